From an optimization exercise on the open Yosys and OpenROAD flow, aimed at a short achievable clock period and few clock cycles; shortcuts taken in it are not production practice. Function was checked by simulation only, so behaviour that the tests miss may differ from the original. Order is by start time. A run may have started before the one above it ended, and the first run may already hold edits. The series may have gaps, and a smaller design here may also do less where the tests do not look. Power is estimated from default activity; no workload was simulated.

==> run.sh <==
#!/bin/bash
# synth_recipe.tcl (not shown) runs the flow's synth.tcl, then flattens the netlist and writes it again
# the make line also repeats each setting of config.mk as NAME=value (left out here)
make -C /OpenROAD-flow-scripts/flow DESIGN_CONFIG=/design/flow/config.mk WORK_HOME=/design/flow/orfs CLKGATE_MAP_FILE= SYNTH_SCRIPT=/design/flow/synth_recipe.tcl finish
==> config.mk <==
export PLATFORM = sky130hd
export DESIGN_NAME = CombinedCUnDP
export DESIGN_NICKNAME = CombinedCUnDP
export VERILOG_FILES = /design/flow/design.v
export SDC_FILE = /design/flow/constraint.sdc
export NUM_CORES = 4
export LEC_CHECK = 0
export CAP_MARGIN = 20
export CORE_MARGIN = 2
export CORE_UTILIZATION = 40
export PLACE_DENSITY = 0.6
export SLEW_MARGIN = 20
==> constraint.sdc <==
create_clock -name core_clock -period 6.5 [get_ports {clock}]
set_input_delay 1.3000 -clock core_clock [delete_from_list [all_inputs] [get_ports {clock}]]
set_output_delay 1.3000 -clock core_clock [all_outputs]
set_load 0.01 [all_outputs]
==> design.v <==
module DFF_reg	#(parameter size = 1)(Q, load, clear, clock, D);
	output reg [size -1 :0]Q;
	input clock, load, clear;
	input [size -1 :0]D;
always @ (posedge clock, negedge clear)
	 if(~clear)
		Q <= 0;
	 else if(load)	
		Q <= D;
	 else
		Q <= Q;
endmodule
module	mux2to1 #(parameter size = 2)(input S0, input[size - 1 :0] i1, i0, output [size - 1 :0] out);
	assign out = (S0 == 0)? i0 :i1 ;	
endmodule		
module mux4to1 #(parameter size = 4)(input S0, S1, input [size - 1 : 0] i0, i1, i2, i3, output [size - 1 : 0] out);
assign out = (({S1, S0} == 2'b00) ? i0 :
			  ({S1, S0} == 2'b01) ? i1 :
			  ({S1, S0} == 2'b10) ? i2 :
			  i3);
endmodule
module addSubstractor(sub,A, B, out);
	input sub;
	input [7:0] A, B;
	output reg [8:0] out;
	always @(sub or A or B)
	begin
		if(sub)
			out = A - B;
		else
			out = A + B;
	end
endmodule	
module RAM #(parameter RAM_LOCATIONS = 32, 	parameter RAM_BITS = 8)(input [RAM_BITS - 1:0] DATA_IN, input [4:0] ADDR, input WRITE, clk,
	input LOAD_WE, input [4:0] LOAD_ADDR, input [RAM_BITS - 1:0] LOAD_DATA,
	output reg[RAM_BITS - 1:0] DATA_OUT);
	reg [RAM_BITS - 1: 0] RAM [RAM_LOCATIONS - 1:0];
	always@(posedge clk)
	    if(LOAD_WE)
			RAM[LOAD_ADDR] <= LOAD_DATA;
	    else if(WRITE)
			RAM[ADDR] <= DATA_IN;
		else
			DATA_OUT <= RAM[ADDR];
endmodule
module CU(
	output reg IRload, JMPmux, PCload, Meminst, MemWr, Aload, Sub, Halt,
	output reg [1:0] Asel,
	input clock, reset, Enter, Aeq0, Apos,
	input [2:0] IR
);
reg [3:0] state, nextState;
parameter start = 4'b0000, fetch = 4'b0001, decode = 4'b0010, 
		  load = 4'b1000, store = 4'b1001, add = 4'b1010, sub = 4'b1011,
		  Input = 4'b1100, jz = 4'b1101, jpos = 4'b1110, halt = 4'b1111;
always @(posedge clock, negedge reset)
begin
	if(~reset)
	state <= start;	 
	else
	state <= nextState;	 
end
always @(*)	 
	case (state)
	start	: begin
			  {IRload, JMPmux, PCload, Meminst, MemWr, Aload, Sub} = 7'b0000000;			  
			  Asel[1:0] = 2'b00;
			  Halt = 1'b0;
			  nextState = fetch;
			  end
	fetch	: begin
			  {IRload, JMPmux, PCload, Meminst, MemWr, Aload, Sub} = 7'b1010000;
			  Asel[1:0] = 2'b00;
			  Halt = 1'b0;	
			  nextState = decode;
			  end
	decode	:begin
			{IRload, JMPmux, PCload, Meminst, MemWr, Aload, Sub} = 7'b0001000; 
			Asel[1:0] = 2'b00;
			Halt = 1'b0;
				case (IR)
					3'b000 :	nextState = load;	
					3'b001 :	nextState = store;	
					3'b010 :	nextState = add;				
					3'b011 :	nextState = sub;		
					3'b100 :	nextState = Input;								
					3'b101 :	nextState = jz;					
					3'b110 :	nextState = jpos;
					3'b111 :	nextState = halt;			
					default :	nextState = decode;							
				endcase
			end
	load	: begin
			  Halt = 1'b0;
			  Asel[1:0] = 2'b10;
			  {IRload, JMPmux, PCload, Meminst, MemWr, Aload, Sub} = 7'b0000010;
			  nextState = fetch;	 
			  end		
	store	: begin
			  Halt = 1'b0;
			  Asel[1:0] = 2'b00;
			  {IRload, JMPmux, PCload, Meminst, MemWr, Aload, Sub} = 7'b0001100;
			  nextState = start;
			  end	
	add		: begin
			  Halt = 1'b0;
			  Asel[1:0] = 2'b00;
			  {IRload, JMPmux, PCload, Meminst, MemWr, Aload, Sub} = 7'b0000010;
			  nextState = fetch;	 
			  end	
	sub		: begin
			  Halt = 1'b0;
			  Asel[1:0] = 2'b00;
			  {IRload, JMPmux, PCload, Meminst, MemWr, Aload, Sub} = 7'b0000011;
			  nextState = fetch;	 
			  end	
	Input	: begin
			  Halt = 1'b0;
			  Asel[1:0] = 2'b01;
			  {IRload, JMPmux, PCload, Meminst, MemWr, Aload, Sub} = 7'b0000010;
			  if(~Enter)
				nextState = Input;
			  else
				nextState = fetch;	 
			  end
	jz		: begin
			  Halt = 1'b0;
			  Asel[1:0] = 2'b00;
			  {IRload, JMPmux, Meminst, MemWr, Aload, Sub} = 6'b010000;
			  PCload = Aeq0;
			  nextState = start;
			  end	
	jpos	: begin
			  Halt = 1'b0;
			  Asel[1:0] = 2'b00;
			  {IRload, JMPmux, Meminst, MemWr, Aload, Sub} = 6'b010000;
			  PCload = Apos;
			  nextState = start;
			  end	
	halt	: begin
			  Halt = 1'b1;
			  Asel[1:0] = 2'b00;
			  {IRload, JMPmux, PCload, Meminst, MemWr, Aload, Sub} = 7'b0000000;
			  nextState = halt;
			  end		  
	default	: begin
			  {IRload, JMPmux, PCload, Meminst, MemWr, Aload, Sub} = 7'b0000000;
			  Asel[1:0] = 2'b00;
			  Halt = 1'b0;
			  nextState = fetch;
			  end
	endcase
endmodule
module DP(
	input IRload, JMPmux, PCload, Meminst, MemWr, Aload, Reset, Clock , Sub, 
	input [1:0] Asel, 
	input [7:0] INPUT,
	input LoadWe,
	input [4:0] LoadAddr,
	input [7:0] LoadData,
	output [7:0] OUTPUT,
	output [2:0] IR, 
	output Aeq0, Apos
);
	wire [7:0] qIR, qA;
	wire [4:0] qPC;
	wire [7:0] qRAM;
	wire [7:0] dIR, dA, dRAM;
	wire [4:0] dPC; 
	wire [1:0] wireNOR;
	wire [4:0] wireJMP;
	wire [7:0] wireAddSubRslt;
	wire [7:0] wireMux4to1;
	wire [1:0] wireAsel;
	wire [4:0] address;
	wire [8:0] resultAddSub;
	wire [4:0] increment5bits;
	wire [7:0] Z;
	assign Z = 8'b00000000;	 
	assign  increment5bits = qPC[4:0] + 5'b00001;
	assign  wireAddSubRslt = resultAddSub;
	assign  IR[2:0] = qIR[7:5];
	assign  wireAsel = Asel;
	assign  OUTPUT = qA;
	or (wireNOR[0], qA[0], qA[1], qA[2], qA[3]);
	or (wireNOR[1], qA[4], qA[5], qA[6], qA[7]);
	nor (Aeq0, wireNOR[0], wireNOR[1]);
	not	(Apos, qA[7]);
	mux2to1	#(5)		muxJMP     (JMPmux, qIR[4:0], increment5bits, dPC);
	mux2to1	#(5)		muxMeminst (Meminst, qIR[4:0], qPC, address);
	mux4to1	#(8)		mux1    (Asel[0], Asel[1], wireAddSubRslt, INPUT, qRAM, Z, wireMux4to1);
	DFF_reg #(8)		IRreg   (qIR, IRload, Reset, Clock, qRAM);
	DFF_reg #(5)		PCreg   (qPC, PCload, Reset, Clock, dPC);
	DFF_reg #(8)		Areg    (qA , Aload , Reset, Clock, wireMux4to1);
	RAM		#(32, 8)	RAM32x8 (qA, address, MemWr, Clock, LoadWe, LoadAddr, LoadData, qRAM);
	addSubstractor 		addSub1 (Sub, qA, qRAM, resultAddSub);
endmodule 
module CombinedCUnDP(input [7:0]dataIn, input clock, input reset, input enter,
		  input progWe, input [4:0]progAddr, input [7:0]progData,
		  output [7:0]dataOut, output Halt, output wire [2:0]IR);
wire IRload, JMPmux, PCload, Meminst, MemWr, Aload, Sub, Aeq0, Apos;
wire [1:0] Asel;
CU controlUnit(IRload, JMPmux, PCload, Meminst, MemWr, Aload, Sub, Halt, Asel,
		  clock, reset, enter, Aeq0, Apos,
		  IR
		  );
DP dataPath(IRload, JMPmux, PCload, Meminst, MemWr, Aload, reset, clock , Sub, 
		  Asel, dataIn, progWe, progAddr, progData, dataOut ,IR, Aeq0, Apos);
endmodule
==> report_table.html, run 1 <==
<table>
<tr><th>Metric</th><th>Value</th></tr>
<tr><th colspan="2">Outcome</th></tr>
<tr><td>Run status</td><td>complete, no violations</td></tr>
<tr><th colspan="2">Die</th></tr>
<tr><td>Std cell rows</td><td>64</td></tr>
<tr><td>Die span in x</td><td>179 µm</td></tr>
<tr><td>Area enclosed by the die boundary</td><td>0.0322 mm²</td></tr>
<tr><td>Initial core utilization</td><td>40.4%</td></tr>
<tr><td>Core footprint</td><td>0.0304 mm²</td></tr>
<tr><td>I/O pin total</td><td>37</td></tr>
<tr><td>Die outline height</td><td>179 µm</td></tr>
<tr><th colspan="2">CTS</th></tr>
<tr><td>Worst-skew pair later-pin latency</td><td>0.55 ns</td></tr>
<tr><td>Number of CTS-inserted buffers</td><td>31</td></tr>
<tr><td>Clock H-tree levels</td><td>1</td></tr>
<tr><td>Quantity of gates resized following cts</td><td>0</td></tr>
<tr><td>TritonCTS clock tree</td><td>built</td></tr>
<tr><td>Clock sink count</td><td>289</td></tr>
<tr><td>Number of buffers between clock root and the deepest sink</td><td>3</td></tr>
<tr><td>Clock Tree Root</td><td>sky130_fd_sc_hd__clkbuf_16</td></tr>
<tr><td>Clock-pin slew reported for the worst setup and hold paths after clock tree synthesis</td><td>0.06 ns</td></tr>
<tr><td>Number of hold buffers added after cts</td><td>0</td></tr>
<tr><td>Setup bufs post-CTS</td><td>0</td></tr>
<tr><th colspan="2">Yosys</th></tr>
<tr><td>Top post-synthesis cells by area</td><td>sky130_fd_sc_hd__edfxtp_1, sky130_fd_sc_hd__mux4_2, sky130_fd_sc_hd__dfrtp_1</td></tr>
<tr><td>Largest area contributor in the synthesized netlist</td><td>sky130_fd_sc_hd__edfxtp_1</td></tr>
<tr><td>Yosys top cell area share</td><td>64.5%</td></tr>
<tr><td>Library cell with the highest instance count after synthesis</td><td>sky130_fd_sc_hd__edfxtp_1</td></tr>
<tr><td>Synth cell count leaders</td><td>sky130_fd_sc_hd__edfxtp_1, sky130_fd_sc_hd__nand2_1, sky130_fd_sc_hd__nand3_1</td></tr>
<tr><td>Share of async-settable or async-resettable flops after synthesis</td><td>8.65%</td></tr>
<tr><td>Mean Syn Cell Area</td><td>14.2 µm²</td></tr>
<tr><td>Synthesized netlist cell count</td><td>865</td></tr>
<tr><td>Number of nets produced by synthesis</td><td>900</td></tr>
<tr><td>Number of synthesized register bits</td><td>289</td></tr>
<tr><td>Yosys warning count</td><td>5</td></tr>
<tr><td>Number of enable-type register cells in the synthesized netlist</td><td>264</td></tr>
<tr><td>Top flip-flop cell by instance count after synthesis</td><td>sky130_fd_sc_hd__edfxtp_1</td></tr>
<tr><td>Synth Cell Area</td><td>0.0123 mm²</td></tr>
<tr><td>Distinct cell type count after synthesis</td><td>51</td></tr>
<tr><td>Post-synthesis sequential area ratio</td><td>69.5%</td></tr>
<tr><th colspan="2">Finish</th></tr>
<tr><td>Post-layout net count</td><td>928</td></tr>
<tr><td>Non-filler instance count after layout</td><td>1309</td></tr>
<tr><td>Multi-input logic area</td><td>0.00349 mm²</td></tr>
<tr><td>Filler Cells Inserted</td><td>2691</td></tr>
<tr><td>Fraction of layout cells with a size suffix above 1</td><td>12.4%</td></tr>
<tr><td>Storage element area</td><td>0.00855 mm²</td></tr>
<tr><td>Final antenna diode count</td><td>0</td></tr>
<tr><td>Area growth from synthesis to final layout</td><td>13.3%</td></tr>
<tr><th colspan="2">Worst setup path</th></tr>
<tr><td>Critical path data arrival time</td><td>4.17 ns</td></tr>
<tr><td>Stage delay of the slowest cell on the critical path</td><td>0.79 ns</td></tr>
<tr><td>Critical Path End Type</td><td>register</td></tr>
<tr><td>Cells along the critical path</td><td>a21oi_1, o21bai_1, and3_4, buf_4, mux2i_1, nor2_1, nand2_1, nor2_1</td></tr>
<tr><td>Setup crit start kind</td><td>register</td></tr>
<tr><td>Crit path max-delay cell type</td><td>sky130_fd_sc_hd__dfrtp_1</td></tr>
<tr><td>Crit Path Class</td><td>register to register</td></tr>
<tr><td>CP Max Fanout</td><td>66</td></tr>
<tr><td>Most frequent cell on the critical path</td><td>sky130_fd_sc_hd__nor2_1</td></tr>
<tr><td>Required time at the endpoint of the critical path</td><td>6.67 ns</td></tr>
<tr><th colspan="2">Global routing</th></tr>
<tr><td>Antenna violations before repair</td><td>0</td></tr>
<tr><td>Final global-route overflow total</td><td>0</td></tr>
<tr><td>Vias in the first global route</td><td>7226</td></tr>
<tr><td>First-pass GRT wire length</td><td>45.0 mm</td></tr>
<tr><td>Maximum number of pins on one net before global-route repair</td><td>67</td></tr>
<tr><td>Total GRT Usage</td><td>18.8%</td></tr>
<tr><th colspan="2">STA</th></tr>
<tr><td>Sum of negative setup slack</td><td>0 ns</td></tr>
<tr><td>Slew of the pin with the lowest slew margin</td><td>1.12 ns</td></tr>
<tr><td>Final hold slack</td><td>0.543 ns</td></tr>
<tr><td>Final Hold Viols</td><td>0</td></tr>
<tr><td>Worst clock skew</td><td>0.0160 ns</td></tr>
<tr><td>Setup repair after global routing missed its margin</td><td>false</td></tr>
<tr><td>Number of max-slew violations in the final report</td><td>0</td></tr>
<tr><td>Period utilisation layout</td><td>61.6%</td></tr>
<tr><td>Max_slew headroom</td><td>24.8%</td></tr>
<tr><td>Max Clk Rate</td><td>250 MHz</td></tr>
<tr><td>Shortest clock period the worst path allows after layout</td><td>4.00 ns</td></tr>
<tr><td>Count of endpoints failing setup in the final report</td><td>0</td></tr>
<tr><td>Minimum setup slack in the final design</td><td>2.50 ns</td></tr>
<tr><th colspan="2">Detailed routing</th></tr>
<tr><td>Final routed DRC violation total</td><td>0</td></tr>
<tr><td>Remaining antenna violation count after routing</td><td>0</td></tr>
<tr><td>Average vias per placed instance</td><td>5.66</td></tr>
<tr><td>Number of violations reported at the end of detailed-routing iteration 0</td><td>708</td></tr>
<tr><td>DR WL/cell</td><td>22.4 µm</td></tr>
<tr><td>Number of vias in the routed layout</td><td>7411</td></tr>
<tr><td>Router iterations before antenna repair</td><td>5</td></tr>
<tr><td>Total wire length after detailed routing</td><td>29.4 mm</td></tr>
<tr><th colspan="2">Pwr</th></tr>
<tr><td>Power density of the placed cells</td><td>502 mW/mm²</td></tr>
<tr><td>Switching component of the power</td><td>2.66 mW</td></tr>
<tr><td>Combinational power share</td><td>41.3%</td></tr>
<tr><td>Cell internal power dissipation</td><td>4.34 mW</td></tr>
<tr><td>Net Sw Frac</td><td>38.0%</td></tr>
<tr><td>Worst vdd ir</td><td>352 µV</td></tr>
<tr><td>Static leakage</td><td>4.58 nW</td></tr>
<tr><td>Power after layout</td><td>7.00 mW</td></tr>
<tr><td>Clk network pwr share</td><td>23.8%</td></tr>
<tr><td>Proportion of power drawn by flip-flops and latches</td><td>34.9%</td></tr>
<tr><th colspan="2">Place</th></tr>
<tr><td>DP HPWL</td><td>18.8 mm</td></tr>
<tr><td>Number of buffers added on ports</td><td>36</td></tr>
<tr><td>Placed cells</td><td>1256</td></tr>
<tr><td>Pre-CTS WS</td><td>2.13 ns</td></tr>
<tr><td>RD Place Congestion</td><td>0.802</td></tr>
<tr><th colspan="2">Run</th></tr>
<tr><td>Number of max-capacitance violations reported</td><td>0</td></tr>
<tr><th colspan="2">Hold path</th></tr>
<tr><td>Worst min path class</td><td>register to register</td></tr>
</table>
==> cell type report <==
| type | instances | share of cell area, % |
|---|---|---|
| Clock inverter | 17 | 1.16 |
| Clock buffer | 36 | 5.70 |
| Multi-Input combinational cell | 520 | 25.1 |
| Tap cell | 396 | 3.56 |
| Inverter | 10 | 0.269 |
| Timing Repair Buffer | 41 | 2.86 |
| Sequential cell | 289 | 61.4 |
==> worst paths after layout <==
check | start | to | slack, ns | depth (start not counted)
worst max-delay path | controlUnit.state[3] | dataPath.RAM32x8.RAM[17][6] | 2.50 | 8
worst min-delay path | dataPath.IRreg.Q[6] | dataPath.IRreg.Q[6] | 0.54 | 1
worst max register to register | controlUnit.state[3] | dataPath.RAM32x8.RAM[17][6] | 2.50 | 8
worst min register to register | dataPath.IRreg.Q[6] | dataPath.IRreg.Q[6] | 0.54 | 1
max in group asynchronous | reset | controlUnit.state[1] | 5.09 | 2
min in group asynchronous | reset | dataPath.Areg.Q[3] | 1.13 | 2
==> critical path: cells and delay by family, from the launching register on <==
kind | cells | cell delay [ns]
multiplexers | 1 | 0.20
flip-flops | 1 | 0.79
AND/OR/NAND/NOR | 4 | 1.57
buffers and inverters | 1 | 0.67
AO/OA/AOI/OAI | 2 | 0.39
==> placed cells by master (no fill, tap or decap), types with 12 or more instances in the layout <==
master / instances
sky130_fd_sc_hd__mux4_2: 32
sky130_fd_sc_hd__a21oi_1: 16
sky130_fd_sc_hd__o21ai_0: 22
sky130_fd_sc_hd__a31oi_1: 28
sky130_fd_sc_hd__nand2_1: 155
sky130_fd_sc_hd__clkdlybuf4s50_1: 36
sky130_fd_sc_hd__edfxtp_1: 264
sky130_fd_sc_hd__clkbuf_16: 31
sky130_fd_sc_hd__nand3_1: 57
sky130_fd_sc_hd__nor3_1: 12
sky130_fd_sc_hd__nor2_1: 55
sky130_fd_sc_hd__nand4_1: 19
sky130_fd_sc_hd__dfrtp_1: 25
sky130_fd_sc_hd__mux2_2: 21
==> per-layer routing <==
metal	up-vias	wire length, µm	global-route usage [%]
li1	3345	-	-
met1	3685	12700	27.1
met2	331	13400	28.8
met3	50	2440	3.88
met4	0	792	5.85
met5	-	0	0
==> sequential cells by signal (all words and copies together) (netlist names) <==
| register | count |
|---|---|
| dataPath.RAM32x8.RAM | 256 |
| dataPath.PCreg.Q | 5 |
| dataPath.IRreg.Q | 8 |
| dataPath.Areg.Q | 8 |
| controlUnit.state | 4 |
| dataPath.RAM32x8.DATA_OUT | 8 |
==> per-stage QoR <==
| stage | instance area (µm²) | utilization, % |
|---|---|---|
| floorplan | 12300 | - |
| global placement | 13000 | 42.6 |
| detailed placement | 13000 | 42.6 |
| CTS | 13900 | 45.8 |
| global route | 13900 | 45.8 |
| finish | 13900 | 45.8 |
==> power by group through the flow <==
stage | logic, mW | registers [mW] | clock network, mW
final | 2.89 | 2.44 | 1.67
after detailed placement | 2.88 | 2.48 | 0
after CTS | 2.89 | 2.44 | 1.69
after floorplan | 2.17 | 2.37 | 0
after global placement | 2.86 | 2.48 | 0
after global routing | 3.18 | 2.47 | 1.76
==> cell families after synthesis <==
kind of cell,after synthesis,synth area share (%)
AND/OR/NAND/NOR,334,12.2
flip-flops,289,69.5
AO/OA/AOI/OAI,101,5.52
multiplexers,65,8.80
buffers and inverters,56,2.18
XOR/XNOR,10,0.712
adder cells (fa/ha/maj),10,1.08
Testbench counts, summed over its fixed seeds: cycles 86,395.
==> run 2, diff against run 1 <==
==> design.v (replaced) <==
module CombinedCUnDP(input [7:0]dataIn, input clock, input reset, input enter,
		  input progWe, input [4:0]progAddr, input [7:0]progData,
		  output [7:0]dataOut, output Halt, output wire [2:0]IR);
	reg [7:0] M [0:31];
	reg [7:0] A;
	reg [4:0] PC;
	reg [7:0] ir;
	reg       halt_q;
	reg       primed;	 
	reg       rs;		 
	wire [2:0] op = ir[7:5];
	wire [4:0] ad = ir[4:0];
	wire valid = primed | ~rs;
	wire isLoad  = op == 3'd0;
	wire isStore = op == 3'd1;
	wire isAdd   = op == 3'd2;
	wire isSub   = op == 3'd3;
	wire isIn    = op == 3'd4;
	wire isJz    = op == 3'd5;
	wire isJpos  = op == 3'd6;
	wire isHalt  = op == 3'd7;
	wire [7:0] opnd = M[ad];
	wire [7:0] seqw = M[PC];
	wire taken = valid & ((isJz & (A == 8'd0)) | (isJpos & ~A[7]));
	wire stall = valid & (isHalt | (isIn & ~enter));
	wire store = valid & isStore & reset;
	wire fwd   = valid & isStore & (ad == PC);
	wire [7:0] fetched = taken ? opnd : (fwd ? A : seqw);
	wire [4:0] nextPC  = taken ? ad + 5'd1 : PC + 5'd1;
	wire [7:0] irRun   = stall ? ir : fetched;
	wire [7:0] word0   = (progWe && progAddr == 5'd0) ? progData : M[0];
	always @(posedge clock) begin
		rs <= reset;
		if (~reset | ~valid)
			ir <= word0;
		else
			ir <= irRun;
	end
	always @(posedge clock, negedge reset)
		if (~reset) begin
			A <= 8'd0;
			PC <= 5'd1;
			halt_q <= 1'b0;
			primed <= 1'b0;
		end else begin
			primed <= 1'b1;
			halt_q <= irRun[7:5] == 3'd7;
			if (valid & ~stall)
				PC <= nextPC;
			if (valid) begin
				if (isLoad)
					A <= opnd;
				else if (isAdd)
					A <= A + opnd;
				else if (isSub)
					A <= A - opnd;
				else if (isIn & enter)
					A <= dataIn;
			end
		end
	integer i;
	always @(posedge clock)
		for (i = 0; i < 32; i = i + 1)
			if (progWe && progAddr == i)
				M[i] <= progData;
			else if (store && ad == i)
				M[i] <= A;
	assign dataOut = A;
	assign Halt = halt_q;
	assign IR = op;
endmodule
==> run 2 against run 1 <==
Register-to-register slack got worse by 1.1 ns. Fmax is 22% lower. Non-clock buffer count increased by 80. Clock skew increased by 0.0028 ns. Critical endpoint is now A[6]. Largest cell class is now multi-input combinational cells. Largest power group unchanged.
==> report_table.html, run 2 <==
<table>
<tr><th>Metric</th><th>Value</th></tr>
<tr><th colspan="2">Finish</th></tr>
<tr><td>Post-layout net count</td><td>1797</td></tr>
<tr><td>Final antenna diode count</td><td>0</td></tr>
<tr><td>Non-filler instance count after layout</td><td>2370</td></tr>
<tr><td>Commonest non-fill, non-tap cells in the layout</td><td>sky130_fd_sc_hd__nand3_1, sky130_fd_sc_hd__edfxtp_1, sky130_fd_sc_hd__mux2_2, sky130_fd_sc_hd__nand2_1, sky130_fd_sc_hd__buf_4</td></tr>
<tr><td>Area growth from synthesis to final layout</td><td>12.0%</td></tr>
<tr><td>Commonest non-fill, non-tap cell in the layout</td><td>sky130_fd_sc_hd__nand3_1</td></tr>
<tr><td>Most flop-heavy register</td><td>M</td></tr>
<tr><td>Largest registers</td><td>M (256), A (8), ir (8)</td></tr>
<tr><td>Fraction of layout cells with a size suffix above 1</td><td>22.2%</td></tr>
<tr><td>Max FFs per register</td><td>256</td></tr>
<tr><th colspan="2">Yosys</th></tr>
<tr><td>Distinct cell type count after synthesis</td><td>79</td></tr>
<tr><td>Synth Cell Area</td><td>0.0179 mm²</td></tr>
<tr><td>Synthesized netlist cell count</td><td>1777</td></tr>
<tr><td>Number of synthesized register bits</td><td>280</td></tr>
<tr><td>Yosys warning count</td><td>2</td></tr>
<tr><td>Share of async-settable or async-resettable flops after synthesis</td><td>5.36%</td></tr>
<tr><td>Largest area contributor in the synthesized netlist</td><td>sky130_fd_sc_hd__edfxtp_1</td></tr>
<tr><td>Post-synthesis sequential area ratio</td><td>46.4%</td></tr>
<tr><td>Number of nets produced by synthesis</td><td>1819</td></tr>
<tr><td>Yosys top cell area share</td><td>43.8%</td></tr>
<tr><td>Top flip-flop cell by instance count after synthesis</td><td>sky130_fd_sc_hd__edfxtp_1</td></tr>
<tr><td>Mean Syn Cell Area</td><td>10.1 µm²</td></tr>
<tr><td>Top post-synthesis cells by area</td><td>sky130_fd_sc_hd__edfxtp_1, sky130_fd_sc_hd__mux2_2, sky130_fd_sc_hd__nand3_1</td></tr>
<tr><td>Library cell with the highest instance count after synthesis</td><td>sky130_fd_sc_hd__nand3_1</td></tr>
<tr><td>Synth cell count leaders</td><td>sky130_fd_sc_hd__nand3_1, sky130_fd_sc_hd__edfxtp_1, sky130_fd_sc_hd__mux2_2</td></tr>
<tr><td>Number of enable-type register cells in the synthesized netlist</td><td>261</td></tr>
<tr><th colspan="2">STA</th></tr>
<tr><td>Sum of negative setup slack</td><td>0 ns</td></tr>
<tr><td>Final Hold Viols</td><td>0</td></tr>
<tr><td>Setup repair after global routing missed its margin</td><td>false</td></tr>
<tr><td>Count of endpoints failing setup in the final report</td><td>0</td></tr>
<tr><td>Final hold slack</td><td>0.661 ns</td></tr>
<tr><td>Slew of the pin with the lowest slew margin</td><td>1.23 ns</td></tr>
<tr><td>Max_slew headroom</td><td>17.6%</td></tr>
<tr><td>Shortest clock period the worst path allows after layout</td><td>5.10 ns</td></tr>
<tr><td>Worst clock skew</td><td>0.0188 ns</td></tr>
<tr><td>Period utilisation layout</td><td>78.5%</td></tr>
<tr><td>Number of max-slew violations in the final report</td><td>0</td></tr>
<tr><td>Minimum setup slack in the final design</td><td>1.40 ns</td></tr>
<tr><td>Max Clk Rate</td><td>196 MHz</td></tr>
<tr><th colspan="2">Global routing</th></tr>
<tr><td>Total GRT Usage</td><td>39.6%</td></tr>
<tr><td>Antenna violations before repair</td><td>0</td></tr>
<tr><td>Final global-route overflow total</td><td>0</td></tr>
<tr><td>Vias in the first global route</td><td>15.9k</td></tr>
<tr><td>First-pass GRT wire length</td><td>128 mm</td></tr>
<tr><td>Maximum number of pins on one net before global-route repair</td><td>41</td></tr>
<tr><th colspan="2">Place</th></tr>
<tr><td>RD Place Congestion</td><td>1.07</td></tr>
<tr><td>Number of buffers added on ports</td><td>36</td></tr>
<tr><td>DP HPWL</td><td>66.5 mm</td></tr>
<tr><td>Placed cells</td><td>2310</td></tr>
<tr><td>Pre-CTS WS</td><td>1.65 ns</td></tr>
<tr><th colspan="2">CTS</th></tr>
<tr><td>Worst-skew pair later-pin latency</td><td>0.56 ns</td></tr>
<tr><td>Quantity of gates resized following cts</td><td>0</td></tr>
<tr><td>Clock sink count</td><td>280</td></tr>
<tr><td>Setup bufs post-CTS</td><td>0</td></tr>
<tr><td>Number of buffers between clock root and the deepest sink</td><td>3</td></tr>
<tr><td>Number of CTS-inserted buffers</td><td>35</td></tr>
<tr><td>Clock H-tree levels</td><td>2</td></tr>
<tr><td>TritonCTS clock tree</td><td>built</td></tr>
<tr><td>Clock-pin slew reported for the worst setup and hold paths after clock tree synthesis</td><td>0.06 ns</td></tr>
<tr><td>Clock Tree Root</td><td>sky130_fd_sc_hd__clkbuf_16</td></tr>
<tr><td>Number of hold buffers added after cts</td><td>0</td></tr>
<tr><th colspan="2">Pwr</th></tr>
<tr><td>Power after layout</td><td>9.80 mW</td></tr>
<tr><td>Worst vdd ir</td><td>304 µV</td></tr>
<tr><td>Static leakage</td><td>6.81 nW</td></tr>
<tr><td>Power density of the placed cells</td><td>490 mW/mm²</td></tr>
<tr><th colspan="2">Worst setup path</th></tr>
<tr><td>Crit Path Class</td><td>register to register</td></tr>
<tr><td>Required time at the endpoint of the critical path</td><td>6.97 ns</td></tr>
<tr><td>Start of the worst register-to-register path</td><td>ir[3]</td></tr>
<tr><td>Critical Path End Type</td><td>register</td></tr>
<tr><td>Reg-to-reg critical path endpoint</td><td>A[6]</td></tr>
<tr><td>CP Max Fanout</td><td>16</td></tr>
<tr><td>Critical path data arrival time</td><td>5.57 ns</td></tr>
<tr><td>Worst reg-to-reg path cell count</td><td>17</td></tr>
<tr><td>Setup crit start kind</td><td>register</td></tr>
<tr><td>Setup slack of the worst register-to-register path</td><td>1.40 ns</td></tr>
<tr><th colspan="2">Hold path</th></tr>
<tr><td>Worst hold start</td><td>PC[0]</td></tr>
<tr><td>Worst min path class</td><td>register to register</td></tr>
<tr><td>Hold Path Depth</td><td>2</td></tr>
<tr><td>Hold-critical path endpoint</td><td>PC[0]</td></tr>
<tr><th colspan="2">Die</th></tr>
<tr><td>Std cell rows</td><td>77</td></tr>
<tr><td>Core footprint</td><td>0.0441 mm²</td></tr>
<tr><td>Initial core utilization</td><td>40.5%</td></tr>
<tr><td>Die outline height</td><td>215 µm</td></tr>
<tr><td>Area enclosed by the die boundary</td><td>0.0464 mm²</td></tr>
<tr><td>Die span in x</td><td>215 µm</td></tr>
<tr><td>I/O pin total</td><td>37</td></tr>
<tr><th colspan="2">Run</th></tr>
<tr><td>Number of max-capacitance violations reported</td><td>0</td></tr>
<tr><th colspan="2">Detailed routing</th></tr>
<tr><td>Number of violations reported at the end of detailed-routing iteration 0</td><td>2534</td></tr>
<tr><td>Number of vias in the routed layout</td><td>16.8k</td></tr>
<tr><td>Remaining antenna violation count after routing</td><td>0</td></tr>
<tr><td>Total wire length after detailed routing</td><td>93.0 mm</td></tr>
<tr><td>DR WL/cell</td><td>39.3 µm</td></tr>
<tr><td>Final routed DRC violation total</td><td>0</td></tr>
<tr><td>Average vias per placed instance</td><td>7.10</td></tr>
<tr><td>Router iterations before antenna repair</td><td>6</td></tr>
<tr><th colspan="2">Outcome</th></tr>
<tr><td>Run status</td><td>complete, no violations</td></tr>
</table>
## run 2: changes by cell type after synthesis, moves of 28 or more
cell / change
sky130_fd_sc_hd__buf_2: +29
sky130_fd_sc_hd__clkbuf_1: +91
sky130_fd_sc_hd__nand3_1: +224
sky130_fd_sc_hd__a22oi_1: +65
sky130_fd_sc_hd__mux4_2: -32
sky130_fd_sc_hd__and3_1: +28
sky130_fd_sc_hd__o21ai_0: +50
sky130_fd_sc_hd__nor2_1: +31
sky130_fd_sc_hd__nand4_1: +59
sky130_fd_sc_hd__mux2_2: +184
## run 2: worst max path at each step
stage               startpoint  endpoint  slack, ns  cells past startpoint
CTS                      ir[3]      A[6]       1.60                     17
finish                   ir[3]      A[6]       1.40                     17
floorplan                ir[1]      A[7]       2.81                     16
global route             ir[3]      A[6]       1.21                     17
detailed placement       ir[3]      A[6]       1.65                     17
global placement         ir[4]      A[7]       1.51                     15
## run 2: critical path, stage by stage (launching register included)
cell and delay (ns):
sky130_fd_sc_hd__edfxtp_1 0.44, sky130_fd_sc_hd__buf_4 0.23, sky130_fd_sc_hd__nand2b_1 0.42, sky130_fd_sc_hd__nor2_1 0.36, sky130_fd_sc_hd__a22oi_1 0.43, sky130_fd_sc_hd__nand2_1 0.16
sky130_fd_sc_hd__nor4_1 0.44, sky130_fd_sc_hd__a21oi_1 0.26, sky130_fd_sc_hd__ha_1 0.30, sky130_fd_sc_hd__fa_1 0.45, sky130_fd_sc_hd__a21o_1 0.21, sky130_fd_sc_hd__a21oi_1 0.19
sky130_fd_sc_hd__nor2_1 0.08, sky130_fd_sc_hd__a2111oi_0 0.35, sky130_fd_sc_hd__a31oi_1 0.10, sky130_fd_sc_hd__xnor2_1 0.24, sky130_fd_sc_hd__o221ai_1 0.14, sky130_fd_sc_hd__o21ai_0 0.21
## run 2: final cells by class
type                       instances  area [µm²]
clock buffer                      49         991
inverter                          19        71.3
timing repair buffer             121         995
clock inverter                    11        87.6
tap                              592         741
sequential                       280        8290
multi-input combinational       1298        8840
fill                            4308       24100
## run 2: where the power goes
| group | total, mW | switching, mW | internal, mW |
|---|---|---|---|
| registers | 2.56 | 0.231 | 2.33 |
| logic | 5.34 | 3.48 | 1.86 |
| clock network | 1.90 | 0.800 | 1.10 |
## run 2: logic make-up after synthesis
| group | after synthesis | share of synthesized area (%) |
|---|---|---|
| AND/OR/NAND/NOR | 746 | 21.3 |
| AO/OA/AOI/OAI | 303 | 11.9 |
| flip-flops | 280 | 46.4 |
| multiplexers | 219 | 13.7 |
| buffers and inverters | 199 | 4.82 |
| adder cells (fa/ha/maj) | 17 | 1.27 |
| XOR/XNOR | 12 | 0.588 |
| other | 1 | 0.0210 |
## run 2: through the flow
step           utilization (%)  cell area [µm²]
6_report                  45.4            20000
5_1_grt                   45.4            20000
4_1_cts                   45.4            20000
3_5_place_dp              42.9            18900
3_3_place_gp              42.8            18900
2_1_floorplan                -            17900
## run 2: per-layer routing
metal	share of wire (%)	wire [µm]	global-route usage, %
met2	43	40400	59.3
met5	0	0	0
met1	39	36000	52.4
met4	7.6	7030	25.1
met3	10	9620	7.96
Testbench counts for the RTL of run 2, summed over its fixed seeds: cycles 33,193.
==> run 3, diff against run 2 <==
==> design.v (replaced) <==
module CombinedCUnDP(input [7:0]dataIn, input clock, input reset, input enter,
		  input progWe, input [4:0]progAddr, input [7:0]progData,
		  output [7:0]dataOut, output Halt, output wire [2:0]IR);
	reg [7:0] M [0:31];
	reg [7:0] A;
	reg [4:0] P;
	reg [7:0] i0, i1;
	reg       halt_q;
	reg       primed;	 
	reg       rs;		 
	wire valid = primed | ~rs;
	wire [2:0] op0 = i0[7:5];
	wire [4:0] a0  = i0[4:0];
	wire [2:0] op1 = i1[7:5];
	wire [4:0] a1  = i1[4:0];
	wire [4:0] P1  = P + 5'd1;
	wire [4:0] P2  = P + 5'd2;
	wire [4:0] P3  = P + 5'd3;
	localparam LOAD = 3'd0, STORE = 3'd1, ADD = 3'd2, SUB = 3'd3,
	           IN = 3'd4, JZ = 3'd5, JPOS = 3'd6, HALT = 3'd7;
	wire [7:0] m_a0  = M[a0];
	wire [7:0] m_a0n = M[a0 + 5'd1];
	wire [7:0] m_a1  = M[a1];
	wire [7:0] m_a1n = M[a1 + 5'd1];
	wire [7:0] m_p2  = M[P2];
	wire [7:0] m_p3  = M[P3];
	wire Az = A == 8'd0;
	wire Ap = ~A[7];
	wire c0 = (op0 == JZ & Az) | (op0 == JPOS & Ap);
	wire c1 = (op1 == JZ & Az) | (op1 == JPOS & Ap);
	wire br0 = op0 == JZ | op0 == JPOS;
	wire br1 = op1 == JZ | op1 == JPOS;
	wire rd1 = op1 == LOAD | op1 == ADD | op1 == SUB;
	wire take0 = valid & c0;
	wire stall = valid & (op0 == HALT | (op0 == IN & ~enter));
	wire pairOK =
		(op0 == STORE & a0 != P1 & ((rd1 & a1 != a0) | op1 == STORE | br1)) |
		(br0 & ~c0 & (rd1 | op1 == STORE | br1)) |
		(op0 == LOAD & rd1);
	wire dual  = valid & pairOK;
	wire take1 = dual & c1;
	wire st0 = valid & reset & op0 == STORE;
	wire st1 = dual & reset & op1 == STORE;
	wire f0 = op0 == STORE;
	wire f1 = dual & op1 == STORE;
	function [7:0] fw(input [7:0] w, input [4:0] wa);
		fw = ((f0 & a0 == wa) | (f1 & a1 == wa)) ? A : w;
	endfunction
	reg [7:0] n0, n1;
	reg [4:0] nP;
	always @(*) begin
		if (take0) begin
			n0 = m_a0; n1 = m_a0n; nP = a0;
		end else if (take1) begin
			n0 = fw(m_a1, a1); n1 = fw(m_a1n, a1 + 5'd1); nP = a1;
		end else if (dual) begin
			n0 = fw(m_p2, P2); n1 = fw(m_p3, P3); nP = P2;
		end else begin
			n0 = fw(i1, P1); n1 = fw(m_p2, P2); nP = P1;
		end
	end
	wire [7:0] r0run = stall ? i0 : n0;
	wire [7:0] r1run = stall ? i1 : n1;
	wire [7:0] w0 = (progWe && progAddr == 5'd0) ? progData : M[0];
	wire [7:0] w1 = (progWe && progAddr == 5'd1) ? progData : M[1];
	always @(posedge clock) begin
		rs <= reset;
		if (~reset | ~valid) begin
			i0 <= w0;
			i1 <= w1;
		end else begin
			i0 <= r0run;
			i1 <= r1run;
		end
	end
	reg       ldA;
	reg [7:0] nA;
	always @(*) begin
		ldA = 1'b1;
		nA = A;
		if (dual & rd1) begin
			if (op0 == LOAD)
				nA = op1 == LOAD ? m_a1 : op1 == ADD ? m_a0 + m_a1 : m_a0 - m_a1;
			else
				nA = op1 == LOAD ? m_a1 : op1 == ADD ? A + m_a1 : A - m_a1;
		end else if (~dual) begin
			case (op0)
				LOAD: nA = m_a0;
				ADD:  nA = A + m_a0;
				SUB:  nA = A - m_a0;
				IN:   nA = dataIn;
				default: ldA = 1'b0;
			endcase
			if (op0 == IN & ~enter)
				ldA = 1'b0;
		end else
			ldA = 1'b0;
	end
	always @(posedge clock, negedge reset)
		if (~reset) begin
			A <= 8'd0;
			P <= 5'd0;
			halt_q <= 1'b0;
			primed <= 1'b0;
		end else begin
			primed <= 1'b1;
			halt_q <= r0run[7:5] == HALT;
			if (valid & ~stall)
				P <= nP;
			if (valid & ldA)
				A <= nA;
		end
	integer i;
	always @(posedge clock)
		for (i = 0; i < 32; i = i + 1)
			if (progWe && progAddr == i)
				M[i] <= progData;
			else if ((st0 && a0 == i) || (st1 && a1 == i))
				M[i] <= A;
	assign dataOut = A;
	assign Halt = halt_q;
	assign IR = op0;
endmodule
==> run 3 against run 2 <==
The flow now stops in 5_1_grt. Synthesized cell count increased by 84%. Area after synthesis increased by 59%.
==> report_table.html, run 3 <==
<table>
<tr><th>Metric</th><th>Value</th></tr>
<tr><th colspan="2">Die</th></tr>
<tr><td>Die span in x</td><td>271 µm</td></tr>
<tr><td>Std cell rows</td><td>97</td></tr>
<tr><td>I/O pin total</td><td>37</td></tr>
<tr><td>Die outline height</td><td>271 µm</td></tr>
<tr><td>Initial core utilization</td><td>40.5%</td></tr>
<tr><th colspan="2">Global routing</th></tr>
<tr><td>Total GRT Usage</td><td>76.9%</td></tr>
<tr><td>Maximum number of pins on one net before global-route repair</td><td>66</td></tr>
<tr><td>Vias in the first global route</td><td>38.9k</td></tr>
<tr><td>Final global-route overflow total</td><td>3</td></tr>
<tr><td>First-pass GRT wire length</td><td>382 mm</td></tr>
<tr><th colspan="2">CTS</th></tr>
<tr><td>Clock sink count</td><td>288</td></tr>
<tr><td>Number of buffers between clock root and the deepest sink</td><td>3</td></tr>
<tr><td>Number of hold buffers added after cts</td><td>0</td></tr>
<tr><td>Setup bufs post-CTS</td><td>0</td></tr>
<tr><td>Clock H-tree levels</td><td>2</td></tr>
<tr><td>Quantity of gates resized following cts</td><td>0</td></tr>
<tr><td>Clock Tree Root</td><td>sky130_fd_sc_hd__clkbuf_16</td></tr>
<tr><td>Number of CTS-inserted buffers</td><td>36</td></tr>
<tr><th colspan="2">Place</th></tr>
<tr><td>Placed cells</td><td>4360</td></tr>
<tr><td>Number of buffers added on ports</td><td>36</td></tr>
<tr><td>RD Place Congestion</td><td>1.42</td></tr>
<tr><td>DP HPWL</td><td>190 mm</td></tr>
<tr><td>Pre-CTS WS</td><td>0.708 ns</td></tr>
<tr><td>Total placed instance area</td><td>0.0320 mm²</td></tr>
<tr><th colspan="2">Yosys</th></tr>
<tr><td>Top flip-flop cell by instance count after synthesis</td><td>sky130_fd_sc_hd__edfxtp_1</td></tr>
<tr><td>Share of async-settable or async-resettable flops after synthesis</td><td>5.21%</td></tr>
<tr><td>Number of synthesized register bits</td><td>288</td></tr>
<tr><td>Distinct cell type count after synthesis</td><td>119</td></tr>
<tr><td>Post-synthesis sequential area ratio</td><td>30.0%</td></tr>
<tr><td>Largest area contributor in the synthesized netlist</td><td>sky130_fd_sc_hd__edfxtp_1</td></tr>
<tr><td>Mean Syn Cell Area</td><td>8.72 µm²</td></tr>
<tr><td>Synth cell count leaders</td><td>sky130_fd_sc_hd__nand2_1, sky130_fd_sc_hd__edfxtp_1, sky130_fd_sc_hd__mux2_2</td></tr>
<tr><td>Synth Cell Area</td><td>0.0285 mm²</td></tr>
<tr><td>Number of nets produced by synthesis</td><td>3334</td></tr>
<tr><td>Synthesized netlist cell count</td><td>3268</td></tr>
<tr><td>Yosys top cell area share</td><td>28.4%</td></tr>
<tr><td>Number of enable-type register cells in the synthesized netlist</td><td>269</td></tr>
<tr><td>Yosys warning count</td><td>2</td></tr>
<tr><td>Top post-synthesis cells by area</td><td>sky130_fd_sc_hd__edfxtp_1, sky130_fd_sc_hd__mux2_2, sky130_fd_sc_hd__a22oi_1</td></tr>
<tr><td>Library cell with the highest instance count after synthesis</td><td>sky130_fd_sc_hd__nand2_1</td></tr>
<tr><th colspan="2">Outcome</th></tr>
<tr><td>Stage reached</td><td>5_1_grt</td></tr>
<tr><td>First error</td><td>[ERROR GRT-0116] Global routing finished with congestion. Check the congestion regions in the DRC Viewer.</td></tr>
<tr><td>Run status</td><td>stopped before the end</td></tr>
</table>
run 3: cell types whose count changed after synthesis, sizes merged, moves of 40 or more:
cell,delta
mux2i,+70
xnor2,+40
nand3,-130
a22oi,+128
nor2,+89
a21oi,+113
o21ai,+113
clkbuf,+67
a221oi,+128
a22o,+104
buf,+52
a32oi,+51
nor3,+57
nand2,+212
run 3: worst min path at each step:
stage | from | slack [ns] | depth (start not counted) | end
global placement | P[1] | 0.69 | 3 | P[1]
detailed placement | P[1] | 0.72 | 3 | P[1]
CTS | P[1] | 0.73 | 3 | P[1]
floorplan | P[3] | 0.63 | 3 | P[3]
run 3: layer usage:
metal | global-route usage, % | GRT overflow
met1 | 78.8 | 0
met2 | 87.8 | 1
met3 | 69.1 | 0
met4 | 68.1 | 2
met5 | 45.8 | 0
run 3: cells by family after synthesis:
group / after synthesis / share of synthesized area [%]
AOI/OAI and AO/OA: 1153 / 30.1
xor gates and xnor gates: 78 / 2.52
adders and majority gates: 43 / 1.93
buffers and inverters: 334 / 5.29
DFF: 288 / 30.0
muxes: 289 / 11.3
other: 1 / 0.0132
and+or+nand+nor: 1082 / 18.8
run 3: power by group through the flow:
stage               sequential [mW]  clock, mW  combinational (mW)
floorplan                      2.58          0                9.78
global placement               2.72          0                15.7
detailed placement             2.73          0                15.8
CTS                            2.69       2.17                15.9
Testbench counts for the RTL of run 3, summed over its fixed seeds: cycles 24,042.
==> run 4, diff against run 3 <==
--- a/config.mk
+++ b/config.mk
@@ -5,8 +5,10 @@
 export SDC_FILE = /design/flow/constraint.sdc
 export NUM_CORES = 4
 export LEC_CHECK = 0
+export ABC_CLOCK_PERIOD_IN_PS = 1500
 export CAP_MARGIN = 20
 export CORE_MARGIN = 2
 export CORE_UTILIZATION = 40
 export PLACE_DENSITY = 0.6
+export SETUP_SLACK_MARGIN = 4.0
 export SLEW_MARGIN = 20
==> run 4 against run 3 <==
The flow again stops in 5_1_grt. Synthesized cell count unchanged. Area after synthesis unchanged.
==> report_table.html, run 4 <==
<table>
<tr><th>Metric</th><th>Value</th></tr>
<tr><th colspan="2">Yosys</th></tr>
<tr><td>Number of nets produced by synthesis</td><td>3334</td></tr>
<tr><td>Number of enable-type register cells in the synthesized netlist</td><td>269</td></tr>
<tr><td>Yosys warning count</td><td>2</td></tr>
<tr><td>Top flip-flop cell by instance count after synthesis</td><td>sky130_fd_sc_hd__edfxtp_1</td></tr>
<tr><td>Mean Syn Cell Area</td><td>8.72 µm²</td></tr>
<tr><td>Synth Cell Area</td><td>0.0285 mm²</td></tr>
<tr><td>Distinct cell type count after synthesis</td><td>119</td></tr>
<tr><td>Synth cell count leaders</td><td>sky130_fd_sc_hd__nand2_1, sky130_fd_sc_hd__edfxtp_1, sky130_fd_sc_hd__mux2_2</td></tr>
<tr><td>Synthesized netlist cell count</td><td>3268</td></tr>
<tr><td>Number of synthesized register bits</td><td>288</td></tr>
<tr><td>Largest area contributor in the synthesized netlist</td><td>sky130_fd_sc_hd__edfxtp_1</td></tr>
<tr><td>Library cell with the highest instance count after synthesis</td><td>sky130_fd_sc_hd__nand2_1</td></tr>
<tr><td>Share of async-settable or async-resettable flops after synthesis</td><td>5.21%</td></tr>
<tr><td>Post-synthesis sequential area ratio</td><td>30.0%</td></tr>
<tr><td>Yosys top cell area share</td><td>28.4%</td></tr>
<tr><td>Top post-synthesis cells by area</td><td>sky130_fd_sc_hd__edfxtp_1, sky130_fd_sc_hd__mux2_2, sky130_fd_sc_hd__a22oi_1</td></tr>
<tr><th colspan="2">Place</th></tr>
<tr><td>Placed cells</td><td>4260</td></tr>
<tr><td>RD Place Congestion</td><td>1.33</td></tr>
<tr><td>Number of buffers added on ports</td><td>36</td></tr>
<tr><td>DP HPWL</td><td>165 mm</td></tr>
<tr><td>Total placed instance area</td><td>0.0323 mm²</td></tr>
<tr><th colspan="2">CTS</th></tr>
<tr><td>Clock H-tree levels</td><td>2</td></tr>
<tr><td>Clock Tree Root</td><td>sky130_fd_sc_hd__clkbuf_16</td></tr>
<tr><td>Number of buffers between clock root and the deepest sink</td><td>3</td></tr>
<tr><td>Clock sink count</td><td>288</td></tr>
<tr><td>Number of hold buffers added after cts</td><td>0</td></tr>
<tr><td>Number of CTS-inserted buffers</td><td>37</td></tr>
<tr><th colspan="2">Outcome</th></tr>
<tr><td>Stage reached</td><td>5_1_grt</td></tr>
<tr><td>First error</td><td>[ERROR GRT-0232] Routing congestion too high. Check the congestion heatmap in the GUI.</td></tr>
<tr><td>Run status</td><td>stopped before the end</td></tr>
<tr><th colspan="2">Global routing</th></tr>
<tr><td>Final global-route overflow total</td><td>1</td></tr>
<tr><td>Maximum number of pins on one net before global-route repair</td><td>86</td></tr>
<tr><td>Total GRT Usage</td><td>77.5%</td></tr>
<tr><th colspan="2">Die</th></tr>
<tr><td>Die span in x</td><td>271 µm</td></tr>
<tr><td>I/O pin total</td><td>37</td></tr>
<tr><td>Initial core utilization</td><td>40.5%</td></tr>
<tr><td>Std cell rows</td><td>97</td></tr>
<tr><td>Die outline height</td><td>271 µm</td></tr>
</table>
run 4: cell counts after synthesis:
Identical to the previous run, type by type.
run 4: cell families after synthesis:
group                    after synthesis  share of synthesized area [%]
buffers and inverters                334                           5.29
AO/OA/AOI/OAI                       1153                           30.1
other                                  1                         0.0132
flip-flops                           288                           30.0
adder cells (fa/ha/maj)               43                           1.93
AND/OR/NAND/NOR                     1082                           18.8
multiplexers                         289                           11.3
XOR/XNOR                              78                           2.52
run 4: worst min-delay path by stage:
stage	startpoint	to	slack (ns)	cells past startpoint
after floorplan	P[0]	P[0]	0.62	2
after global placement	P[0]	P[0]	0.77	2
after detailed placement	P[0]	P[0]	0.79	2
after CTS	P[3]	P[3]	0.78	2
run 4: layer usage:
layer	GRT usage, %	GRT overflow
met1	78.0	1
met2	88.3	0
met3	69.3	0
met4	72.3	0
met5	49.1	0
run 4: timing repair:
action,CTS
endpoints found under the hold margin,0
gates cloned,16
setup buffers,182
gates resized for setup,350
pin swaps,89
setup endpoints to repair,567
run 4: power by group through the flow:
stage	Combinational [mW]	Sequential [mW]	Clock, mW
floorplan	10.5	2.59	0
global placement	15.1	2.74	0
detailed placement	15.5	2.75	0
CTS	18.7	2.69	2.04
run 4: metrics by stage:
step | power, mW | hold slack (ns) | worst slack, ns | utilization, %
2_1_floorplan | 13.1 | 0.619 | 1.34 | -
3_3_place_gp | 17.9 | 0.766 | 0.917 | 46.0
3_5_place_dp | 18.3 | 0.786 | 0.824 | 46.0
4_1_cts | 23.4 | 0.781 | 1.62 | 52.4
==> run 5, diff against run 4 <==
==> design.v (replaced) <==
module CombinedCUnDP(input [7:0]dataIn, input clock, input reset, input enter,
		  input progWe, input [4:0]progAddr, input [7:0]progData,
		  output [7:0]dataOut, output Halt, output wire [2:0]IR);
	reg [7:0] M [0:31];
	reg [7:0] A;
	reg [4:0] PC;
	reg [7:0] ir;
	reg       halt_q;
	reg       primed;	 
	reg       rs;		 
	wire [2:0] op = ir[7:5];
	wire [4:0] ad = ir[4:0];
	wire valid = primed | ~rs;
	wire isLoad  = op == 3'd0;
	wire isStore = op == 3'd1;
	wire isAdd   = op == 3'd2;
	wire isSub   = op == 3'd3;
	wire isIn    = op == 3'd4;
	wire isJz    = op == 3'd5;
	wire isJpos  = op == 3'd6;
	wire isHalt  = op == 3'd7;
	wire [7:0] opnd = M[ad];
	wire [7:0] seqw = M[PC];
	wire taken = valid & ((isJz & (A == 8'd0)) | (isJpos & ~A[7]));
	wire stall = valid & (isHalt | (isIn & ~enter));
	wire store = valid & isStore & reset;
	wire fwd   = valid & isStore & (ad == PC);
	wire [7:0] fetched = taken ? opnd : (fwd ? A : seqw);
	wire [4:0] nextPC  = taken ? ad + 5'd1 : PC + 5'd1;
	wire [7:0] irRun   = stall ? ir : fetched;
	wire [7:0] word0   = (progWe && progAddr == 5'd0) ? progData : M[0];
	always @(posedge clock) begin
		rs <= reset;
		if (~reset | ~valid)
			ir <= word0;
		else
			ir <= irRun;
	end
	always @(posedge clock, negedge reset)
		if (~reset) begin
			A <= 8'd0;
			PC <= 5'd1;
			halt_q <= 1'b0;
			primed <= 1'b0;
		end else begin
			primed <= 1'b1;
			halt_q <= irRun[7:5] == 3'd7;
			if (valid & ~stall)
				PC <= nextPC;
			if (valid) begin
				if (isLoad)
					A <= opnd;
				else if (isAdd)
					A <= A + opnd;
				else if (isSub)
					A <= A - opnd;
				else if (isIn & enter)
					A <= dataIn;
			end
		end
	integer i;
	always @(posedge clock)
		for (i = 0; i < 32; i = i + 1)
			if (progWe && progAddr == i)
				M[i] <= progData;
			else if (store && ad == i)
				M[i] <= A;
	assign dataOut = A;
	assign Halt = halt_q;
	assign IR = op;
endmodule
--- a/config.mk
+++ b/config.mk
@@ -8,7 +8,7 @@
 export ABC_CLOCK_PERIOD_IN_PS = 1500
 export CAP_MARGIN = 20
 export CORE_MARGIN = 2
-export CORE_UTILIZATION = 40
-export PLACE_DENSITY = 0.6
+export CORE_UTILIZATION = 30
+export PLACE_DENSITY = 0.5
 export SETUP_SLACK_MARGIN = 4.0
 export SLEW_MARGIN = 20
==> run 5 against run 4 <==
The run now finishes clean. Synthesized cell count shrank 46%. Area after synthesis fell by 37%.
==> report_table.html, run 5 <==
<table>
<tr><th>Metric</th><th>Value</th></tr>
<tr><th colspan="2">Outcome</th></tr>
<tr><td>Run status</td><td>complete, no violations</td></tr>
<tr><th colspan="2">CTS</th></tr>
<tr><td>Clock H-tree levels</td><td>2</td></tr>
<tr><td>TritonCTS clock tree</td><td>built</td></tr>
<tr><td>Clock Tree Root</td><td>sky130_fd_sc_hd__clkbuf_16</td></tr>
<tr><td>Clock-pin slew reported for the worst setup and hold paths after clock tree synthesis</td><td>0.06 ns</td></tr>
<tr><td>Number of buffers between clock root and the deepest sink</td><td>3</td></tr>
<tr><td>Worst-skew pair later-pin latency</td><td>0.58 ns</td></tr>
<tr><td>Number of CTS-inserted buffers</td><td>35</td></tr>
<tr><td>Clock sink count</td><td>280</td></tr>
<tr><td>Number of hold buffers added after cts</td><td>0</td></tr>
<tr><th colspan="2">Yosys</th></tr>
<tr><td>Synth Cell Area</td><td>0.0179 mm²</td></tr>
<tr><td>Number of nets produced by synthesis</td><td>1819</td></tr>
<tr><td>Number of enable-type register cells in the synthesized netlist</td><td>261</td></tr>
<tr><td>Post-synthesis sequential area ratio</td><td>46.4%</td></tr>
<tr><td>Yosys warning count</td><td>2</td></tr>
<tr><td>Share of async-settable or async-resettable flops after synthesis</td><td>5.36%</td></tr>
<tr><td>Distinct cell type count after synthesis</td><td>79</td></tr>
<tr><td>Number of synthesized register bits</td><td>280</td></tr>
<tr><td>Synth cell count leaders</td><td>sky130_fd_sc_hd__nand3_1, sky130_fd_sc_hd__edfxtp_1, sky130_fd_sc_hd__mux2_2</td></tr>
<tr><td>Synthesized netlist cell count</td><td>1777</td></tr>
<tr><td>Top flip-flop cell by instance count after synthesis</td><td>sky130_fd_sc_hd__edfxtp_1</td></tr>
<tr><td>Largest area contributor in the synthesized netlist</td><td>sky130_fd_sc_hd__edfxtp_1</td></tr>
<tr><td>Library cell with the highest instance count after synthesis</td><td>sky130_fd_sc_hd__nand3_1</td></tr>
<tr><td>Mean Syn Cell Area</td><td>10.1 µm²</td></tr>
<tr><td>Top post-synthesis cells by area</td><td>sky130_fd_sc_hd__edfxtp_1, sky130_fd_sc_hd__mux2_2, sky130_fd_sc_hd__nand3_1</td></tr>
<tr><td>Yosys top cell area share</td><td>43.8%</td></tr>
<tr><th colspan="2">STA</th></tr>
<tr><td>Worst clock skew</td><td>0.0237 ns</td></tr>
<tr><td>Slew of the pin with the lowest slew margin</td><td>0.767 ns</td></tr>
<tr><td>Final Hold Viols</td><td>0</td></tr>
<tr><td>Max Clk Rate</td><td>253 MHz</td></tr>
<tr><td>Number of max-slew violations in the final report</td><td>0</td></tr>
<tr><td>Count of endpoints failing setup in the final report</td><td>0</td></tr>
<tr><td>Sum of negative setup slack</td><td>0 ns</td></tr>
<tr><td>Max_slew headroom</td><td>48.9%</td></tr>
<tr><td>Setup repair after global routing missed its margin</td><td>true</td></tr>
<tr><td>Shortest clock period the worst path allows after layout</td><td>3.96 ns</td></tr>
<tr><td>Period utilisation layout</td><td>60.9%</td></tr>
<tr><th colspan="2">Worst setup path</th></tr>
<tr><td>Critical Path End Type</td><td>register</td></tr>
<tr><td>Crit Path Class</td><td>register to register</td></tr>
<tr><td>Setup slack of the worst register-to-register path</td><td>2.54 ns</td></tr>
<tr><td>Required time at the endpoint of the critical path</td><td>6.99 ns</td></tr>
<tr><td>Setup crit start kind</td><td>register</td></tr>
<tr><td>Start of the worst register-to-register path</td><td>ir[1]</td></tr>
<tr><td>Buf+Inv Stages, Crit Path</td><td>3</td></tr>
<tr><td>Cells along the critical path</td><td>buf_6, or3b_4, buf_6, nor2_4, a22oi_2, and4_1, nand4_1, o32a_4, ha_4, a21oi_4, o211ai_1, o41ai_2, buf_4, nor2_1, or3_1, a21oi_2, nor3_2, a31oi_1</td></tr>
<tr><td>Reg-to-reg critical path endpoint</td><td>A[7]</td></tr>
<tr><td>Most frequent cell on the critical path</td><td>sky130_fd_sc_hd__buf_6</td></tr>
<tr><td>Crit path max-delay cell type</td><td>sky130_fd_sc_hd__edfxtp_1</td></tr>
<tr><td>Crit path to</td><td>A[7]</td></tr>
<tr><td>Top delay family on crit path</td><td>compound AO/OA/AOI/OAI gates</td></tr>
<tr><td>Critical path data arrival time</td><td>4.45 ns</td></tr>
<tr><td>Start point of the critical path</td><td>ir[1]</td></tr>
<tr><td>Critical Path Stages</td><td>18</td></tr>
<tr><td>Worst reg-to-reg path cell count</td><td>18</td></tr>
<tr><td>CP Max Fanout</td><td>7</td></tr>
<tr><td>Stage delay of the slowest cell on the critical path</td><td>0.48 ns</td></tr>
<tr><th colspan="2">Pwr</th></tr>
<tr><td>Static leakage</td><td>8.81 nW</td></tr>
<tr><td>Net Sw Frac</td><td>43.8%</td></tr>
<tr><td>Combinational power share</td><td>64.6%</td></tr>
<tr><td>Power density of the placed cells</td><td>517 mW/mm²</td></tr>
<tr><td>Worst vdd ir</td><td>335 µV</td></tr>
<tr><td>Clk network pwr share</td><td>15.6%</td></tr>
<tr><td>Cell internal power dissipation</td><td>7.21 mW</td></tr>
<tr><td>Proportion of power drawn by flip-flops and latches</td><td>19.8%</td></tr>
<tr><td>Switching component of the power</td><td>5.63 mW</td></tr>
<tr><th colspan="2">Finish</th></tr>
<tr><td>Area growth from synthesis to final layout</td><td>39.0%</td></tr>
<tr><td>Commonest non-fill, non-tap cells in the layout</td><td>sky130_fd_sc_hd__nand3_1, sky130_fd_sc_hd__edfxtp_1, sky130_fd_sc_hd__buf_4, sky130_fd_sc_hd__mux2_2, sky130_fd_sc_hd__nand2_1</td></tr>
<tr><td>Most flop-heavy register</td><td>M</td></tr>
<tr><td>Fraction of layout cells with a size suffix above 1</td><td>42.1%</td></tr>
<tr><td>Commonest non-fill, non-tap cell in the layout</td><td>sky130_fd_sc_hd__nand3_1</td></tr>
<tr><td>Non-filler instance count after layout</td><td>2755</td></tr>
<tr><td>Max FFs per register</td><td>256</td></tr>
<tr><td>Post-route cell area</td><td>0.0248 mm²</td></tr>
<tr><td>Filler Cells Inserted</td><td>5640</td></tr>
<tr><td>Post-layout net count</td><td>1999</td></tr>
<tr><td>Largest registers</td><td>M (256), A (8), ir (8)</td></tr>
<tr><th colspan="2">Die</th></tr>
<tr><td>Initial core utilization</td><td>30.3%</td></tr>
<tr><td>Die span in x</td><td>248 µm</td></tr>
<tr><td>Die outline height</td><td>248 µm</td></tr>
<tr><td>Std cell rows</td><td>89</td></tr>
<tr><td>Area enclosed by the die boundary</td><td>0.0616 mm²</td></tr>
<tr><td>Core footprint</td><td>0.0590 mm²</td></tr>
<tr><td>I/O pin total</td><td>37</td></tr>
<tr><th colspan="2">Detailed routing</th></tr>
<tr><td>Number of violations reported at the end of detailed-routing iteration 0</td><td>2845</td></tr>
<tr><td>Total wire length after detailed routing</td><td>102 mm</td></tr>
<tr><td>Router iterations before antenna repair</td><td>6</td></tr>
<tr><td>Number of vias in the routed layout</td><td>18.1k</td></tr>
<tr><td>Final routed DRC violation total</td><td>0</td></tr>
<tr><td>DR WL/cell</td><td>37.1 µm</td></tr>
<tr><td>Remaining antenna violation count after routing</td><td>0</td></tr>
<tr><td>Average vias per placed instance</td><td>6.57</td></tr>
<tr><th colspan="2">Global routing</th></tr>
<tr><td>Total GRT Usage</td><td>32.6%</td></tr>
<tr><td>Vias in the first global route</td><td>17.0k</td></tr>
<tr><td>Final global-route overflow total</td><td>0</td></tr>
<tr><td>Antenna violations before repair</td><td>0</td></tr>
<tr><td>Maximum number of pins on one net before global-route repair</td><td>57</td></tr>
<tr><td>First-pass GRT wire length</td><td>139 mm</td></tr>
<tr><th colspan="2">Place</th></tr>
<tr><td>Total placed instance area</td><td>0.0199 mm²</td></tr>
<tr><td>Number of buffers added on ports</td><td>36</td></tr>
<tr><td>RD Place Congestion</td><td>1.04</td></tr>
<tr><td>Placed cells</td><td>2461</td></tr>
<tr><td>DP HPWL</td><td>66.6 mm</td></tr>
<tr><th colspan="2">Hold path</th></tr>
<tr><td>Worst min path class</td><td>register to register</td></tr>
<tr><th colspan="2">Run</th></tr>
<tr><td>Number of max-capacitance violations reported</td><td>0</td></tr>
</table>
-- run 5: cell count changes after synthesis, moves of 89 or more --
| cell | previous run | this run |
|---|---|---|
| sky130_fd_sc_hd__a22oi_1 | 193 | 66 |
| sky130_fd_sc_hd__nand3_1 | 152 | 282 |
| sky130_fd_sc_hd__a22o_1 | 112 | 8 |
| sky130_fd_sc_hd__nand2_1 | 351 | 140 |
| sky130_fd_sc_hd__a21oi_1 | 143 | 29 |
| sky130_fd_sc_hd__nor2_1 | 176 | 87 |
| sky130_fd_sc_hd__a221oi_1 | 131 | 4 |
| sky130_fd_sc_hd__o21ai_0 | 181 | 72 |
-- run 5: what timing repair did --
action | in CTS | in global routing
gates resized for setup | 306 | 103
gates cloned | 12 | 2
buffers inserted | 175 | 43
pin swaps | 109 | 85
hold endpoints to repair | 0 | 0
endpoints found under the setup margin | 551 | 163
-- run 5: per-layer routing --
metal | track usage [%] | part of all wire, %
met2 | 49.4 | 43
met4 | 17.4 | 6.9
met5 | 0 | 0
met1 | 43.3 | 39
met3 | 7.42 | 11
-- run 5: cell families after synthesis --
kind of cell,synth area share (%)
adder cells (fa/ha/maj),1.27
other,0.0210
AND/OR/NAND/NOR,21.3
multiplexers,13.7
buffers and inverters,4.82
AO/OA/AOI/OAI,11.9
XOR/XNOR,0.588
flip-flops,46.4
-- run 5: worst min-delay path by stage --
stage	from	end	slack, ns	cells past startpoint
2_1_floorplan	M[0][2]	ir[2]	0.61	2
3_3_place_gp	PC[0]	PC[0]	0.63	2
3_5_place_dp	PC[0]	PC[0]	0.67	2
4_1_cts	ir[7]	A[3]	0.68	2
5_1_grt	ir[7]	A[3]	0.72	2
6_report	ir[7]	A[3]	0.70	2
-- run 5: layout make-up --
cell class	count	area, µm²	share of cell area (%)
repair buffers	322	3500	14.1
clock inverters	22	199	0.801
flip-flops and latches	280	8330	33.5
clock buffers	39	912	3.67
well taps	773	967	3.89
multi-input cells	1299	10900	43.7
diodes	1	2.50	0.0101
inverters	19	75.1	0.302
-- run 5: worst reg2reg max path, cell delays in order, from the launching register on --
cell	delay, ns
sky130_fd_sc_hd__edfxtp_1	0.48
sky130_fd_sc_hd__buf_6	0.19
sky130_fd_sc_hd__or3b_4	0.27
sky130_fd_sc_hd__buf_6	0.14
sky130_fd_sc_hd__nor2_4	0.07
sky130_fd_sc_hd__a22oi_2	0.20
sky130_fd_sc_hd__and4_1	0.21
sky130_fd_sc_hd__nand4_1	0.16
sky130_fd_sc_hd__o32a_4	0.42
sky130_fd_sc_hd__ha_4	0.26
sky130_fd_sc_hd__a21oi_4	0.14
sky130_fd_sc_hd__o211ai_1	0.17
sky130_fd_sc_hd__o41ai_2	0.24
sky130_fd_sc_hd__buf_4	0.20
sky130_fd_sc_hd__nor2_1	0.04
sky130_fd_sc_hd__or3_1	0.32
sky130_fd_sc_hd__a21oi_2	0.16
sky130_fd_sc_hd__nor3_2	0.06
sky130_fd_sc_hd__a31oi_1	0.15
-- run 5: through the flow --
step / setup slack [ns] / utilization (%) / hold WS, ns / total power, mW
5_1_grt: 2.48 / 42.1 / 0.723 / 13.2
2_1_floorplan: 3.08 / - / 0.613 / 6.27
4_1_cts: 2.63 / 40.6 / 0.683 / 11.8
3_3_place_gp: 1.44 / 33.6 / 0.628 / 7.96
6_report: 2.54 / 42.1 / 0.703 / 12.8
3_5_place_dp: 1.39 / 33.7 / 0.669 / 7.96
-- run 5: power by group through the flow --
stage / logic (mW) / registers (mW) / clock network [mW]
floorplan: 3.80 / 2.47 / 0
global placement: 5.31 / 2.65 / 0
detailed placement: 5.31 / 2.65 / 0
CTS: 7.28 / 2.54 / 2.00
global route: 8.56 / 2.55 / 2.06
finish: 8.29 / 2.54 / 2.00
Testbench counts for the RTL of run 5, summed over its fixed seeds: cycles 33,193.
==> run 6, diff against run 5 <==
==> design.v (replaced) <==
module CombinedCUnDP(input [7:0]dataIn, input clock, input reset, input enter,
		  input progWe, input [4:0]progAddr, input [7:0]progData,
		  output [7:0]dataOut, output Halt, output wire [2:0]IR);
	localparam LOAD = 3'd0, STORE = 3'd1, ADD = 3'd2, SUB = 3'd3,
	           IN = 3'd4, JZ = 3'd5, JPOS = 3'd6, HALT = 3'd7;
	reg [255:0] mem;	 
	reg [7:0] A;
	reg [4:0] P;
	reg [7:0] i0, i1;
	reg       halt_q;
	reg       primed;	 
	reg       rs;		 
	wire valid = primed | ~rs;
	wire [2:0] op0 = i0[7:5];
	wire [4:0] a0  = i0[4:0];
	wire [2:0] op1 = i1[7:5];
	wire [4:0] a1  = i1[4:0];
	wire [4:0] P1  = P + 5'd1;
	wire [4:0] P2  = P + 5'd2;
	wire [4:0] P3  = P + 5'd3;
	wire [255:0] mem1 = {mem[7:0], mem[255:8]};
	wire [255:0] mem2 = {mem[15:0], mem[255:16]};
	wire [255:0] mem3 = {mem[23:0], mem[255:24]};
	function [7:0] rd(input [255:0] m, input [4:0] a);
		rd = m[8*a +: 8];
	endfunction
	function [7:0] add8(input [7:0] x, input [7:0] y, input ci);
		reg [7:0] g, p, gg, pp, gn, pn;
		reg [8:0] c;
		integer k, d;
		begin
			g = x & y;
			p = x ^ y;
			gg = g;
			pp = p;
			for (d = 1; d < 8; d = d * 2) begin
				gn = gg;
				pn = pp;
				for (k = d; k < 8; k = k + 1) begin
					gn[k] = gg[k] | (pp[k] & gg[k-d]);
					pn[k] = pp[k] & pp[k-d];
				end
				gg = gn;
				pp = pn;
			end
			c[0] = ci;
			for (k = 0; k < 8; k = k + 1)
				c[k+1] = gg[k] | (pp[k] & ci);
			add8 = p ^ c[7:0];
		end
	endfunction
	wire [7:0] m_a0  = rd(mem,  a0);
	wire [7:0] m_a0n = rd(mem1, a0);
	wire [7:0] m_a1  = rd(mem,  a1);
	wire [7:0] m_a1n = rd(mem1, a1);
	wire [7:0] m_p2  = rd(mem2, P);
	wire [7:0] m_p3  = rd(mem3, P);
	wire Az = A == 8'd0;
	wire Ap = ~A[7];
	wire c0 = (op0 == JZ & Az) | (op0 == JPOS & Ap);
	wire c1 = (op1 == JZ & Az) | (op1 == JPOS & Ap);
	wire br0 = op0 == JZ | op0 == JPOS;
	wire br1 = op1 == JZ | op1 == JPOS;
	wire rd1 = op1 == LOAD | op1 == ADD | op1 == SUB;
	wire hold0 = op0 == STORE & ~primed;
	wire take0 = valid & c0;
	wire stall = valid & (op0 == HALT | (op0 == IN & ~enter) | hold0);
	wire pairOK =
		(op0 == STORE & primed & a0 != P1 & ((rd1 & a1 != a0) | op1 == STORE | br1)) |
		(br0 & ~c0 & (rd1 | op1 == STORE | br1)) |
		(op0 == LOAD & rd1);
	wire dual  = valid & pairOK;
	wire take1 = dual & c1;
	wire st0 = valid & primed & op0 == STORE;
	wire st1 = dual & op1 == STORE;
	function [7:0] fw(input [7:0] w, input [4:0] wa);
		fw = ((st0 & a0 == wa) | (st1 & a1 == wa)) ? A : w;
	endfunction
	reg [7:0] n0, n1;
	reg [4:0] nP;
	always @(*) begin
		if (take0) begin
			n0 = m_a0; n1 = m_a0n; nP = a0;
		end else if (take1) begin
			n0 = fw(m_a1, a1); n1 = fw(m_a1n, a1 + 5'd1); nP = a1;
		end else if (dual) begin
			n0 = fw(m_p2, P2); n1 = fw(m_p3, P3); nP = P2;
		end else begin
			n0 = fw(i1, P1); n1 = fw(m_p2, P2); nP = P1;
		end
	end
	wire [7:0] r0run = stall ? i0 : n0;
	wire [7:0] r1run = stall ? i1 : n1;
	wire [7:0] w0 = (progWe && progAddr == 5'd0) ? progData : mem[7:0];
	wire [7:0] w1 = (progWe && progAddr == 5'd1) ? progData : mem[15:8];
	always @(posedge clock) begin
		rs <= reset;
		if (~reset | ~valid) begin
			i0 <= w0;
			i1 <= w1;
		end else begin
			i0 <= r0run;
			i1 <= r1run;
		end
	end
	wire sgl = ~dual;
	wire [7:0] nA =
		({8{sgl & op0 == LOAD}} & m_a0) |
		({8{sgl & op0 == ADD}} & add8(A, m_a0, 1'b0)) |
		({8{sgl & op0 == SUB}} & add8(A, ~m_a0, 1'b1)) |
		({8{sgl & op0 == IN}} & dataIn) |
		({8{dual & op1 == LOAD}} & m_a1) |
		({8{dual & op0 != LOAD & op1 == ADD}} & add8(A, m_a1, 1'b0)) |
		({8{dual & op0 != LOAD & op1 == SUB}} & add8(A, ~m_a1, 1'b1)) |
		({8{dual & op0 == LOAD & op1 == ADD}} & add8(m_a0, m_a1, 1'b0)) |
		({8{dual & op0 == LOAD & op1 == SUB}} & add8(m_a0, ~m_a1, 1'b1));
	wire ldA = valid & (sgl ? (op0 == LOAD | op0 == ADD | op0 == SUB | (op0 == IN & enter)) : rd1);
	always @(posedge clock, negedge reset)
		if (~reset) begin
			A <= 8'd0;
			P <= 5'd0;
			halt_q <= 1'b0;
			primed <= 1'b0;
		end else begin
			primed <= 1'b1;
			halt_q <= r0run[7:5] == HALT;
			if (valid & ~stall)
				P <= nP;
			if (ldA)
				A <= nA;
		end
	integer i;
	always @(posedge clock)
		for (i = 0; i < 32; i = i + 1)
			if (progWe && progAddr == i)
				mem[8*i +: 8] <= progData;
			else if ((st0 && a0 == i) || (st1 && a1 == i))
				mem[8*i +: 8] <= A;
	assign dataOut = A;
	assign Halt = halt_q;
	assign IR = op0;
endmodule
--- a/config.mk
+++ b/config.mk
@@ -8,7 +8,7 @@
 export ABC_CLOCK_PERIOD_IN_PS = 1500
 export CAP_MARGIN = 20
 export CORE_MARGIN = 2
-export CORE_UTILIZATION = 30
-export PLACE_DENSITY = 0.5
+export CORE_UTILIZATION = 25
+export PLACE_DENSITY = 0.45
 export SETUP_SLACK_MARGIN = 4.0
 export SLEW_MARGIN = 20
==> run 6 against run 5 <==
Hold slack improved by 0.010 ns. Sequential cell count increased by 8. Non-clock buffer count up 87. Via count increased by 47%. Critical path type unchanged.
==> report_table.html, run 6 <==
<table>
<tr><th>Metric</th><th>Value</th></tr>
<tr><th colspan="2">Yosys</th></tr>
<tr><td>Yosys warning count</td><td>1</td></tr>
<tr><td>Number of nets produced by synthesis</td><td>2510</td></tr>
<tr><td>Share of async-settable or async-resettable flops after synthesis</td><td>5.21%</td></tr>
<tr><td>Library cell with the highest instance count after synthesis</td><td>sky130_fd_sc_hd__mux4_2</td></tr>
<tr><td>Top post-synthesis cells by area</td><td>sky130_fd_sc_hd__mux4_2, sky130_fd_sc_hd__edfxtp_1, sky130_fd_sc_hd__mux2_2</td></tr>
<tr><td>Number of synthesized register bits</td><td>288</td></tr>
<tr><td>Top flip-flop cell by instance count after synthesis</td><td>sky130_fd_sc_hd__edfxtp_1</td></tr>
<tr><td>Synth Cell Area</td><td>0.0288 mm²</td></tr>
<tr><td>Synth cell count leaders</td><td>sky130_fd_sc_hd__mux4_2, sky130_fd_sc_hd__nand2_1, sky130_fd_sc_hd__edfxtp_1</td></tr>
<tr><td>Post-synthesis sequential area ratio</td><td>29.7%</td></tr>
<tr><td>Number of enable-type register cells in the synthesized netlist</td><td>269</td></tr>
<tr><td>Synthesized netlist cell count</td><td>2425</td></tr>
<tr><td>Distinct cell type count after synthesis</td><td>84</td></tr>
<tr><td>Yosys top cell area share</td><td>32.9%</td></tr>
<tr><td>Mean Syn Cell Area</td><td>11.9 µm²</td></tr>
<tr><td>Largest area contributor in the synthesized netlist</td><td>sky130_fd_sc_hd__mux4_2</td></tr>
<tr><th colspan="2">Worst setup path</th></tr>
<tr><td>Critical path data arrival time</td><td>4.63 ns</td></tr>
<tr><td>Cells along the critical path</td><td>buf_12, buf_12, mux4_2, mux4_2, mux2i_4, inv_4, buf_12, ha_4, fa_2, nand2b_1, a21oi_1, nor2_1, o21bai_1, a211oi_2, nor3_1, nand3b_1, a31oi_2</td></tr>
<tr><td>Setup crit start kind</td><td>register</td></tr>
<tr><td>Reg-to-reg critical path endpoint</td><td>A[6]</td></tr>
<tr><td>Required time at the endpoint of the critical path</td><td>7.00 ns</td></tr>
<tr><td>Critical Path End Type</td><td>register</td></tr>
<tr><td>Crit Path Class</td><td>register to register</td></tr>
<tr><td>Stage delay of the slowest cell on the critical path</td><td>0.58 ns</td></tr>
<tr><td>Crit path max-delay cell type</td><td>sky130_fd_sc_hd__mux4_2</td></tr>
<tr><td>CP Max Fanout</td><td>5</td></tr>
<tr><td>Worst reg-to-reg path cell count</td><td>17</td></tr>
<tr><td>Setup slack of the worst register-to-register path</td><td>2.38 ns</td></tr>
<tr><td>Most frequent cell on the critical path</td><td>sky130_fd_sc_hd__buf_12</td></tr>
<tr><td>Start of the worst register-to-register path</td><td>i1[0]</td></tr>
<tr><th colspan="2">Run</th></tr>
<tr><td>Number of max-capacitance violations reported</td><td>0</td></tr>
<tr><th colspan="2">Pwr</th></tr>
<tr><td>Proportion of power drawn by flip-flops and latches</td><td>13.0%</td></tr>
<tr><td>Power density of the placed cells</td><td>553 mW/mm²</td></tr>
<tr><td>Worst vdd ir</td><td>218 µV</td></tr>
<tr><td>Combinational power share</td><td>75.9%</td></tr>
<tr><td>Net Sw Frac</td><td>45.9%</td></tr>
<tr><td>Clk network pwr share</td><td>11.2%</td></tr>
<tr><td>Switching component of the power</td><td>9.64 mW</td></tr>
<tr><td>Cell internal power dissipation</td><td>11.4 mW</td></tr>
<tr><td>Static leakage</td><td>12.9 nW</td></tr>
<tr><th colspan="2">Detailed routing</th></tr>
<tr><td>Number of vias in the routed layout</td><td>26.6k</td></tr>
<tr><td>Router iterations before antenna repair</td><td>6</td></tr>
<tr><td>Number of violations reported at the end of detailed-routing iteration 0</td><td>3850</td></tr>
<tr><td>DR WL/cell</td><td>36.1 µm</td></tr>
<tr><td>Average vias per placed instance</td><td>6.36</td></tr>
<tr><td>Remaining antenna violation count after routing</td><td>0</td></tr>
<tr><td>Total wire length after detailed routing</td><td>151 mm</td></tr>
<tr><td>Final routed DRC violation total</td><td>0</td></tr>
<tr><th colspan="2">CTS</th></tr>
<tr><td>Worst-skew pair later-pin latency</td><td>0.62 ns</td></tr>
<tr><td>Clock Tree Root</td><td>sky130_fd_sc_hd__clkbuf_16</td></tr>
<tr><td>Clock sink count</td><td>288</td></tr>
<tr><td>TritonCTS clock tree</td><td>built</td></tr>
<tr><td>Number of CTS-inserted buffers</td><td>39</td></tr>
<tr><td>Number of buffers between clock root and the deepest sink</td><td>3</td></tr>
<tr><td>Number of hold buffers added after cts</td><td>0</td></tr>
<tr><td>Clock-pin slew reported for the worst setup and hold paths after clock tree synthesis</td><td>0.07 ns</td></tr>
<tr><td>Clock H-tree levels</td><td>2</td></tr>
<tr><th colspan="2">STA</th></tr>
<tr><td>Max Clk Rate</td><td>243 MHz</td></tr>
<tr><td>Count of endpoints failing setup in the final report</td><td>0</td></tr>
<tr><td>Slew of the pin with the lowest slew margin</td><td>1.08 ns</td></tr>
<tr><td>Worst clock skew</td><td>0.0256 ns</td></tr>
<tr><td>Number of max-slew violations in the final report</td><td>0</td></tr>
<tr><td>Period utilisation layout</td><td>63.4%</td></tr>
<tr><td>Sum of negative setup slack</td><td>0 ns</td></tr>
<tr><td>Final Hold Viols</td><td>0</td></tr>
<tr><td>Shortest clock period the worst path allows after layout</td><td>4.12 ns</td></tr>
<tr><td>Minimum setup slack in the final design</td><td>2.38 ns</td></tr>
<tr><td>Max_slew headroom</td><td>27.4%</td></tr>
<tr><td>Setup repair after global routing missed its margin</td><td>true</td></tr>
<tr><th colspan="2">Global routing</th></tr>
<tr><td>First-pass GRT wire length</td><td>206 mm</td></tr>
<tr><td>Maximum number of pins on one net before global-route repair</td><td>46</td></tr>
<tr><td>Total GRT Usage</td><td>24.7%</td></tr>
<tr><td>Antenna violations before repair</td><td>8</td></tr>
<tr><td>Vias in the first global route</td><td>25.1k</td></tr>
<tr><td>Final global-route overflow total</td><td>0</td></tr>
<tr><th colspan="2">Hold path</th></tr>
<tr><td>Hold-critical path endpoint</td><td>P[3]</td></tr>
<tr><td>Hold Path Depth</td><td>2</td></tr>
<tr><td>Worst hold start</td><td>P[3]</td></tr>
<tr><td>Worst min path class</td><td>register to register</td></tr>
<tr><th colspan="2">Place</th></tr>
<tr><td>Number of buffers added on ports</td><td>36</td></tr>
<tr><td>RD Place Congestion</td><td>0.918</td></tr>
<tr><td>Pre-CTS WS</td><td>1.70 ns</td></tr>
<tr><td>DP HPWL</td><td>95.1 mm</td></tr>
<tr><td>Total placed instance area</td><td>0.0314 mm²</td></tr>
<tr><th colspan="2">Finish</th></tr>
<tr><td>Commonest non-fill, non-tap cell in the layout</td><td>sky130_fd_sc_hd__mux4_2</td></tr>
<tr><td>Post-layout net count</td><td>2726</td></tr>
<tr><td>Filler Cells Inserted</td><td>11.2k</td></tr>
<tr><td>Commonest non-fill, non-tap cells in the layout</td><td>sky130_fd_sc_hd__mux4_2, sky130_fd_sc_hd__edfxtp_1, sky130_fd_sc_hd__nand2_1, sky130_fd_sc_hd__buf_4, sky130_fd_sc_hd__o21ai_0</td></tr>
<tr><td>Most flop-heavy register</td><td>mem</td></tr>
<tr><td>Post-route cell area</td><td>0.0380 mm²</td></tr>
<tr><td>Max FFs per register</td><td>256</td></tr>
<tr><td>Fraction of layout cells with a size suffix above 1</td><td>46.8%</td></tr>
<tr><td>Area growth from synthesis to final layout</td><td>32.1%</td></tr>
<tr><th colspan="2">Die</th></tr>
<tr><td>I/O pin total</td><td>37</td></tr>
<tr><td>Area enclosed by the die boundary</td><td>0.118 mm²</td></tr>
<tr><td>Core footprint</td><td>0.114 mm²</td></tr>
<tr><td>Die span in x</td><td>343 µm</td></tr>
<tr><td>Std cell rows</td><td>124</td></tr>
<tr><td>Die outline height</td><td>343 µm</td></tr>
<tr><td>Initial core utilization</td><td>25.2%</td></tr>
<tr><th colspan="2">Outcome</th></tr>
<tr><td>Run status</td><td>complete, no violations</td></tr>
</table>
-- run 6: power groups by stage --
stage / sequential (mW) / clock (mW) / combinational (mW)
5_1_grt: 2.73 / 2.41 / 16.6
6_report: 2.73 / 2.34 / 15.9
3_3_place_gp: 2.94 / 0 / 11.9
2_1_floorplan: 2.62 / 0 / 9.30
3_5_place_dp: 2.95 / 0 / 12.0
4_1_cts: 2.72 / 2.34 / 14.6
-- run 6: kinds of logic (layout without fill, tap and decap cells) --
kind of cell / count (synthesis) / after routing / share of synthesized area, %
multiplexers: 627 / 627 / 40.6
AND/OR/NAND/NOR: 583 / 585 / 9.07
flip-flops: 288 / 288 / 29.7
AO/OA/AOI/OAI: 517 / 517 / 11.3
other: 1 / 5 / 0.0130
buffers and inverters: 288 / 531 / 4.73
XOR/XNOR: 61 / 61 / 1.98
adder cells (fa/ha/maj): 60 / 60 / 2.69
-- run 6: layout make-up --
type	instances	area, µm²	area share [%]
antenna	4	10.0	0.0264
clock buffer	45	998	2.63
clock inverter	25	317	0.833
inverter	52	240	0.632
multi-input combinational	1851	20700	54.6
sequential	288	8570	22.6
tap	1512	1890	4.98
timing repair buffer	409	5210	13.7
-- run 6: repair_timing --
action / CTS / global route
gates resized for setup: 365 / 98
endpoints found under the setup margin: 567 / 416
cloned: 21 / 10
pin swaps: 84 / 47
buffers inserted: 224 / 43
-- run 6: worst max path at each step --
stage	start	endpoint	slack [ns]
after floorplan	i1[1]	A[7]	2.74
after global placement	i1[1]	A[4]	1.75
after detailed placement	i1[1]	A[4]	1.70
after CTS	i1[0]	A[4]	2.42
after global routing	i0[1]	A[7]	2.25
final	i1[0]	A[6]	2.38
-- run 6: per-layer routing --
layer	vias to the layer above	global-route usage [%]	part of all wire [%]
met5	-	0	0.075
met4	12	12.1	6.2
met3	486	8.47	14
met2	2299	36.4	43
met1	13500	32.3	37
li1	10300	-	-
-- run 6: critical path: cells and delay by family, from the launching register on --
family	cells	cell delay (ns)
AOI/OAI and AO/OA	4	0.63
adders and majority gates	2	0.54
buffers and inverters	4	0.53
DFF	1	0.42
muxes	3	1.41
and+or+nand+nor	4	0.45
-- run 6: through the flow --
stage | util [%] | power [mW] | hold WS, ns | instances
2_1_floorplan | - | 11.9 | 0.685 | 2425
3_5_place_dp | 27.5 | 15.0 | 0.770 | 3813
5_1_grt | 33.3 | 21.7 | 0.743 | 4183
3_3_place_gp | 27.5 | 14.9 | 0.774 | 3813
4_1_cts | 32.4 | 19.7 | 0.708 | 4128
6_report | 33.3 | 21.0 | 0.713 | 4186
Testbench counts for the RTL of run 6, summed over its fixed seeds: cycles 24,098.
==> run 7, diff against run 6 <==
==> design.v (replaced) <==
module CombinedCUnDP(input [7:0]dataIn, input clock, input reset, input enter,
		  input progWe, input [4:0]progAddr, input [7:0]progData,
		  output [7:0]dataOut, output Halt, output wire [2:0]IR);
	localparam LOAD = 3'd0, STORE = 3'd1, ADD = 3'd2, SUB = 3'd3,
	           IN = 3'd4, JZ = 3'd5, JPOS = 3'd6, HALT = 3'd7;
	reg [255:0] mem;	 
	reg [255:0] opm;	 
	reg [7:0] A;
	reg [4:0] P, P1, P2, P3;	 
	reg [7:0] i0, i1, o0, o1;
	reg       ls0, ls1;
	reg [4:0] la0, la1;
	reg [7:0] lv;
	reg       halt_q;
	reg       run;		 
	reg       rs;		 
	reg       w01;		 
	reg       pf_valid;	 
	reg [4:0] pf_addr;	 
	reg [7:0] pd;		 
	wire [2:0] op0 = i0[7:5];
	wire [4:0] a0  = i0[4:0];
	wire [2:0] op1 = i1[7:5];
	wire [4:0] a1  = i1[4:0];
	wire [4:0] a0n = a0 + 5'd1;
	wire [4:0] a1n = a1 + 5'd1;
	function [7:0] rd(input [255:0] m, input [4:0] a);
		rd = m[8*a +: 8];
	endfunction
	function [7:0] add8(input [7:0] x, input [7:0] y, input ci);
		reg [7:0] g, p, gg, pp, gn, pn;
		reg [8:0] c;
		integer k, d;
		begin
			g = x & y;
			p = x ^ y;
			gg = g;
			pp = p;
			for (d = 1; d < 8; d = d * 2) begin
				gn = gg;
				pn = pp;
				for (k = d; k < 8; k = k + 1) begin
					gn[k] = gg[k] | (pp[k] & gg[k-d]);
					pn[k] = pp[k] & pp[k-d];
				end
				gg = gn;
				pp = pn;
			end
			c[0] = ci;
			for (k = 0; k < 8; k = k + 1)
				c[k+1] = gg[k] | (pp[k] & ci);
			add8 = p ^ c[7:0];
		end
	endfunction
	function fixhit(input [4:0] x);
		fixhit = (ls0 & la0 == x) | (ls1 & la1 == x);
	endfunction
	wire [7:0] e0 = fixhit(a0) ? lv : o0;
	wire [7:0] e1 = fixhit(a1) ? lv : o1;
	wire Az = A == 8'd0;
	wire Ap = ~A[7];
	wire c0 = (op0 == JZ & Az) | (op0 == JPOS & Ap);
	wire c1 = (op1 == JZ & Az) | (op1 == JPOS & Ap);
	wire br0 = op0 == JZ | op0 == JPOS;
	wire br1 = op1 == JZ | op1 == JPOS;
	wire rd1 = op1 == LOAD | op1 == ADD | op1 == SUB;
	wire refetch = ~run & (rs | w01);
	wire go = run | ~refetch;	 
	wire take0 = go & c0;
	wire hold0 = ~run & op0 == STORE;
	wire stall = go & (op0 == HALT | (op0 == IN & ~enter) | hold0);
	wire pairOK =
		(op0 == STORE & run & a0 != P1 & ((rd1 & a1 != a0) | op1 == STORE | br1)) |
		(br0 & ~c0 & (rd1 | op1 == STORE | br1)) |
		(op0 == LOAD & rd1);
	wire dual  = go & pairOK;
	wire sgl   = go & ~pairOK;
	wire take1 = dual & c1;
	wire st0 = run & op0 == STORE;
	wire st1 = dual & op1 == STORE;
	wire f0 = fixhit(a0);
	wire f1 = fixhit(a1);
	wire sLd0  = sgl & op0 == LOAD;
	wire sAdd0 = sgl & op0 == ADD;
	wire sSub0 = sgl & op0 == SUB;
	wire sIn   = sgl & op0 == IN;
	wire sLd1  = dual & op1 == LOAD;
	wire sAddA = dual & op0 != LOAD & op1 == ADD;
	wire sSubA = dual & op0 != LOAD & op1 == SUB;
	wire sAdd2 = dual & op0 == LOAD & op1 == ADD;
	wire sSub2 = dual & op0 == LOAD & op1 == SUB;
	wire [7:0] nA =
		({8{sLd0}} & e0) |
		({8{sAdd0 & ~f0}} & add8(A, o0, 1'b0)) |
		({8{sAdd0 &  f0}} & add8(A, lv, 1'b0)) |
		({8{sSub0 & ~f0}} & add8(A, ~o0, 1'b1)) |
		({8{sSub0 &  f0}} & add8(A, ~lv, 1'b1)) |
		({8{sIn}} & dataIn) |
		({8{sLd1}} & e1) |
		({8{sAddA & ~f1}} & add8(A, o1, 1'b0)) |
		({8{sAddA &  f1}} & add8(A, lv, 1'b0)) |
		({8{sSubA & ~f1}} & add8(A, ~o1, 1'b1)) |
		({8{sSubA &  f1}} & add8(A, ~lv, 1'b1)) |
		({8{sAdd2 & ~f0 & ~f1}} & add8(o0, o1, 1'b0)) |
		({8{sAdd2 & ~f0 &  f1}} & add8(o0, lv, 1'b0)) |
		({8{sAdd2 &  f0 & ~f1}} & add8(lv, o1, 1'b0)) |
		({8{sAdd2 &  f0 &  f1}} & add8(lv, lv, 1'b0)) |
		({8{sSub2 & ~f0 & ~f1}} & add8(o0, ~o1, 1'b1)) |
		({8{sSub2 & ~f0 &  f1}} & add8(o0, ~lv, 1'b1)) |
		({8{sSub2 &  f0 & ~f1}} & add8(lv, ~o1, 1'b1));
	wire ldA = sgl & (op0 == LOAD | op0 == ADD | op0 == SUB | (op0 == IN & enter)) |
	           dual & rd1;
	function sthit(input [4:0] x);
		sthit = (st0 & a0 == x) | (st1 & a1 == x);
	endfunction
	wire [7:0] RA = sthit(A[4:0]) ? A : rd(mem, A[4:0]);
	wire [7:0] RPr = rd(mem, pd[4:0]);
	wire [7:0] RP = (progWe && progAddr == pd[4:0]) ? progData : RPr;
	reg [255:0] opp;
	integer i;
	always @(*)
		for (i = 0; i < 32; i = i + 1)
			opp[8*i +: 8] = sthit(mem[8*i +: 5]) ? A : opm[8*i +: 8];
	reg [255:0] memn, opmn;
	always @(*)
		for (i = 0; i < 32; i = i + 1) begin
			if (progWe && progAddr == i)
				memn[8*i +: 8] = progData;
			else if (sthit(i))
				memn[8*i +: 8] = A;
			else
				memn[8*i +: 8] = mem[8*i +: 8];
			if (progWe && progAddr == i)
				opmn[8*i +: 8] = opm[8*i +: 8];
			else if (sthit(i))
				opmn[8*i +: 8] = RA;
			else if (pf_valid && pf_addr == i)
				opmn[8*i +: 8] = RP;
			else if (progWe && progAddr == mem[8*i +: 5])
				opmn[8*i +: 8] = progData;
			else
				opmn[8*i +: 8] = opp[8*i +: 8];
		end
	always @(posedge clock) begin
		pf_valid <= progWe;
		pf_addr <= progAddr;
		pd <= progData;
		rs <= reset;
		w01 <= progWe && (progAddr[4:1] == 4'd0 ||
		                  progAddr == mem[4:0] || progAddr == mem[12:8]);
		mem <= memn;
		opm <= opmn;
	end
	function [7:0] rdm(input [255:0] m, input [4:0] r, input [4:0] x);
		rdm = sthit(x) ? A : rd(m, r);
	endfunction
	function [7:0] rdo(input [255:0] m, input [4:0] r, input [4:0] x);
		rdo = sthit(x) ? RA : (pf_valid & pf_addr == x) ? RPr : rd(m, r);
	endfunction
	wire [255:0] mem1 = {mem[7:0], mem[255:8]};	 
	wire [255:0] opm1 = {opm[7:0], opm[255:8]};
	wire cW  = ~reset | refetch;	 
	wire cT0 = ~cW & take0;		 
	wire cT1 = ~cW & take1;		 
	wire cD  = ~cW & dual & ~c1;	 
	wire cS  = ~cW & ~take0 & ~dual;	 
	function [7:0] sel(input c, input [7:0] v);
		sel = {8{c}} & v;
	endfunction
	wire [7:0] w0 = mem[7:0];
	wire [7:0] q0 = (pf_valid & pf_addr == 5'd0) ? RPr : opm[7:0];
	wire [7:0] w1 = mem[15:8];
	wire [7:0] q1 = (pf_valid & pf_addr == 5'd1) ? RPr : opm[15:8];
	wire [7:0] n0 = sel(cW, w0) | sel(cT0, e0) | sel(cT1, sthit(a1) ? A : e1) |
	                sel(cD, rdm(mem, P2, P2)) | sel(cS, sthit(P1) ? A : i1);
	wire [7:0] m0 = sel(cW, q0) | sel(cT0, rdo(opm, a0, a0)) | sel(cT1, rdo(opm, a1, a1)) |
	                sel(cD, rdo(opm, P2, P2)) | sel(cS, sthit(P1) ? RA : e1);
	wire [7:0] n1 = sel(cW, w1) | sel(cT0, rdm(mem1, a0, a0n)) | sel(cT1, rdm(mem1, a1, a1n)) |
	                sel(cD, rdm(mem, P3, P3)) | sel(cS, rdm(mem, P2, P2));
	wire [7:0] m1 = sel(cW, q1) | sel(cT0, rdo(opm1, a0, a0n)) | sel(cT1, rdo(opm1, a1, a1n)) |
	                sel(cD, rdo(opm, P3, P3)) | sel(cS, rdo(opm, P2, P2));
	wire [4:0] nP = ({5{cT0}} & a0) | ({5{cT1}} & a1) | ({5{cD}} & P2) | ({5{cS}} & P1);
	wire [7:0] n0s = stall ? i0 : n0;
	always @(posedge clock) begin
		if (~stall | ~reset) begin
			i0 <= n0;
			o0 <= m0;
			i1 <= n1;
			o1 <= m1;
		end else begin
			o0 <= e0;
			o1 <= e1;
		end
		ls0 <= st0;
		ls1 <= st1;
		la0 <= a0;
		la1 <= a1;
		lv <= A;
	end
	always @(posedge clock, negedge reset)
		if (~reset) begin
			A <= 8'd0;
			P <= 5'd0;
			P1 <= 5'd1;
			P2 <= 5'd2;
			P3 <= 5'd3;
			halt_q <= 1'b0;
			run <= 1'b0;
		end else begin
			run <= 1'b1;
			halt_q <= n0s[7:5] == HALT;
			if (~stall) begin
				P <= nP;
				P1 <= nP + 5'd1;
				P2 <= nP + 5'd2;
				P3 <= nP + 5'd3;
			end
			if (ldA)
				A <= nA;
		end
	assign dataOut = A;
	assign Halt = halt_q;
	assign IR = op0;
endmodule
==> run 7 against run 6 <==
Setup slack improved by 0.63 ns. Area after synthesis rose by 140%. Fmax rose by 18%. Hold slack got worse by 0.17 ns. Combinational power rose by 150%. Cell count rose to 2.5 times the previous value. Highest routed layer unchanged.
==> report_table.html, run 7 <==
<table>
<tr><th>Metric</th><th>Value</th></tr>
<tr><th colspan="2">Finish</th></tr>
<tr><td>Commonest non-fill, non-tap cell in the layout</td><td>sky130_fd_sc_hd__mux4_2</td></tr>
<tr><td>Storage element area</td><td>0.0175 mm²</td></tr>
<tr><td>Post-layout net count</td><td>6936</td></tr>
<tr><td>Filler Cells Inserted</td><td>26.8k</td></tr>
<tr><td>Commonest non-fill, non-tap cells in the layout</td><td>sky130_fd_sc_hd__mux4_2, sky130_fd_sc_hd__nand2_1, sky130_fd_sc_hd__edfxtp_1, sky130_fd_sc_hd__buf_4, sky130_fd_sc_hd__xor2_1</td></tr>
<tr><td>Area growth from synthesis to final layout</td><td>35.7%</td></tr>
<tr><td>Multi-input logic area</td><td>0.0537 mm²</td></tr>
<tr><td>Fraction of layout cells with a size suffix above 1</td><td>46.5%</td></tr>
<tr><td>Post-route cell area</td><td>0.0934 mm²</td></tr>
<tr><td>Largest registers</td><td>mem (256), opm (256)</td></tr>
<tr><th colspan="2">Die</th></tr>
<tr><td>Std cell rows</td><td>192</td></tr>
<tr><td>Initial core utilization</td><td>25.1%</td></tr>
<tr><td>I/O pin total</td><td>37</td></tr>
<tr><td>Core footprint</td><td>0.274 mm²</td></tr>
<tr><td>Die span in x</td><td>529 µm</td></tr>
<tr><td>Area enclosed by the die boundary</td><td>0.280 mm²</td></tr>
<tr><td>Die outline height</td><td>529 µm</td></tr>
<tr><th colspan="2">Worst setup path</th></tr>
<tr><td>Critical Path End Type</td><td>register</td></tr>
<tr><td>Critical path data arrival time</td><td>4.14 ns</td></tr>
<tr><td>Worst reg-to-reg path cell count</td><td>14</td></tr>
<tr><td>Start of the worst register-to-register path</td><td>i1[0]</td></tr>
<tr><td>Setup slack of the worst register-to-register path</td><td>3.01 ns</td></tr>
<tr><td>Required time at the endpoint of the critical path</td><td>7.15 ns</td></tr>
<tr><td>Crit Path Class</td><td>register to register</td></tr>
<tr><td>Reg-to-reg critical path endpoint</td><td>o0[7]</td></tr>
<tr><td>Start point of the critical path</td><td>i1[0]</td></tr>
<tr><td>CP Max Fanout</td><td>7</td></tr>
<tr><td>Crit path to</td><td>o0[7]</td></tr>
<tr><td>Setup crit start kind</td><td>register</td></tr>
<tr><th colspan="2">Pwr</th></tr>
<tr><td>Net Sw Frac</td><td>50.4%</td></tr>
<tr><td>Worst vdd ir</td><td>295 µV</td></tr>
<tr><td>Cell internal power dissipation</td><td>25.3 mW</td></tr>
<tr><td>Switching component of the power</td><td>25.6 mW</td></tr>
<tr><td>Combinational power share</td><td>78.1%</td></tr>
<tr><td>Power density of the placed cells</td><td>545 mW/mm²</td></tr>
<tr><td>Proportion of power drawn by flip-flops and latches</td><td>12.0%</td></tr>
<tr><td>Static leakage</td><td>32.4 nW</td></tr>
<tr><td>Clk network pwr share</td><td>9.9%</td></tr>
<tr><th colspan="2">CTS</th></tr>
<tr><td>Worst-skew pair later-pin latency</td><td>0.78 ns</td></tr>
<tr><td>TritonCTS clock tree</td><td>built</td></tr>
<tr><td>Clock H-tree levels</td><td>3</td></tr>
<tr><td>Clock Tree Root</td><td>sky130_fd_sc_hd__clkbuf_16</td></tr>
<tr><td>Clock sink count</td><td>601</td></tr>
<tr><td>Number of hold buffers added after cts</td><td>0</td></tr>
<tr><td>Number of buffers between clock root and the deepest sink</td><td>3</td></tr>
<tr><td>Number of CTS-inserted buffers</td><td>84</td></tr>
<tr><td>Clock-pin slew reported for the worst setup and hold paths after clock tree synthesis</td><td>0.06 ns</td></tr>
<tr><th colspan="2">Yosys</th></tr>
<tr><td>Number of synthesized register bits</td><td>601</td></tr>
<tr><td>Largest area contributor in the synthesized netlist</td><td>sky130_fd_sc_hd__mux4_2</td></tr>
<tr><td>Synth Cell Area</td><td>0.0689 mm²</td></tr>
<tr><td>Share of async-settable or async-resettable flops after synthesis</td><td>3.99%</td></tr>
<tr><td>Yosys warning count</td><td>1</td></tr>
<tr><td>Synthesized netlist cell count</td><td>6499</td></tr>
<tr><td>Mean Syn Cell Area</td><td>10.6 µm²</td></tr>
<tr><td>Library cell with the highest instance count after synthesis</td><td>sky130_fd_sc_hd__mux4_2</td></tr>
<tr><td>Yosys top cell area share</td><td>30.0%</td></tr>
<tr><td>Top flip-flop cell by instance count after synthesis</td><td>sky130_fd_sc_hd__edfxtp_1</td></tr>
<tr><td>Top post-synthesis cells by area</td><td>sky130_fd_sc_hd__mux4_2, sky130_fd_sc_hd__edfxtp_1, sky130_fd_sc_hd__xor2_1</td></tr>
<tr><td>Number of nets produced by synthesis</td><td>6636</td></tr>
<tr><td>Distinct cell type count after synthesis</td><td>99</td></tr>
<tr><td>Number of enable-type register cells in the synthesized netlist</td><td>528</td></tr>
<tr><td>Synth cell count leaders</td><td>sky130_fd_sc_hd__mux4_2, sky130_fd_sc_hd__nand2_1, sky130_fd_sc_hd__o21ai_0</td></tr>
<tr><td>Post-synthesis sequential area ratio</td><td>25.3%</td></tr>
<tr><th colspan="2">STA</th></tr>
<tr><td>Period utilisation layout</td><td>53.7%</td></tr>
<tr><td>Shortest clock period the worst path allows after layout</td><td>3.49 ns</td></tr>
<tr><td>Count of endpoints failing setup in the final report</td><td>0</td></tr>
<tr><td>Final Hold Viols</td><td>0</td></tr>
<tr><td>Slew of the pin with the lowest slew margin</td><td>1.10 ns</td></tr>
<tr><td>Setup repair after global routing missed its margin</td><td>true</td></tr>
<tr><td>Worst clock skew</td><td>0.0597 ns</td></tr>
<tr><td>Max_slew headroom</td><td>26.6%</td></tr>
<tr><td>Sum of negative setup slack</td><td>0 ns</td></tr>
<tr><td>Number of max-slew violations in the final report</td><td>0</td></tr>
<tr><td>Max Clk Rate</td><td>286 MHz</td></tr>
<tr><th colspan="2">Global routing</th></tr>
<tr><td>First-pass GRT wire length</td><td>567 mm</td></tr>
<tr><td>Antenna violations before repair</td><td>26</td></tr>
<tr><td>Maximum number of pins on one net before global-route repair</td><td>65</td></tr>
<tr><td>Final global-route overflow total</td><td>0</td></tr>
<tr><td>Total GRT Usage</td><td>29.4%</td></tr>
<tr><td>Vias in the first global route</td><td>63.2k</td></tr>
<tr><th colspan="2">Outcome</th></tr>
<tr><td>Run status</td><td>complete, no violations</td></tr>
<tr><th colspan="2">Place</th></tr>
<tr><td>DP HPWL</td><td>258 mm</td></tr>
<tr><td>Total placed instance area</td><td>0.0739 mm²</td></tr>
<tr><td>Number of buffers added on ports</td><td>36</td></tr>
<tr><td>RD Place Congestion</td><td>0.967</td></tr>
<tr><th colspan="2">Run</th></tr>
<tr><td>Number of max-capacitance violations reported</td><td>0</td></tr>
<tr><th colspan="2">Detailed routing</th></tr>
<tr><td>Number of vias in the routed layout</td><td>68.5k</td></tr>
<tr><td>Final routed DRC violation total</td><td>0</td></tr>
<tr><td>Average vias per placed instance</td><td>6.55</td></tr>
<tr><td>Router iterations before antenna repair</td><td>10</td></tr>
<tr><td>Number of violations reported at the end of detailed-routing iteration 0</td><td>12.2k</td></tr>
<tr><td>Remaining antenna violation count after routing</td><td>0</td></tr>
<tr><td>Total wire length after detailed routing</td><td>432 mm</td></tr>
<tr><td>DR WL/cell</td><td>41.3 µm</td></tr>
<tr><th colspan="2">Hold path</th></tr>
<tr><td>Worst min path class</td><td>register to register</td></tr>
</table>
==> run 7: changes by cell type after synthesis, sizes merged, moves of 211 or more <==
cell | before | now
nand2 | 281 | 789
mux4 | 420 | 917
o21ai | 228 | 602
xor2 | 21 | 366
clkbuf | 109 | 438
buf | 127 | 414
edfxtp | 269 | 528
xnor2 | 38 | 274
mux2i | 93 | 304
==> run 7: power by group through the flow <==
stage	Clock, mW	Sequential (mW)	Combinational (mW)
after floorplan	0	5.60	18.3
after global placement	0	6.76	24.8
after detailed placement	0	6.77	25.0
after CTS	5.02	6.05	34.7
after global routing	5.14	6.13	40.0
final	5.03	6.12	39.7
==> run 7: layer usage <==
metal | vias to the layer above | track usage, % | part of all wire, %
li1 | 25700 | - | -
met1 | 34500 | 35.7 | 35
met2 | 6663 | 42.2 | 41
met3 | 1568 | 13.6 | 17
met4 | 26 | 17.8 | 7.9
met5 | - | 0.277 | 0.091
==> run 7: cell families after synthesis <==
logic type / share of synthesized area [%]
flip-flops: 25.3
XOR/XNOR: 8.14
AO/OA/AOI/OAI: 11.3
multiplexers: 37.7
adder cells (fa/ha/maj): 2.10
AND/OR/NAND/NOR: 9.75
buffers and inverters: 5.65
other: 0.00545
==> run 7: critical path: stages, from the launching register on <==
cell,delay [ns]
sky130_fd_sc_hd__edfxtp_1,0.41
sky130_fd_sc_hd__buf_12,0.17
sky130_fd_sc_hd__buf_16,0.16
sky130_fd_sc_hd__buf_16,0.18
sky130_fd_sc_hd__buf_4,0.15
sky130_fd_sc_hd__buf_12,0.12
sky130_fd_sc_hd__buf_4,0.14
sky130_fd_sc_hd__mux4_2,0.42
sky130_fd_sc_hd__mux2i_1,0.33
sky130_fd_sc_hd__a21oi_1,0.13
sky130_fd_sc_hd__a21o_1,0.28
sky130_fd_sc_hd__a31oi_4,0.33
sky130_fd_sc_hd__a211oi_1,0.14
sky130_fd_sc_hd__nor4bb_4,0.29
sky130_fd_sc_hd__a32oi_1,0.13
==> run 7: per-stage QoR <==
step | power [mW] | hold WS (ns) | utilization (%) | cells | worst slack (ns)
final | 50.9 | 0.542 | 34.1 | 10500 | 3.01
after global routing | 51.3 | 0.586 | 34.1 | 10500 | 3.02
after global placement | 31.6 | 0.628 | 27.0 | 9479 | 1.86
after detailed placement | 31.7 | 0.620 | 27.0 | 9480 | 1.83
after floorplan | 23.9 | 0.343 | - | 6499 | 3.23
after CTS | 45.8 | 0.541 | 32.8 | 10300 | 3.14
==> run 7: final cells by class <==
cell class	instances	share of cell area [%]
clock buffer	114	2.58
clock inverter	38	0.426
timing repair inverter	2	0.0348
timing repair buffer	1033	15.5
multi-input combinational	4996	57.5
inverter	81	0.398
sequential	601	18.8
tap	3589	4.81
antenna	11	0.0295
==> run 7: timing repair <==
| action | CTS | global route |
|---|---|---|
| setup endpoints to repair | 1104 | 948 |
| gates resized for setup | 1123 | 594 |
| gates cloned | 118 | 22 |
| buffers inserted | 543 | 139 |
| pin swaps | 234 | 211 |
==> run 7: how the worst min path moves through the flow <==
stage,to,startpoint,slack (ns),cells after the start
6_report,la0[2],i0[2],0.54,1
5_1_grt,la0[2],i0[2],0.59,1
4_1_cts,la0[2],i0[2],0.54,1
3_5_place_dp,P1[1],P1[1],0.62,2
3_3_place_gp,P1[1],P1[1],0.63,2
2_1_floorplan,la0[3],i0[3],0.34,0
Testbench counts for the RTL of run 7, summed over its fixed seeds: cycles 24,113.

-- re-timing with driven ports --
No port has a modelled driver above. Below, the same layouts with a new extraction and two added sets of constraints. Step 1 assumes that a clkbuf_16 drives the clock port and a buf_2 every other input. Step 2 times the ports against the registers' clock, not the clock port: input delays grow and output delays shrink by t, the midpoint of the rising clock arrivals with the driver on. a / b / c = no drivers / after step 1 / after step 2; a / b = the first two.
run	shift t [ns]	setup WS [ns]	cell pins on the clock port's net
run 1	0.586	2.497 / 2.497 / 2.068	1
run 2	0.613	1.399 / 1.399 / 1.399	1
run 5	0.633	2.544 / 2.544 / 2.544	1
run 6	0.688	2.378 / 2.378 / 2.378	1
run 7	0.844	3.009 / 3.009 / 2.457	1
After both steps every run listed still meets setup and hold. For run 7, which loses most, drivers alone change the setup slack by 0.000 ns; drivers and shift together by -0.552 ns.
